From an optimization exercise on the open Yosys and OpenROAD flow, aimed at small area; shortcuts taken in it are not production practice.
At most, simulation tests tie the RTL to the original design; equivalence was not proved.
Order is by start time. A run may have started before the one above it ended, and the first run may already hold edits.
Not every run is shown, and edits may drop behaviour that the tests do not exercise.
Only the layout flow was run in runs 2 to 4, 7 and 9; the RTL was not checked for function there.
Power figures rest on the tool's default switching activity, not on a simulated workload.

==> flow/design.v <==
module button (input clk, input rst, input pin, output q);
    localparam [13:0] SEED      = 14'b10111010000111;
    localparam [13:0] LAST      = 14'b11111001101111;
    localparam [13:0] LAST_MASK = 14'b01110101111111;
    reg        s0, s1;
    reg        r_q;
    reg [13:0] timer;
    wire rising = s0 & ~s1;
    wire last   = ((timer & LAST_MASK) == (LAST & LAST_MASK));
    always @(posedge clk) begin
        if (rst) begin
            s0    <= 1'b0;
            s1    <= 1'b0;
            r_q   <= 1'b0;
            timer <= 14'd0;
        end else begin
            s0  <= pin;
            s1  <= s0;
            r_q <= last & s0;
            if (rising)
                timer <= SEED;
            else if (last)
                timer <= 14'd0;
            else
                timer <= {timer[12:0], timer[13] ^ timer[0]};
        end
    end
    assign q = r_q;
endmodule
module clock_div (input clk, input rst, output clk_out, output tick);
    reg [2:0] j;
    always @(posedge clk) begin
        if (rst) j <= 3'b000;
        else     j <= {j[1:0], ~j[2]};
    end
    assign clk_out = j[2];
    assign tick    = j[1] & ~j[2];
endmodule
module pwm (
    input        i_clk,
    input        i_rst,
    input        i_en,
    input  [4:0] i_r,
    input  [4:0] i_g,
    input  [4:0] i_b,
    output       o_r,
    output       o_g,
    output       o_b
);
    reg [4:0] ph_q;
    reg [3:0] ph_r;
    reg       r_r, r_g, r_b;
    wire r_at_9  = ph_r[3] & ph_r[0];               
    wire at_255  = ph_q[4] & ph_q[3] & ph_q[0]      
                 & ph_r[2] & ph_r[0];               
    always @(posedge i_clk) begin
        if (i_rst) begin
            ph_q <= 5'd0;
            ph_r <= 4'd0;
            r_r  <= 1'b0;
            r_g  <= 1'b0;
            r_b  <= 1'b0;
        end else if (i_en) begin
            r_r <= ph_q < i_r;
            r_g <= ph_q < i_g;
            r_b <= ph_q < i_b;
            if (at_255) begin
                ph_q <= 5'd0;
                ph_r <= 4'd0;
            end else if (r_at_9) begin
                ph_q <= ph_q + 5'd1;
                ph_r <= 4'd0;
            end else
                ph_r <= ph_r + 4'd1;
        end
    end
    assign o_r = r_r;
    assign o_g = r_g;
    assign o_b = r_b;
endmodule
module binary_to_bcd (
    input  [4:0] i_lvl,
    output [3:0] o_tens,
    output [1:0] o_hundreds
);
    assign o_hundreds = (i_lvl >= 5'd20) ? 2'd2 : (i_lvl >= 5'd10) ? 2'd1 : 2'd0;
    assign o_tens     = (i_lvl >= 5'd20) ? i_lvl - 5'd20 :
                        (i_lvl >= 5'd10) ? i_lvl - 5'd10 : i_lvl;
endmodule
module four_digit_display (
    input        i_clk,
    input        i_rst,
    input  [4:0] i_lvl,
    output [7:0] o_cathode,
    output [3:0] o_anode
);
    localparam [10:0] RST_STATE  = 11'b10001010110;
    localparam [10:0] WRAP_STATE = 11'b01000110100;
    localparam [10:0] LAST       = 11'b11110011111;
    localparam [10:0] LAST_MASK  = 11'b11110101111;
    reg [10:0] timer;
    reg [3:0]  r_anode;
    reg [3:0]  r_digit;
    reg [6:0]  r_cathode;
    wire step = ((timer & LAST_MASK) == (LAST & LAST_MASK));
    wire [3:0] tens;
    wire [1:0] hundreds;
    binary_to_bcd u_bcd (.i_lvl(i_lvl), .o_tens(tens), .o_hundreds(hundreds));
    wire idle = ~r_anode[0] & ~r_anode[1];
    always @(posedge i_clk) begin
        if (i_rst) begin
            timer   <= RST_STATE;
            r_anode <= 4'b0000;
            r_digit <= 4'd0;
        end else begin
            if (step) begin
                timer   <= WRAP_STATE;
                r_anode <= {r_anode[2:0] | {3{idle}}, r_anode[3]};
                if (~r_anode[0] & r_anode[1])
                    r_digit <= tens;
                else if (r_anode[0] & ~r_anode[1])
                    r_digit <= {2'b00, hundreds};
                else
                    r_digit <= 4'd0;
            end else
                timer <= {timer[9:0], timer[10] ^ timer[8]};
        end
    end
    always @(*) begin
        case (r_digit)
            4'd0    : r_cathode = 7'b0111111;
            4'd1    : r_cathode = 7'b0000110;
            4'd2    : r_cathode = 7'b1011011;
            4'd3    : r_cathode = 7'b1001111;
            4'd4    : r_cathode = 7'b1100110;
            4'd5    : r_cathode = 7'b1101101;
            4'd6    : r_cathode = 7'b1111101;
            4'd7    : r_cathode = 7'b0000111;
            4'd8    : r_cathode = 7'b1111111;
            4'd9    : r_cathode = 7'b1100111;
            default : r_cathode = 7'bxxxxxxx;
        endcase
    end
    assign o_cathode = {1'b1, ~r_cathode};
    assign o_anode   = r_anode;
endmodule
module main
(
    input   CLK100MHZ,
    input   RESET,
    input   [2:0] SW,
    input BTNU, BTND, BTNC,
    output  CLK_LED,
    output  LED16_R,
    output  LED16_G,
    output  LED16_B,
    output [7:0] AN,
    output [7:0] SEG
);
    wire pwm_tick;
    reg [4:0] red, green, blue;
    wire is_up, is_down, is_ctr;
    clock_div u1 (CLK100MHZ, RESET, CLK_LED, pwm_tick);
    four_digit_display u_fdd
    (
        .i_clk(CLK100MHZ),
        .i_rst(RESET),
        .i_lvl(red),
        .o_cathode(SEG),
        .o_anode(AN[3:0])
    );
    pwm u_pwm (CLK100MHZ, RESET, pwm_tick, red, green, blue, LED16_R, LED16_G, LED16_B);
    button u_up  (CLK100MHZ, RESET, BTNU, is_up  );
    button u_ctr (CLK100MHZ, RESET, BTNC, is_ctr );
    button u_down(CLK100MHZ, RESET, BTND, is_down);
    function automatic [4:0] next_level(input [4:0] lvl, input sel);
        if (is_down && sel && lvl != 5'd0)
            next_level = lvl - 5'd1;
        else if (is_up && sel && lvl != 5'd25)
            next_level = lvl + 5'd1;
        else if (is_ctr)
            next_level = 5'd0;
        else
            next_level = lvl;
    endfunction
    always @(posedge CLK100MHZ) begin
        if (RESET) begin
            red   <= 5'd20;
            green <= 5'd10;
            blue  <= 5'd10;
        end else begin
            red   <= next_level(red,   SW[0]);
            green <= next_level(green, SW[1]);
            blue  <= next_level(blue,  SW[2]);
        end
    end
    assign AN[7:4] = 4'b1111;
endmodule
==> flow/run.sh <==
#!/bin/bash
# synth_recipe.tcl (not shown) runs the flow's synth.tcl, then flattens the netlist and writes it again
# the make line also repeats each setting of config.mk as NAME=value (left out here)
make -C /OpenROAD-flow-scripts/flow DESIGN_CONFIG=/design/flow/config.mk WORK_HOME=/design/flow/orfs CLKGATE_MAP_FILE= SYNTH_SCRIPT=/design/flow/synth_recipe.tcl finish
==> flow/config.mk <==
export PLATFORM = sky130hd
export DESIGN_NAME = main
export DESIGN_NICKNAME = main
export VERILOG_FILES = /design/flow/design.v
export SDC_FILE = /design/flow/constraint.sdc
export NUM_CORES = 4
export LEC_CHECK = 0
export CAP_MARGIN = 20
export CORE_MARGIN = 2
export CORE_UTILIZATION = 40
export SLEW_MARGIN = 20
==> flow/constraint.sdc <==
create_clock -name core_clock -period 10.0 [get_ports {CLK100MHZ}]
set_input_delay 2.0000 -clock core_clock [delete_from_list [all_inputs] [get_ports {CLK100MHZ}]]
set_output_delay 2.0000 -clock core_clock [all_outputs]
set_load 0.01 [all_outputs]
==> flow_metrics.tcl, run 1 <==
set metrics [dict create \
    outcome "complete, no violations" \
    grt.total_usage 0.152 \
    crit_chain "buf_2 -> buf_4 -> inv_1 -> and3_1 -> a31oi_1 -> inv_1 -> or4_1" \
    synthMuxAreaShare 0.00656 \
    irDropWorstVdd_mv 0.0996 \
    antenna_found_initial 0 \
    synth_xor_area_frac 0.0275 \
    die_w_um 113 \
    cts_resized 0 \
    hold_buffers 0 \
    dp_cells 663 \
    n_antenna_cell 0 \
    max_freq_mhz 249 \
    critical-path-max-stage-delay_ps 440 \
    die_h_um 113 \
    grt_pass1_vias 3361 \
    rows 39 \
    crit_arrival_ps 4250 \
    viasPerCell 5.21 \
    reg2regPathDepth 9 \
    cts_max_path_buffers 2 \
    cts_root_buf "clkbuf_16" \
    min_path_cells 1 \
    synth-simple-area-share 0.212 \
    critPathSlowestCell "inv_1" \
    io-pin-count 28 \
    synth.avg_cell_area_um2 9.21 \
    leakagePower_nw 2.44 \
    report.final.setup_viol 0 \
    htree_levels 3 \
    drtPass1Iterations 15 \
    syn_to_final_growth_pct 12.9 \
    grt_max_degree 48 \
    drc 0 \
    multiInputGateArea_um2 2410 \
    ys_ff_latch 107 \
    hold_path_class "flop to flop" \
    synth_compound_area_frac 0.163 \
    fin_skew_ps 11.3 \
    ys.flop_type "dfxtp_1" \
    synthAdderAreaFrac 0.0918 \
    startpoint "RESET" \
    critPathTopFamily "buffers and inverters" \
    wl_per_cell_um 13.4 \
    finalCritPeriodShare 0.402 \
    coreArea_um2 11500 \
    synth_top_family_by_area "simple AND/OR/NAND/NOR gates" \
    worst_slew_pin_slew_ps 729 \
    netlist-cell-type-count 52 \
    cp_max_fo 47 \
    timing.rr.start "red[2]" \
    gp_congestion 0.807 \
    cp-start-kind "input port" \
    end_kind "flop" \
    nNetsFinal 574 \
    slew-limit-headroom 0.514 \
    clk_latency_ps 340 \
    min_period_ps 4020 \
    fin_setup_tns_ps 0 \
    io_buffers 22 \
    fin_cells 679 \
    hold_violations 0 \
    critPathMostFrequentCell "inv_1" \
    slew_viol_final 0 \
    dp_slack_ps 5580 \
    drtAntennaViolNets 0 \
    placed_cell_area_um2 5080 \
    yosysWarnings 5 \
    synth-edff-count 0 \
    cp_num_cells 7 \
    maxCapViolCount 0 \
    netlist_area_um2 4770 \
    cts_setup_buffers 0 \
    nFillCells 1090 \
    clkTransAtPathRegs_ps 80 \
    layout_setup_ws_ps 5980 \
    globalRoute.totalOverflow 0 \
    fin_util 0.468 \
    final_cell_mix "107 x dfxtp_1, 38 x nand2_1, 35 x ha_1" \
    ys_seq_area_frac 0.449 \
    crit_required_ps 10230 \
    dp_hpwl_mm 6.22 \
    netlist_instances 518 \
    crit_buf_inv 4 \
    grt_pass1_wl_mm 15.9 \
    drt_iter0_markers 173 \
    die_area_um2 12800 \
    synthArstFlopShare 0 \
    layout_commonest_cell "dfxtp_1" \
    power_density_nw_per_um2 156 \
    cts.sinks 107 \
    cts-buffers-inserted 9 \
    path_class "input port to flop" \
    drive_above_1_share 0.0485 \
    seqCellArea_um2 2140 \
    cts_tree "yes" \
    final_cell_area_um2 5390 \
    vias 3537 \
    hold_path.startpoint "u_ctr.timer[9]" \
    routed_wl_mm 9.11 \
    start_util 0.414 \
    rsz0062_at_grt "no" \
]
final timing paths:
kind                             end  slack [ps]
setup / recovery  u_fdd.r_cathode[2]        5980
hold / removal       u_ctr.timer[10]         430
setup reg to reg  u_fdd.r_cathode[1]        6730
hold reg to reg      u_ctr.timer[10]         430
state kept, by name, summed over array words and instances (netlist names), 3 cells and up:
signal	count
red	5
u_ctr.timer	14
u_fdd.r_anode	4
blue	5
u_up.timer	14
u_fdd.r_digit	4
u1.j	3
u_fdd.r_cathode	7
u_fdd.timer	11
u_pwm.ph_r	4
u_pwm.ph_q	5
u_down.timer	14
green	5
per-layer routing:
layer	share of wire	track usage
met3	0.032	0.0300
met4	0.013	0.0512
met1	0.50	0.204
met5	0	0
met2	0.45	0.244
power by group:
part | internal, mW | total [mW] | switching (mW)
logic | 0.0159 | 0.0324 | 0.0165
registers | 0.441 | 0.449 | 0.00801
clock network | 0.184 | 0.356 | 0.172
cells in the mapped netlist, types with 3 or more instances:
| master | number | area, um2 |
|---|---|---|
| a41oi_1 | 4 | 35.0 |
| buf_4 | 5 | 37.5 |
| o31ai_1 | 3 | 22.5 |
| a211oi_1 | 11 | 82.6 |
| and2_1 | 26 | 163 |
| nor3_1 | 18 | 90.1 |
| xor2_1 | 7 | 61.3 |
| inv_1 | 30 | 113 |
| a211o_1 | 3 | 26.3 |
| nand4_1 | 7 | 43.8 |
| nor2_1 | 29 | 109 |
| a21oi_1 | 14 | 70.1 |
| or2_2 | 3 | 18.8 |
| buf_1 | 3 | 11.3 |
| or4_1 | 3 | 22.5 |
| o311ai_0 | 3 | 26.3 |
| nor2b_1 | 20 | 125 |
| a31oi_1 | 6 | 37.5 |
| and3_1 | 9 | 56.3 |
| nand3_1 | 8 | 40.0 |
| a21o_1 | 33 | 248 |
| nor4_1 | 3 | 18.8 |
| dfxtp_1 | 107 | 2140 |
| and2_0 | 4 | 25.0 |
| o21ai_0 | 16 | 80.1 |
| clkbuf_1 | 16 | 60.1 |
| ha_1 | 35 | 438 |
| nand2_1 | 38 | 143 |
| nand2b_1 | 11 | 68.8 |
| nand4b_1 | 5 | 43.8 |
| xnor2_1 | 8 | 70.1 |
per-stage QoR:
stage | total power, mW | hold slack [ps]
finish | 0.838 | 430
CTS | 0.851 | 434
global route | 0.870 | 441
detailed placement | 0.493 | 416
global placement | 0.491 | 411
floorplan | 0.482 | 403
logic make-up after synthesis:
family / after synthesis
multiplexers: 3
buffers and inverters: 57
other: 1
flip-flops: 107
adder cells (fa/ha/maj): 35
AND/OR/NAND/NOR: 190
AO/OA/AOI/OAI: 110
XOR/XNOR: 15
layout make-up:
cell class,count,area share
sequential,107,0.398
clock inverter,6,0.0121
tap,143,0.0332
timing repair buffer,24,0.0428
clock buffer,10,0.0444
inverter,31,0.0216
multi-input combinational,358,0.448
==> run 2, diff against run 1 <==
--- a/flow/design.v
+++ b/flow/design.v
@@ -52,9 +52,29 @@
     reg       r_r, r_g, r_b;
-    wire r_at_9  = ph_r[3] & ph_r[0];               
-    wire at_255  = ph_q[4] & ph_q[3] & ph_q[0]      
-                 & ph_r[2] & ph_r[0];               
+    function automatic lt5(input [4:0] a, input [4:0] b);
+        reg     l;
+        integer k;
+        begin
+            l = 1'b0;
+            for (k = 0; k < 5; k = k + 1)
+                l = (~a[k] & b[k]) | (~a[k] & l) | (b[k] & l);
+            lt5 = l;
+        end
+    endfunction
+    wire r_at_9 = ph_r[3] & ph_r[0];                        
+    wire at_255 = ph_q[4] & ph_q[3] & ph_q[0] & ph_r[2] & ph_r[0];   
+    wire step_q = i_en & r_at_9;
+    wire wrap   = i_rst | (i_en & at_255);
+    reg [4:0] q_ones;
+    reg [3:0] r_ones;
+    integer k;
+    always @(*) begin
+        q_ones[0] = step_q;
+        for (k = 1; k < 5; k = k + 1) q_ones[k] = q_ones[k-1] & ph_q[k-1];
+        r_ones[0] = i_en;
+        for (k = 1; k < 4; k = k + 1) r_ones[k] = r_ones[k-1] & ph_r[k-1];
+    end
     always @(posedge i_clk) begin
+        ph_q <= (ph_q ^ q_ones) & ~{5{wrap}};
+        ph_r <= (ph_r ^ r_ones) & ~{4{wrap | step_q}};
         if (i_rst) begin
-            ph_q <= 5'd0;
-            ph_r <= 4'd0;
             r_r  <= 1'b0;
@@ -63,13 +83,5 @@
         end else if (i_en) begin
-            r_r <= ph_q < i_r;
-            r_g <= ph_q < i_g;
-            r_b <= ph_q < i_b;
-            if (at_255) begin
-                ph_q <= 5'd0;
-                ph_r <= 4'd0;
-            end else if (r_at_9) begin
-                ph_q <= ph_q + 5'd1;
-                ph_r <= 4'd0;
-            end else
-                ph_r <= ph_r + 4'd1;
+            r_r <= lt5(ph_q, i_r);
+            r_g <= lt5(ph_q, i_g);
+            r_b <= lt5(ph_q, i_b);
         end
@@ -85,5 +97,6 @@
 );
-    assign o_hundreds = (i_lvl >= 5'd20) ? 2'd2 : (i_lvl >= 5'd10) ? 2'd1 : 2'd0;
-    assign o_tens     = (i_lvl >= 5'd20) ? i_lvl - 5'd20 :
-                        (i_lvl >= 5'd10) ? i_lvl - 5'd10 : i_lvl;
+    localparam [127:0] TENS = {4'd11, 4'd10, 4'd9, 4'd8, 4'd7, 4'd6, 4'd5, 4'd4, 4'd3, 4'd2, 4'd1, 4'd0, 4'd9, 4'd8, 4'd7, 4'd6, 4'd5, 4'd4, 4'd3, 4'd2, 4'd1, 4'd0, 4'd9, 4'd8, 4'd7, 4'd6, 4'd5, 4'd4, 4'd3, 4'd2, 4'd1, 4'd0};
+    localparam [63:0]  HUND = {2'd2, 2'd2, 2'd2, 2'd2, 2'd2, 2'd2, 2'd2, 2'd2, 2'd2, 2'd2, 2'd2, 2'd2, 2'd1, 2'd1, 2'd1, 2'd1, 2'd1, 2'd1, 2'd1, 2'd1, 2'd1, 2'd1, 2'd0, 2'd0, 2'd0, 2'd0, 2'd0, 2'd0, 2'd0, 2'd0, 2'd0, 2'd0};
+    assign o_tens     = TENS[i_lvl * 4 +: 4];
+    assign o_hundreds = HUND[i_lvl * 2 +: 2];
 endmodule
@@ -128,16 +141,11 @@
     end
+    wire A = r_digit[3], B = r_digit[2], C = r_digit[1], D = r_digit[0];
     always @(*) begin
-        case (r_digit)
-            4'd0    : r_cathode = 7'b0111111;
-            4'd1    : r_cathode = 7'b0000110;
-            4'd2    : r_cathode = 7'b1011011;
-            4'd3    : r_cathode = 7'b1001111;
-            4'd4    : r_cathode = 7'b1100110;
-            4'd5    : r_cathode = 7'b1101101;
-            4'd6    : r_cathode = 7'b1111101;
-            4'd7    : r_cathode = 7'b0000111;
-            4'd8    : r_cathode = 7'b1111111;
-            4'd9    : r_cathode = 7'b1100111;
-            default : r_cathode = 7'bxxxxxxx;
-        endcase
+        r_cathode[0] = A | C | (B & D) | (~B & ~D);
+        r_cathode[1] = ~B | (~C & ~D) | (C & D);
+        r_cathode[2] = B | ~C | D;
+        r_cathode[3] = (~B & ~D) | (~B & C) | (C & ~D) | (B & ~C & D);
+        r_cathode[4] = (~B & ~D) | (C & ~D);
+        r_cathode[5] = A | (~C & ~D) | (B & ~C) | (B & ~D);
+        r_cathode[6] = A | (B & ~C) | (~B & C) | (C & ~D);
     end
@@ -176,10 +184,17 @@
     function automatic [4:0] next_level(input [4:0] lvl, input sel);
-        if (is_down && sel && lvl != 5'd0)
-            next_level = lvl - 5'd1;
-        else if (is_up && sel && lvl != 5'd25)
-            next_level = lvl + 5'd1;
-        else if (is_ctr)
-            next_level = 5'd0;
-        else
-            next_level = lvl;
+        reg       dn, up, clr;
+        reg [4:0] ones, zeros;
+        integer   k;
+        begin
+            dn  = is_down & sel & (lvl != 5'd0);
+            up  = is_up & sel & ~(lvl[4] & lvl[3] & lvl[0]) & ~dn;
+            clr = is_ctr & ~dn & ~up;
+            ones[0]  = 1'b1;
+            zeros[0] = 1'b1;
+            for (k = 1; k < 5; k = k + 1) begin
+                ones[k]  = ones[k-1] & lvl[k-1];
+                zeros[k] = zeros[k-1] & ~lvl[k-1];
+            end
+            next_level = (lvl ^ ((ones & {5{up}}) | (zeros & {5{dn}}))) & ~{5{clr}};
+        end
     endfunction
--- a/flow/config.mk
+++ b/flow/config.mk
@@ -10,2 +10,4 @@
 export CORE_UTILIZATION = 40
+export CTS_BUF_LIST = sky130_fd_sc_hd__clkbuf_8
+export CTS_CLUSTER_SIZE = 50
 export SLEW_MARGIN = 20
==> run 2 against run 1 <==
Effect of this change:
- die area is 12% lower
- fmax rose by 8.5%
- area after synthesis down 12%
- count of clock-buffer cells in the layout unchanged
- non-clock buffer count stayed put
- total power down 15%
- sequential power shrank 6.0%
- sequential share of layout area increased by 3.0 points
- wire length fell by 15%
- critical path depth decreased by 3
- critical endpoint is now SEG[3]
==> flow_metrics.tcl, run 2 <==
set metrics [dict create \
    fin_setup_tns_ps 0 \
    path_class "flop to primary output" \
    report.final.setup_viol 0 \
    clkTransAtPathRegs_ps 110 \
    slew_viol_final 0 \
    min_period_ps 3710 \
    wl_per_cell_um 12.9 \
    globalRoute.totalOverflow 0 \
    synth_xor_area_frac 0.0378 \
    synthAdderAreaFrac 0.0354 \
    crit_chain "nand2b_1 -> nand3_1 -> o21ai_0 -> clkdlybuf4s50_1" \
    clk_latency_ps 360 \
    synthMuxAreaShare 0.0147 \
    io_buffers 22 \
    drtPass1Iterations 4 \
    htree_levels 3 \
    synth-edff-count 0 \
    finalCritPeriodShare 0.371 \
    die_area_um2 11300 \
    cp_num_cells 4 \
    grt_pass1_wl_mm 13.4 \
    drive_above_1_share 0.0693 \
    yosys-top-cells-count "100 x dfxtp_1, 39 x and2_1, 28 x nand2_1" \
    cts_root_buf "clkbuf_8" \
    critPathSlowestCell "clkdlybuf4s50_1" \
    cp-start-kind "flop" \
    drt_iter0_markers 102 \
    yosysWarnings 5 \
    synthArstFlopShare 0 \
    top_regs "u_ctr.timer: 14 flops, u_down.timer: 14 flops, u_up.timer: 14 flops" \
    cts_tree "yes" \
    min_path_cells 1 \
    maxCapViolCount 0 \
    final_cell_mix "100 x dfxtp_1, 39 x and2_1, 28 x nand2_1" \
    synth.largest_area_cell "dfxtp_1" \
    crit_required_ps 8000 \
    rsz0062_at_grt "no" \
    outcome "complete, no violations" \
    synth-simple-area-share 0.230 \
    hold_path_class "flop to flop" \
    max_freq_mhz 270 \
    ys_seq_area_frac 0.479 \
    end_kind "primary output" \
    cts_setup_buffers 0 \
    routed_wl_mm 7.70 \
    gp_congestion 0.819 \
    drc 0 \
    crit_arrival_ps 1710 \
    critical-path-max-stage-delay_ps 550 \
    hold_buffers 0 \
    viasPerCell 5.04 \
    netlist_area_um2 4180 \
    dp_hpwl_mm 5.44 \
    cts_max_path_buffers 2 \
    grt.total_usage 0.147 \
    critPathTopFamily "buffers and inverters" \
    antenna_found_initial 0 \
    netlist_instances 442 \
    fin_skew_ps 12.3 \
    cts-buffers-inserted 9 \
    synthTopCellsByArea "dfxtp_1 48%, and2_1 5.8%, a21o_1 4.9%" \
    vias 3014 \
    reg2regPathDepth 8 \
    fin_util 0.457 \
    drtAntennaViolNets 0 \
    rows 37 \
    layout_commonest_cell "dfxtp_1" \
    power_density_nw_per_um2 152 \
    cts_resized 0 \
    coreArea_um2 10200 \
    die_h_um 106 \
    ys.flop_type "dfxtp_1" \
    worst_slew_pin_slew_ps 671 \
    grt_max_degree 43 \
    synth_top_family_by_area "simple AND/OR/NAND/NOR gates" \
    syn_to_final_growth_pct 12.0 \
    hold_violations 0 \
    irDropWorstVdd_mv 0.0624 \
    grt_pass1_vias 2859 \
    synth_compound_area_frac 0.162 \
    cts.sinks 100 \
    leakagePower_nw 1.96 \
    synth.most_common_cell "dfxtp_1" \
    ys_ff_latch 100 \
    io-pin-count 28 \
    die_w_um 106 \
    cp_max_fo 7 \
    n_antenna_cell 0 \
    synth.avg_cell_area_um2 9.45 \
    nNetsFinal 476 \
    netlist-cell-type-count 54 \
    crit_buf_inv 1 \
    start_util 0.408 \
    slew-limit-headroom 0.552 \
    synth_top_area_frac 0.479 \
]
[run 2: final cells by class]
cell class | instances | area [um2]
fillers | 969 | 5550
multi-input cells | 309 | 2020
flip-flops and latches | 100 | 2000
repair buffers | 24 | 235
well taps | 136 | 170
clock buffers | 10 | 138
clock inverters | 6 | 65.1
inverters | 13 | 48.8
[run 2: logic make-up after synthesis]
family,after synthesis
buffers and inverters,37
xor gates and xnor gates,18
adders and majority gates,12
AOI/OAI and AO/OA,94
and+or+nand+nor,174
muxes,6
DFF,100
other,1
[run 2: final timing paths]
path / from / slack (ps) / end
worst max-delay path: u_fdd.r_digit[1] / 6290 / SEG[3]
worst min-delay path: u_ctr.timer[9] / 430 / u_ctr.timer[10]
worst max register to register: u1.j[1] / 7940 / u_pwm.ph_q[4]
worst min register to register: u_ctr.timer[9] / 430 / u_ctr.timer[10]
[run 2: power by group]
part	switching [mW]	internal [mW]	total (mW)
Sequential	0.00820	0.414	0.422
Clock	0.150	0.106	0.256
Combinational	0.0156	0.0160	0.0316
[run 2: per-layer routing]
| metal | routed length, um | track usage |
|---|---|---|
| met1 | 3790 | 0.188 |
| met2 | 3600 | 0.242 |
| met3 | 257 | 0.0411 |
| met4 | 57 | 0.0423 |
| met5 | 0 | 0 |
[run 2: stage by stage]
stage	std cells	setup slack [ps]	instance area (um2)	hold slack [ps]	power, mW
floorplan	446	6970	4190	403	0.452
global placement	582	6240	4470	414	0.462
detailed placement	582	6160	4470	413	0.463
CTS	598	6260	4680	432	0.723
global route	598	6140	4680	454	0.745
finish	598	6290	4680	429	0.709
==> run 3, diff against run 2 <==
==> flow/flow/run.sh (new file) <==
#!/bin/bash
# Layout flow: the standard synthesis, then its combinational logic
# re-mapped for area by ABC (registers and tie cells kept: same instances,
# names and cells), proven equivalent to the standard netlist by yosys, then
# the standard layout from the floorplan on.  If the re-mapping or the
# proof fails, the standard netlist is laid out unchanged.
set -uo pipefail
R=orfs/results/$FLOW_PLATFORM/main/base
bash standard.sh synth > 1_standard_synth.log 2>&1 || exit 1
cp $R/1_2_yosys.v synth_standard.v
if REABC_SCRIPT=flow/area.abc yosys -c flow/reabc.tcl > 2_reabc.log 2>&1 &&
   yosys -c flow/eq.tcl > 3_equiv.log 2>&1; then
    cp synth_reabc.v $R/1_2_yosys.v
    rm -f $R/1_synth.odb
    echo "re-mapped netlist used" > netlist_choice.log
else
    echo "standard netlist used" > netlist_choice.log
fi
bash standard.sh > 4_standard_layout.log 2>&1
==> flow/flow/area.abc (new file) <==
strash
&get -n
&deepsyn -T 5
&put
dch -f
map -a
==> flow/flow/eq.tcl (new file) <==
yosys -import
set lib $::env(FLOW_HOME)/platforms/sky130hd/lib/sky130_fd_sc_hd__tt_025C_1v80.lib
read_liberty -ignore_miss_func $lib
read_verilog synth_standard.v
yosys rename main gold
read_verilog synth_reabc.v
yosys rename main gate
flatten gold gate
opt_clean gold gate
equiv_make gold gate equiv
hierarchy -top equiv
equiv_simple -seq 2 equiv
equiv_induct equiv
tee -o eq_status.txt equiv_status equiv
equiv_status -assert equiv
==> flow/flow/reabc.tcl (new file) <==
# Re-map the combinational logic of the standard synthesis for area.
# Registers and tie cells are kept as they are (same instances, names, cells).
yosys -import
set lib $::env(FLOW_HOME)/platforms/sky130hd/lib/sky130_fd_sc_hd__tt_025C_1v80.lib
set dont_use {sky130_fd_sc_hd__probe_p_8 sky130_fd_sc_hd__probec_p_8 sky130_fd_sc_hd__lpflow_bleeder_1 sky130_fd_sc_hd__lpflow_clkbufkapwr_1 sky130_fd_sc_hd__lpflow_clkbufkapwr_16 sky130_fd_sc_hd__lpflow_clkbufkapwr_2 sky130_fd_sc_hd__lpflow_clkbufkapwr_4 sky130_fd_sc_hd__lpflow_clkbufkapwr_8 sky130_fd_sc_hd__lpflow_clkinvkapwr_1 sky130_fd_sc_hd__lpflow_clkinvkapwr_16 sky130_fd_sc_hd__lpflow_clkinvkapwr_2 sky130_fd_sc_hd__lpflow_clkinvkapwr_4 sky130_fd_sc_hd__lpflow_clkinvkapwr_8 sky130_fd_sc_hd__lpflow_decapkapwr_12 sky130_fd_sc_hd__lpflow_decapkapwr_3 sky130_fd_sc_hd__lpflow_decapkapwr_4 sky130_fd_sc_hd__lpflow_decapkapwr_6 sky130_fd_sc_hd__lpflow_decapkapwr_8 sky130_fd_sc_hd__lpflow_inputiso0n_1 sky130_fd_sc_hd__lpflow_inputiso0p_1 sky130_fd_sc_hd__lpflow_inputiso1n_1 sky130_fd_sc_hd__lpflow_inputiso1p_1 sky130_fd_sc_hd__lpflow_inputisolatch_1 sky130_fd_sc_hd__lpflow_isobufsrc_1 sky130_fd_sc_hd__lpflow_isobufsrc_16 sky130_fd_sc_hd__lpflow_isobufsrc_2 sky130_fd_sc_hd__lpflow_isobufsrc_4 sky130_fd_sc_hd__lpflow_isobufsrc_8 sky130_fd_sc_hd__lpflow_isobufsrckapwr_16 sky130_fd_sc_hd__lpflow_lsbuf_lh_hl_isowell_tap_1 sky130_fd_sc_hd__lpflow_lsbuf_lh_hl_isowell_tap_2 sky130_fd_sc_hd__lpflow_lsbuf_lh_hl_isowell_tap_4 sky130_fd_sc_hd__lpflow_lsbuf_lh_isowell_4 sky130_fd_sc_hd__lpflow_lsbuf_lh_isowell_tap_1 sky130_fd_sc_hd__lpflow_lsbuf_lh_isowell_tap_2 sky130_fd_sc_hd__lpflow_lsbuf_lh_isowell_tap_4 }
read_liberty -ignore_miss_func $lib
read_verilog synth_standard.v
hierarchy -top main
setattr -mod -set keep_hierarchy 1 sky130_fd_sc_hd__dfxtp_1 sky130_fd_sc_hd__conb_1
flatten main
yosys rename -hide main/w:_*_.*
opt_clean main
tee -o stat_before.txt stat -liberty $lib main
set du_args {}
foreach c $dont_use { lappend du_args -dont_use $c }
abc -liberty $lib -script $::env(REABC_SCRIPT) {*}$du_args main
opt_clean -purge main
tee -o stat_after.txt stat -liberty $lib main
select main
write_verilog -noattr -nohex -nodec -selected synth_reabc.v
==> flow/standard.sh (new file) <==
#!/bin/bash
# synth_recipe.tcl (not shown) runs the flow's synth.tcl, then flattens the netlist and writes it again
# the make line also repeats each setting of config.mk as NAME=value (left out here)
make -C /OpenROAD-flow-scripts/flow DESIGN_CONFIG=/design/flow/config.mk WORK_HOME=/design/flow/orfs CLKGATE_MAP_FILE= SYNTH_SCRIPT=/design/flow/synth_recipe.tcl "${@:-finish}"
removed: flow/run.sh
==> run 3 against run 2 <==
Effect of this change:
- still clean
- clock skew down 1.4 ps
- count of clock-buffer cells in the layout down 1
- die area is 8.0% lower
- sequential cell count unchanged
- setup slack worse by 670 ps
- non-clock buffer count shrank 2
- fmax fell by 15%
- first-iteration DRC count rose by 71%
- via count grew 7.6%
- largest cell class is now registers
==> flow_metrics.tcl, run 3 <==
set metrics [dict create \
    finalCritPeriodShare 0.438 \
    fin_skew_ps 11.0 \
    cts_resized 0 \
    crit_required_ps 10240 \
    rsz0062_at_grt "no" \
    cts_tree "yes" \
    n_antenna_cell 0 \
    slew-limit-headroom 0.504 \
    cp_max_fo 24 \
    cts-buffers-inserted 9 \
    drc 0 \
    dp_cells 668 \
    critPathTopFamily "buffers and inverters" \
    irDropWorstVdd_mv 0.0749 \
    grt_max_degree 25 \
    grtUsageMet2 0.257 \
    vias 3243 \
    critPathSlowestCell "clkdlybuf4s50_1" \
    clk_latency_ps 360 \
    synth.avg_cell_area_um2 7.47 \
    report.final.setup_viol 0 \
    cts_setup_buffers 0 \
    grt_use_met1 0.189 \
    htree_levels 3 \
    routed_wl_mm 7.28 \
    yosysWarnings 5 \
    start_util 0.413 \
    wl_per_cell_um 10.6 \
    fin_cells 684 \
    drive_above_1_share 0.0288 \
    hold_buffers 0 \
    crit_buf_inv 3 \
    globalRoute.totalOverflow 0 \
    fin_setup_tns_ps 0 \
    outcome "complete, no violations" \
    grt_pass1_wl_mm 12.7 \
    worst_slew_pin_slew_ps 740 \
    hold_path_class "flop to flop" \
    io-pin-count 28 \
    hold_violations 0 \
    leakagePower_nw 1.61 \
    final_cell_mix "105 x clkinv_1, 100 x dfxtp_1, 97 x nor2_1" \
    end_kind "flop" \
    max_freq_mhz 228 \
    drtPass1Iterations 4 \
    die_w_um 102 \
    clkTransAtPathRegs_ps 100 \
    io_buffers 22 \
    drtAntennaViolNets 0 \
    cp-start-kind "input port" \
    netlist_instances 513 \
    coreArea_um2 9280 \
    cts_root_buf "clkbuf_8" \
    dp_hpwl_mm 5.38 \
    die_h_um 102 \
    gp_congestion 0.868 \
    die_area_um2 10400 \
    critical-path-max-stage-delay_ps 950 \
    cts_max_path_buffers 2 \
    viasPerCell 4.74 \
    antenna_found_initial 0 \
    crit_chain "clkdlybuf4s50_1 -> clkinv_1 -> nand2_1 -> clkinv_1 -> nand2_1 -> o221ai_1" \
    netlist_area_um2 3830 \
    rows 35 \
    syn_to_final_growth_pct 15.3 \
    grt_busiest_layer "met2" \
    cts.sinks 100 \
    power_density_nw_per_um2 158 \
    drt_iter0_markers 174 \
    grt_pass1_vias 2987 \
    slew_viol_final 0 \
    crit_arrival_ps 4620 \
    top_regs "u_ctr.timer: 14 flops, u_down.timer: 14 flops, u_up.timer: 14 flops" \
    grt.total_usage 0.153 \
    min_period_ps 4380 \
    maxCapViolCount 0 \
    use_met3 0.0451 \
    nNetsFinal 558 \
    path_class "input port to flop" \
    layout_commonest_cell "clkinv_1" \
]
-- run 3: power breakdown --
part / switching (mW) / leakage (nW) / internal (mW)
Clock: 0.146 / 0.0955 / 0.0948
Combinational: 0.0232 / 0.693 / 0.0133
Sequential: 0.00749 / 0.818 / 0.414
-- run 3: area by class of cell --
class | instances | area [um2]
Clock buffer | 9 | 124
Clock inverter | 7 | 65.1
Fill cell | 952 | 4870
Inverter | 105 | 394
Multi-Input combinational cell | 312 | 1450
Sequential cell | 100 | 2000
Tap cell | 129 | 161
Timing Repair Buffer | 22 | 220
-- run 3: metal layers --
metal	up-vias	wire [um]	part of all wire
met2	56	3320	0.46
met3	11	289	0.040
met4	0	133	0.018
li1	1730	-	-
met5	-	0	0
met1	1446	3540	0.49
-- run 3: through the flow --
stage               utilization  setup WS, ps  power, mW  hold WS (ps)  instance area, um2
floorplan                     -          6500      0.453           383                3840
global placement          0.455          5290      0.467           385                4230
detailed placement        0.455          5150      0.468           395                4230
CTS                       0.476          5590      0.708           412                4420
global route              0.476          5320      0.732           424                4420
finish                    0.476          5620      0.699           408                4420
-- run 3: worst paths after layout --
check | start | end | slack [ps] | cells past startpoint
setup / recovery | RESET | u_fdd.r_digit[0] | 5620 | 6
hold / removal | u_fdd.timer[6] | u_fdd.timer[7] | 410 | 2
setup reg to reg | red[4] | red[3] | 7930 | 13
hold reg to reg | u_fdd.timer[6] | u_fdd.timer[7] | 410 | 2
-- run 3: worst min-delay path: cells and delay by family, from the launching register on --
kind / cells / cell delay [ps]
flip-flops: 1 / 310
buffers and inverters: 1 / 40
AND/OR/NAND/NOR: 1 / 30
==> run 4, diff against run 3 <==
==> flow/run.sh (new file) <==
#!/bin/bash
# synth_recipe.tcl (not shown) runs the flow's synth.tcl, then flattens the netlist and writes it again
# the make line also repeats each setting of config.mk as NAME=value (left out here)
make -C /OpenROAD-flow-scripts/flow DESIGN_CONFIG=/design/flow/config.mk WORK_HOME=/design/flow/orfs CLKGATE_MAP_FILE= SYNTH_SCRIPT=/design/flow/synth_recipe.tcl finish
--- a/flow/config.mk
+++ b/flow/config.mk
@@ -10,4 +10,5 @@
 export CORE_UTILIZATION = 40
-export CTS_BUF_LIST = sky130_fd_sc_hd__clkbuf_8
-export CTS_CLUSTER_SIZE = 50
+export CTS_BUF_LIST = sky130_fd_sc_hd__clkbuf_16
+export CTS_CLUSTER_DIAMETER = 500
+export CTS_CLUSTER_SIZE = 100
 export SLEW_MARGIN = 20
removed: flow/flow/run.sh
removed: flow/flow/area.abc
removed: flow/flow/eq.tcl
removed: flow/flow/reabc.tcl
removed: flow/standard.sh
==> run 4 against run 3 <==
Effect of this change:
- clock skew fell by 4.8 ps
- global-route usage fell by 0.60 points
- sequential share of layout area fell by 3.4 points
- still clean on timing, DRC and antenna
- area after synthesis rose by 9.0%
- final cell count fell by 13%
- register-to-register slack barely moved
- core utilization fell by 0.95 points
- design area rose by 8.0%
- sequential power barely moved
- non-clock buffer count rose by 2
- total power rose by 13%
- die area rose by 8.7%
==> flow_metrics.tcl, run 4 <==
set metrics [dict create \
    io-pin-count 28 \
    hold_violations 0 \
    cp_max_fo 7 \
    total_power_mw 0.792 \
    slew-limit-headroom 0.541 \
    yosys-top-cells-count "100 x dfxtp_1, 39 x and2_1, 28 x nand2_1" \
    io_buffers 22 \
    viasPerCell 5.06 \
    synth.largest_area_cell "dfxtp_1" \
    synth-edff-count 0 \
    netlist_instances 442 \
    synth.avg_cell_area_um2 9.45 \
    final_cell_mix "100 x dfxtp_1, 39 x and2_1, 28 x nand2_1" \
    report.final.setup_viol 0 \
    vias 3027 \
    grt_max_degree 43 \
    fin_skew_ps 6.21 \
    cts_root_buf "clkbuf_16" \
    finalCritPeriodShare 0.368 \
    synthMuxAreaShare 0.0147 \
    synthAdderAreaFrac 0.0354 \
    coreArea_um2 10200 \
    antenna_found_initial 0 \
    clk_latency_ps 340 \
    routed_wl_mm 7.73 \
    start_util 0.408 \
    path_class "flop to primary output" \
    worst_slew_pin_slew_ps 687 \
    crit_chain "nand2b_1 -> nand3_1 -> o21ai_0 -> clkdlybuf4s50_1" \
    globalRoute.totalOverflow 0 \
    crit_arrival_ps 1680 \
    min_period_ps 3680 \
    cts-buffers-inserted 9 \
    rows 37 \
    drc 0 \
    maxCapViolCount 0 \
    die_area_um2 11300 \
    htree_levels 3 \
    n_antenna_cell 0 \
    dp_hpwl_mm 5.44 \
    wl_per_cell_um 12.9 \
    drtPass1Iterations 4 \
    final_cell_area_um2 4770 \
    hold_path_class "flop to flop" \
    hold_buffers 0 \
    synthArstFlopShare 0 \
    critical-path-max-stage-delay_ps 550 \
    synth.most_common_cell "dfxtp_1" \
    synth_xor_area_frac 0.0378 \
    syn_to_final_growth_pct 14.2 \
    grt.total_usage 0.147 \
    leakagePower_nw 2.00 \
    placed_cell_area_um2 4470 \
    top_regs "u_ctr.timer: 14 flops, u_down.timer: 14 flops, u_up.timer: 14 flops" \
    drt_iter0_markers 116 \
    clkTransAtPathRegs_ps 70 \
    slew_viol_final 0 \
    cts_setup_buffers 0 \
    drtAntennaViolNets 0 \
    nFillCells 956 \
    cts_resized 0 \
    synth_top_area_frac 0.479 \
    end_kind "primary output" \
    rsz0062_at_grt "no" \
    cts.sinks 100 \
    cts_tree "yes" \
    layout_commonest_cell "dfxtp_1" \
    critPathSlowestCell "clkdlybuf4s50_1" \
    yosysWarnings 5 \
    cp-start-kind "flop" \
    max_freq_mhz 271 \
    crit_required_ps 8000 \
    synth-simple-area-share 0.230 \
    fin_setup_tns_ps 0 \
    nNetsFinal 476 \
    synth_compound_area_frac 0.162 \
    synthTopCellsByArea "dfxtp_1 48%, and2_1 5.8%, a21o_1 4.9%" \
    gp_congestion 0.819 \
    ys_ff_latch 100 \
    grt_pass1_wl_mm 13.4 \
    cts_max_path_buffers 2 \
    ys.flop_type "dfxtp_1" \
    netlist_area_um2 4180 \
    grt_pass1_vias 2872 \
    die_h_um 106 \
    outcome "complete, no violations" \
    irDropWorstVdd_mv 0.0865 \
    netlist-cell-type-count 54 \
    synth_top_family_by_area "simple AND/OR/NAND/NOR gates" \
    drive_above_1_share 0.0671 \
    power_density_nw_per_um2 166 \
    die_w_um 106 \
    ys_seq_area_frac 0.479 \
]
[run 4: power breakdown]
part | total (mW) | leakage [nW] | internal (mW) | switching, mW
clock | 0.338 | 0.145 | 0.176 | 0.162
combinational | 0.0316 | 1.04 | 0.0160 | 0.0157
sequential | 0.422 | 0.818 | 0.414 | 0.00816
[run 4: worst max-delay path, delay by kind of cell (launching register included)]
kind / cells / cell delay (ps)
flops: 1 / 450
compound gates: 1 / 90
simple gates: 2 / 250
buf+inv: 1 / 550
[run 4: area by class of cell]
| class | count | area [um2] | area share |
|---|---|---|---|
| clock buffers | 9 | 225 | 0.0472 |
| clock inverters | 7 | 68.8 | 0.0144 |
| inverters | 13 | 48.8 | 0.0102 |
| multi-input cells | 309 | 2020 | 0.423 |
| flip-flops and latches | 100 | 2000 | 0.420 |
| well taps | 136 | 170 | 0.0357 |
| repair buffers | 24 | 235 | 0.0493 |
[run 4: final timing paths]
check                                       from               to  slack [ps]  depth (start not counted)
worst max-delay path            u_fdd.r_digit[1]           SEG[3]        6320                          4
worst min-delay path              u_ctr.timer[9]  u_ctr.timer[10]         430                          1
worst max register to register           u1.j[1]    u_pwm.ph_q[4]        7940                          8
worst min register to register    u_ctr.timer[9]  u_ctr.timer[10]         430                          1
[run 4: cells by family (layout without fill, tap and decap cells)]
family	count (synthesis)	in the layout
AO/OA/AOI/OAI	94	94
AND/OR/NAND/NOR	174	174
other	1	5
buffers and inverters	37	53
XOR/XNOR	18	18
flip-flops	100	100
multiplexers	6	6
adder cells (fa/ha/maj)	12	12
[run 4: metal layers]
| metal | global-route usage | vias up | share of wire |
|---|---|---|---|
| li1 | - | 1556 | - |
| met1 | 0.187 | 1420 | 0.49 |
| met2 | 0.242 | 40 | 0.46 |
| met3 | 0.0374 | 11 | 0.036 |
| met4 | 0.0508 | 0 | 0.014 |
| met5 | 0 | - | 0 |
[run 4: through the flow]
stage | hold WS [ps] | setup WS [ps] | cells | utilization
floorplan | 403 | 6970 | 446 | -
finish | 431 | 6320 | 598 | 0.466
CTS | 434 | 6300 | 598 | 0.466
global placement | 414 | 6240 | 582 | 0.437
detailed placement | 413 | 6160 | 582 | 0.437
global route | 452 | 6180 | 598 | 0.466
==> run 5, diff against run 4 <==
--- a/flow/design.v
+++ b/flow/design.v
@@ -9,2 +9,3 @@
     wire last   = ((timer & LAST_MASK) == (LAST & LAST_MASK));
+    always @(posedge clk) s1 <= s0;
     always @(posedge clk) begin
@@ -12,3 +13,2 @@
             s0    <= 1'b0;
-            s1    <= 1'b0;
             r_q   <= 1'b0;
@@ -17,3 +17,2 @@
             s0  <= pin;
-            s1  <= s0;
             r_q <= last & s0;
@@ -92,12 +91,2 @@
 endmodule
-module binary_to_bcd (
-    input  [4:0] i_lvl,
-    output [3:0] o_tens,
-    output [1:0] o_hundreds
-);
-    localparam [127:0] TENS = {4'd11, 4'd10, 4'd9, 4'd8, 4'd7, 4'd6, 4'd5, 4'd4, 4'd3, 4'd2, 4'd1, 4'd0, 4'd9, 4'd8, 4'd7, 4'd6, 4'd5, 4'd4, 4'd3, 4'd2, 4'd1, 4'd0, 4'd9, 4'd8, 4'd7, 4'd6, 4'd5, 4'd4, 4'd3, 4'd2, 4'd1, 4'd0};
-    localparam [63:0]  HUND = {2'd2, 2'd2, 2'd2, 2'd2, 2'd2, 2'd2, 2'd2, 2'd2, 2'd2, 2'd2, 2'd2, 2'd2, 2'd1, 2'd1, 2'd1, 2'd1, 2'd1, 2'd1, 2'd1, 2'd1, 2'd1, 2'd1, 2'd0, 2'd0, 2'd0, 2'd0, 2'd0, 2'd0, 2'd0, 2'd0, 2'd0, 2'd0};
-    assign o_tens     = TENS[i_lvl * 4 +: 4];
-    assign o_hundreds = HUND[i_lvl * 2 +: 2];
-endmodule
 module four_digit_display (
@@ -113,26 +102,25 @@
     localparam [10:0] LAST_MASK  = 11'b11110101111;
+    localparam [3:0] S_RESET = 4'd10, S_ONES = 4'd14, S_THOUSANDS = 4'd11;
+    localparam [63:0]  ANODES   = {4'b1011, 4'b1110, 4'b1011, 4'b1011, 4'b0111, 4'b0000, 4'b1101, 4'b1101, 4'b1101, 4'b1101, 4'b1101, 4'b1101, 4'b1101, 4'b1101, 4'b1101, 4'b1101};
+    localparam [111:0] CATHODES = {7'b0100100, 7'b1000000, 7'b1111001, 7'b1000000, 7'b1000000, 7'b1000000, 7'b0011000, 7'b0000000, 7'b1111000, 7'b0000010, 7'b0010010, 7'b0011001, 7'b0110000, 7'b0100100, 7'b1111001, 7'b1000000};
+    localparam [31:0]  NEXT     = {2'd1, 2'd2, 2'd1, 2'd1, 2'd3, 2'd3, 2'd0, 2'd0, 2'd0, 2'd0, 2'd0, 2'd0, 2'd0, 2'd0, 2'd0, 2'd0};
+    localparam [127:0] TENS     = {4'd9, 4'd9, 4'd9, 4'd9, 4'd9, 4'd9, 4'd5, 4'd4, 4'd3, 4'd2, 4'd1, 4'd0, 4'd9, 4'd8, 4'd7, 4'd6, 4'd5, 4'd4, 4'd3, 4'd2, 4'd1, 4'd0, 4'd9, 4'd8, 4'd7, 4'd6, 4'd5, 4'd4, 4'd3, 4'd2, 4'd1, 4'd0};
+    localparam [127:0] HUNDREDS = {4'd15, 4'd15, 4'd15, 4'd15, 4'd15, 4'd15, 4'd15, 4'd15, 4'd15, 4'd15, 4'd15, 4'd15, 4'd13, 4'd13, 4'd13, 4'd13, 4'd13, 4'd13, 4'd13, 4'd13, 4'd13, 4'd13, 4'd12, 4'd12, 4'd12, 4'd12, 4'd12, 4'd12, 4'd12, 4'd12, 4'd12, 4'd12};
     reg [10:0] timer;
-    reg [3:0]  r_anode;
-    reg [3:0]  r_digit;
-    reg [6:0]  r_cathode;
+    reg [3:0]  state;
     wire step = ((timer & LAST_MASK) == (LAST & LAST_MASK));
-    wire [3:0] tens;
-    wire [1:0] hundreds;
-    binary_to_bcd u_bcd (.i_lvl(i_lvl), .o_tens(tens), .o_hundreds(hundreds));
-    wire idle = ~r_anode[0] & ~r_anode[1];
+    wire [1:0] next = NEXT[state * 2 +: 2];
     always @(posedge i_clk) begin
         if (i_rst) begin
-            timer   <= RST_STATE;
-            r_anode <= 4'b0000;
-            r_digit <= 4'd0;
+            timer <= RST_STATE;
+            state <= S_RESET;
         end else begin
             if (step) begin
-                timer   <= WRAP_STATE;
-                r_anode <= {r_anode[2:0] | {3{idle}}, r_anode[3]};
-                if (~r_anode[0] & r_anode[1])
-                    r_digit <= tens;
-                else if (r_anode[0] & ~r_anode[1])
-                    r_digit <= {2'b00, hundreds};
-                else
-                    r_digit <= 4'd0;
+                timer <= WRAP_STATE;
+                case (next)
+                    2'd0: state <= HUNDREDS[i_lvl * 4 +: 4];
+                    2'd1: state <= S_THOUSANDS;
+                    2'd2: state <= TENS[i_lvl * 4 +: 4];
+                    2'd3: state <= S_ONES;
+                endcase
             end else
@@ -141,14 +129,4 @@
     end
-    wire A = r_digit[3], B = r_digit[2], C = r_digit[1], D = r_digit[0];
-    always @(*) begin
-        r_cathode[0] = A | C | (B & D) | (~B & ~D);
-        r_cathode[1] = ~B | (~C & ~D) | (C & D);
-        r_cathode[2] = B | ~C | D;
-        r_cathode[3] = (~B & ~D) | (~B & C) | (C & ~D) | (B & ~C & D);
-        r_cathode[4] = (~B & ~D) | (C & ~D);
-        r_cathode[5] = A | (~C & ~D) | (B & ~C) | (B & ~D);
-        r_cathode[6] = A | (B & ~C) | (~B & C) | (C & ~D);
-    end
-    assign o_cathode = {1'b1, ~r_cathode};
-    assign o_anode   = r_anode;
+    assign o_anode   = ANODES[state * 4 +: 4];
+    assign o_cathode = {1'b1, CATHODES[state * 7 +: 7]};
 endmodule
==> flow/flow/run.sh (new file) <==
#!/bin/bash
# Layout flow: the standard synthesis, then its combinational logic
# re-mapped for area by ABC (registers and tie cells kept: same instances,
# names and cells), proven equivalent to the standard netlist by yosys, then
# the standard layout from the floorplan on.  If the re-mapping or the
# proof fails, the standard netlist is laid out unchanged.
set -uo pipefail
R=orfs/results/$FLOW_PLATFORM/main/base
bash standard.sh synth > 1_standard_synth.log 2>&1 || exit 1
cp $R/1_2_yosys.v synth_standard.v
if REABC_SCRIPT=flow/area.abc yosys -c flow/reabc.tcl > 2_reabc.log 2>&1 &&
   yosys -c flow/eq.tcl > 3_equiv.log 2>&1; then
    cp synth_reabc.v $R/1_2_yosys.v
    rm -f $R/1_synth.odb
    echo "re-mapped netlist used" > netlist_choice.log
else
    echo "standard netlist used" > netlist_choice.log
fi
bash standard.sh > 4_standard_layout.log 2>&1
==> flow/flow/area.abc (new file) <==
strash
balance -l
resub -K 6 -l
rewrite -l
resub -K 6 -N 2 -l
refactor -l
resub -K 8 -l
balance -l
resub -K 8 -N 2 -l
rewrite -l
resub -K 10 -l
rewrite -z -l
resub -K 10 -N 2 -l
balance -l
resub -K 12 -l
refactor -z -l
resub -K 12 -N 2 -l
rewrite -z -l
balance -l
&get -n
&dch -f
&nf -a -R 1000
&put
mfs2 -W 4 -M 5000
strash
&get -n
&dch -f
&nf -a -R 1000
&put
==> flow/flow/eq.tcl (new file) <==
yosys -import
set lib $::env(FLOW_HOME)/platforms/sky130hd/lib/sky130_fd_sc_hd__tt_025C_1v80.lib
read_liberty -ignore_miss_func $lib
read_verilog synth_standard.v
yosys rename main gold
read_verilog synth_reabc.v
yosys rename main gate
flatten gold gate
opt_clean gold gate
equiv_make gold gate equiv
hierarchy -top equiv
equiv_simple -seq 2 equiv
equiv_induct equiv
tee -o eq_status.txt equiv_status equiv
equiv_status -assert equiv
==> flow/flow/reabc.tcl (new file) <==
# Re-map the combinational logic of the standard synthesis for area.
# Registers and tie cells are kept as they are (same instances, names, cells).
yosys -import
set lib $::env(FLOW_HOME)/platforms/sky130hd/lib/sky130_fd_sc_hd__tt_025C_1v80.lib
set dont_use {sky130_fd_sc_hd__probe_p_8 sky130_fd_sc_hd__probec_p_8 sky130_fd_sc_hd__lpflow_bleeder_1 sky130_fd_sc_hd__lpflow_clkbufkapwr_1 sky130_fd_sc_hd__lpflow_clkbufkapwr_16 sky130_fd_sc_hd__lpflow_clkbufkapwr_2 sky130_fd_sc_hd__lpflow_clkbufkapwr_4 sky130_fd_sc_hd__lpflow_clkbufkapwr_8 sky130_fd_sc_hd__lpflow_clkinvkapwr_1 sky130_fd_sc_hd__lpflow_clkinvkapwr_16 sky130_fd_sc_hd__lpflow_clkinvkapwr_2 sky130_fd_sc_hd__lpflow_clkinvkapwr_4 sky130_fd_sc_hd__lpflow_clkinvkapwr_8 sky130_fd_sc_hd__lpflow_decapkapwr_12 sky130_fd_sc_hd__lpflow_decapkapwr_3 sky130_fd_sc_hd__lpflow_decapkapwr_4 sky130_fd_sc_hd__lpflow_decapkapwr_6 sky130_fd_sc_hd__lpflow_decapkapwr_8 sky130_fd_sc_hd__lpflow_inputiso0n_1 sky130_fd_sc_hd__lpflow_inputiso0p_1 sky130_fd_sc_hd__lpflow_inputiso1n_1 sky130_fd_sc_hd__lpflow_inputiso1p_1 sky130_fd_sc_hd__lpflow_inputisolatch_1 sky130_fd_sc_hd__lpflow_isobufsrc_1 sky130_fd_sc_hd__lpflow_isobufsrc_16 sky130_fd_sc_hd__lpflow_isobufsrc_2 sky130_fd_sc_hd__lpflow_isobufsrc_4 sky130_fd_sc_hd__lpflow_isobufsrc_8 sky130_fd_sc_hd__lpflow_isobufsrckapwr_16 sky130_fd_sc_hd__lpflow_lsbuf_lh_hl_isowell_tap_1 sky130_fd_sc_hd__lpflow_lsbuf_lh_hl_isowell_tap_2 sky130_fd_sc_hd__lpflow_lsbuf_lh_hl_isowell_tap_4 sky130_fd_sc_hd__lpflow_lsbuf_lh_isowell_4 sky130_fd_sc_hd__lpflow_lsbuf_lh_isowell_tap_1 sky130_fd_sc_hd__lpflow_lsbuf_lh_isowell_tap_2 sky130_fd_sc_hd__lpflow_lsbuf_lh_isowell_tap_4 }
read_liberty -ignore_miss_func $lib
read_verilog synth_standard.v
hierarchy -top main
setattr -mod -set keep_hierarchy 1 sky130_fd_sc_hd__dfxtp_1 sky130_fd_sc_hd__conb_1
flatten main
yosys rename -hide main/w:_*_.*
opt_clean main
tee -o stat_before.txt stat -liberty $lib main
set du_args {}
foreach c $dont_use { lappend du_args -dont_use $c }
abc -liberty $lib -script $::env(REABC_SCRIPT) {*}$du_args main
opt_clean -purge main
tee -o stat_after.txt stat -liberty $lib main
select main
write_verilog -noattr -nohex -nodec -selected synth_reabc.v
==> flow/standard.sh (new file) <==
#!/bin/bash
# synth_recipe.tcl (not shown) runs the flow's synth.tcl, then flattens the netlist and writes it again
# the make line also repeats each setting of config.mk as NAME=value (left out here)
make -C /OpenROAD-flow-scripts/flow DESIGN_CONFIG=/design/flow/config.mk WORK_HOME=/design/flow/orfs CLKGATE_MAP_FILE= SYNTH_SCRIPT=/design/flow/synth_recipe.tcl "${@:-finish}"
--- a/flow/config.mk
+++ b/flow/config.mk
@@ -10,5 +10,4 @@
 export CORE_UTILIZATION = 40
-export CTS_BUF_LIST = sky130_fd_sc_hd__clkbuf_16
-export CTS_CLUSTER_DIAMETER = 500
-export CTS_CLUSTER_SIZE = 100
+export CTS_BUF_LIST = sky130_fd_sc_hd__clkbuf_8
+export CTS_CLUSTER_SIZE = 50
 export SLEW_MARGIN = 20
removed: flow/run.sh
==> run 5 against run 4 <==
Effect of this change:
- via count fell by 2.4%
- die area fell by 12%
- largest power group unchanged
- hold slack got worse by 82 ps
- clock power fell by 36%
- total power fell by 17%
- critical endpoint is now SEG[2]
- sequential cell count fell by 4
- first-iteration DRC count rose by 14%
- global-route usage rose by 0.99 points
- largest cell class is now registers
- clock skew rose by 6.8 ps
==> flow_metrics.tcl, run 5 <==
set metrics [dict create \
    power_density_nw_per_um2 157 \
    io-pin-count 28 \
    critPathSlowestCell "clkdlybuf4s50_1" \
    clk_latency_ps 360 \
    viasPerCell 5.30 \
    layout_setup_ws_ps 5840 \
    drt_iter0_markers 132 \
    grt_max_degree 34 \
    hold_path_class "flop to flop" \
    r2r-end "u_pwm.ph_r[3]" \
    path_class "flop to primary output" \
    placed_cell_area_um2 4020 \
    dp_slack_ps 5740 \
    cts_resized 0 \
    drtAntennaViolNets 0 \
    cts_max_path_buffers 2 \
    min_to "u_down.s1" \
    start_util 0.416 \
    drtPass1Iterations 4 \
    hold_path.startpoint "u_down.s0" \
    io_buffers 22 \
    grt.total_usage 0.157 \
    crit_arrival_ps 2160 \
    cp_max_fo 8 \
    maxCapViolCount 0 \
    syn_to_final_growth_pct 14.8 \
    final_cell_mix "96 x dfxtp_1, 50 x nor2_1, 30 x nand2_1" \
    clkTransAtPathRegs_ps 90 \
    leakagePower_nw 1.71 \
    outcome "complete, no violations" \
    min_period_ps 4160 \
    slew_viol_final 0 \
    coreArea_um2 8760 \
    rsz0062_at_grt "no" \
    irDropWorstVdd_mv 0.0726 \
    cts_root_buf "clkbuf_8" \
    reg2regPathDepth 6 \
    fin_util 0.477 \
    cts_setup_buffers 0 \
    vias 2953 \
    dp_hpwl_mm 5.02 \
    top_regs "u_ctr.timer: 14 flops, u_down.timer: 14 flops, u_up.timer: 14 flops" \
    drc 0 \
    min_path_cells 0 \
    rows 34 \
    finalCritPeriodShare 0.416 \
    crit_required_ps 8000 \
    synth.avg_cell_area_um2 8.96 \
    fin_skew_ps 13.1 \
    grt_pass1_vias 2748 \
    hold_violations 0 \
    critical-path-max-stage-delay_ps 540 \
    antenna_found_initial 0 \
    regToRegSetupSlack_ps 7840 \
    cts_tree "yes" \
    cp-start-kind "flop" \
    worst_slew_pin_slew_ps 938 \
    drive_above_1_share 0.0334 \
    hold_buffers 0 \
    cts-buffers-inserted 9 \
    layout_commonest_cell "dfxtp_1" \
    netlist_instances 407 \
    fin_setup_tns_ps 0 \
    yosysWarnings 5 \
    gp_congestion 0.887 \
    die_area_um2 9890 \
    die_w_um 99.5 \
    timing.rr.start "u1.j[2]" \
    crit_chain "clkinv_1 -> a22oi_1 -> o22ai_1 -> nor2b_1 -> clkdlybuf4s50_1" \
    netlist_area_um2 3640 \
    final_cell_area_um2 4180 \
    max_freq_mhz 240 \
    wl_per_cell_um 12.9 \
    cts.sinks 96 \
    end_kind "primary output" \
    die_h_um 99.5 \
    report.final.setup_viol 0 \
    htree_levels 3 \
    globalRoute.totalOverflow 0 \
    nNetsFinal 453 \
    routed_wl_mm 7.21 \
    grt_pass1_wl_mm 12.6 \
    n_antenna_cell 0 \
    slew-limit-headroom 0.373 \
]
run 5: worst max-delay path, delay by kind of cell, from the launching register on:
kind            cells  cell delay (ps)
compound gates      2              450
buf+inv             2              740
flops               1              490
simple gates        1              120
run 5: power by group:
part           leakage [nW]  internal, mW  switching [mW]
registers             0.786         0.398         0.00897
logic                 0.839        0.0159          0.0168
clock network        0.0827        0.0881           0.130
run 5: per-layer routing:
layer  up-vias  track usage  wire length [um]
li1       1514            -                 -
met1      1362        0.215              3610
met2        63        0.239              3130
met3        14       0.0358               340
met4         0       0.0664               133
met5         -            0                 0
run 5: layout make-up:
cell class | instances | area (um2)
Fill cell | 854 | 4580
Clock inverter | 6 | 37.5
Tap cell | 108 | 135
Sequential cell | 96 | 1920
Inverter | 11 | 41.3
Timing Repair Buffer | 23 | 228
Multi-Input combinational cell | 304 | 1700
Clock buffer | 9 | 124
run 5: how the worst max path moves through the flow:
stage                   startpoint       endpoint  slack, ps  cells past startpoint
global placement             RESET  u_pwm.ph_r[2]       5780                      6
CTS                 u_fdd.state[3]         SEG[2]       5810                      5
global route        u_fdd.state[3]         SEG[2]       5600                      5
finish              u_fdd.state[3]         SEG[2]       5840                      5
detailed placement           RESET  u_pwm.ph_r[2]       5740                      6
floorplan           u_fdd.state[2]         SEG[2]       6670                      4
run 5: metrics by stage:
step                      power, mW  hold slack (ps)  cells
final                         0.658              350    557
after CTS                     0.667              350    557
after global placement        0.448              341    542
after global routing          0.689              370    557
after floorplan               0.434              336    411
after detailed placement      0.449              348    542
==> run 6, diff against run 5 <==
--- a/flow/flow/run.sh
+++ b/flow/flow/run.sh
@@ -4,3 +4,5 @@
 # names and cells), proven equivalent to the standard netlist by yosys, then
-# the standard layout from the floorplan on.  If the re-mapping or the
+# the standard layout from the floorplan on, with two settings passed to
+# its steps: ports buffered with buf_1 rather than clkdlybuf4s50_1, and clock
+# tree synthesis without dummy loads.  If the re-mapping or the
 # proof fails, the standard netlist is laid out unchanged.
@@ -18,2 +20,5 @@
 fi
-bash standard.sh > 4_standard_layout.log 2>&1
+bash standard.sh \
+    BUFFER_PORTS_ARGS="-inputs -outputs -buffer_cell sky130_fd_sc_hd__buf_1" \
+    CTS_ARGS="-sink_clustering_enable -repair_clock_nets -sink_clustering_size 50 -buf_list sky130_fd_sc_hd__clkbuf_8 -dont_use_dummy_load" \
+    finish > 4_standard_layout.log 2>&1
==> run 6 against run 5 <==
Effect of this change:
- hold slack improved by 9.4 ps
- area after synthesis unchanged
- clock power decreased by 12%
- wire length is 1.4% lower
- sequential power is essentially flat
- count of clock-buffer cells in the layout is the same
- fmax is 11% higher
- core utilization decreased by 2.0 points
- critical endpoint unchanged
- combinational power decreased by 9.5%
- total power decreased by 4.4%
==> flow_metrics.tcl, run 6 <==
set metrics [dict create \
    vias 2880 \
    cts_root_buf "clkbuf_8" \
    path_class "flop to primary output" \
    final_cell_mix "96 x dfxtp_1, 50 x nor2_1, 30 x nand2_1" \
    nFillCells 868 \
    syn_to_final_growth_pct 9.99 \
    irDropWorstVdd_mv 0.0717 \
    die_area_um2 9890 \
    critical-path-max-stage-delay_ps 490 \
    fin_cells 551 \
    dp_hpwl_mm 5.04 \
    maxCapViolCount 0 \
    total_power_mw 0.629 \
    io_buffers 22 \
    netlist_instances 407 \
    htree_levels 3 \
    finalCritPeriodShare 0.376 \
    drc 0 \
    rsz0062_at_grt "no" \
    worst_slew_pin_slew_ps 964 \
    start_util 0.416 \
    hold_violations 0 \
    viasPerCell 5.23 \
    coreArea_um2 8760 \
    drtPass1Iterations 4 \
    cts_tree "yes" \
    netlist_area_um2 3640 \
    wl_per_cell_um 12.9 \
    globalRoute.totalOverflow 0 \
    yosysWarnings 5 \
    slew_viol_final 0 \
    fin_skew_ps 38.3 \
    hold_buffers 0 \
    hold_path_class "flop to flop" \
    min_period_ps 3760 \
    critPathSlowestCell "dfxtp_1" \
    grt_max_degree 34 \
    regToRegSetupSlack_ps 7810 \
    outcome "complete, no violations" \
    grt_pass1_wl_mm 12.2 \
    drive_above_1_share 0.0226 \
    dp_cells 542 \
    top_regs "u_ctr.timer: 14 flops, u_down.timer: 14 flops, u_up.timer: 14 flops" \
    io-pin-count 28 \
    routed_wl_mm 7.10 \
    end_kind "primary output" \
    power_density_nw_per_um2 157 \
    fin_setup_tns_ps 0 \
    cp_max_fo 8 \
    layout_commonest_cell "dfxtp_1" \
    max_freq_mhz 266 \
    drtAntennaViolNets 0 \
    rows 34 \
    antenna_found_initial 0 \
    synth.avg_cell_area_um2 8.96 \
    n_antenna_cell 0 \
    grt.total_usage 0.152 \
    cts.sinks 96 \
    clkTransAtPathRegs_ps 100 \
    clk_latency_ps 350 \
    cts-buffers-inserted 9 \
    grt_pass1_vias 2647 \
    report.final.setup_viol 0 \
    die_w_um 99.5 \
    die_h_um 99.5 \
    cts_resized 0 \
    leakagePower_nw 1.64 \
    gp_congestion 0.859 \
    crit_required_ps 8000 \
    cp-start-kind "flop" \
    cts_max_path_buffers 2 \
    crit_arrival_ps 1760 \
    crit_chain "clkinv_1 -> a22oi_1 -> o22ai_1 -> nor2b_1 -> buf_1" \
    nNetsFinal 453 \
    drt_iter0_markers 101 \
    cts_setup_buffers 0 \
    slew-limit-headroom 0.356 \
]
## run 6: critical path, delay by kind of cell, from the launching register on
kind / cells / cell delay [ps]
simple gates: 1 / 120
compound gates: 2 / 470
buf+inv: 2 / 330
flops: 1 / 490
## run 6: worst paths after layout
check                                    start       endpoint  cells past startpoint
worst max-delay path            u_fdd.state[3]         SEG[2]                      5
worst min-delay path                 u_down.s0      u_down.s1                      0
worst max register to register         u1.j[2]  u_pwm.ph_r[2]                      6
worst min register to register       u_down.s0      u_down.s1                      0
## run 6: power by group
group	total, mW	internal, mW	switching [mW]
combinational	0.0296	0.0129	0.0167
clock	0.192	0.0809	0.111
sequential	0.407	0.398	0.00920
## run 6: area by class of cell
type | instances | area [um2] | share of cell area
Inverter | 11 | 41.3 | 0.0103
Timing Repair Buffer | 23 | 90.1 | 0.0225
Multi-Input combinational cell | 304 | 1700 | 0.423
Tap cell | 108 | 135 | 0.0337
Clock buffer | 9 | 124 | 0.0309
Sequential cell | 96 | 1920 | 0.479
## run 6: per-stage QoR
| step | cell area (um2) | setup WS, ps | hold WS (ps) | utilization |
|---|---|---|---|---|
| floorplan | 3660 | 6670 | 336 | - |
| detailed placement | 3880 | 6200 | 348 | 0.443 |
| finish | 4010 | 6240 | 359 | 0.457 |
| global placement | 3880 | 6220 | 348 | 0.443 |
| global route | 4010 | 6060 | 363 | 0.457 |
| CTS | 4010 | 6200 | 359 | 0.457 |
## run 6: per-layer routing
layer,up-vias,GRT usage,routed length (um)
met5,-,0,0
met4,0,0.0558,83
met3,9,0.0288,300
met2,62,0.229,3050
met1,1304,0.216,3670
li1,1505,-,-
==> run 7, diff against run 6 <==
--- a/flow/design.v
+++ b/flow/design.v
@@ -98,6 +98,5 @@
 );
-    localparam [10:0] RST_STATE  = 11'b10001010110;
-    localparam [10:0] WRAP_STATE = 11'b01000110100;
-    localparam [10:0] LAST       = 11'b11110011111;
-    localparam [10:0] LAST_MASK  = 11'b11110101111;
+    localparam [9:0] START     = 10'b1110111110;
+    localparam [9:0] LAST      = 10'b0110111111;
+    localparam [9:0] LAST_MASK = 10'b0110111111;
     localparam [3:0] S_RESET = 4'd10, S_ONES = 4'd14, S_THOUSANDS = 4'd11;
@@ -106,7 +105,19 @@
     localparam [31:0]  NEXT     = {2'd1, 2'd2, 2'd1, 2'd1, 2'd3, 2'd3, 2'd0, 2'd0, 2'd0, 2'd0, 2'd0, 2'd0, 2'd0, 2'd0, 2'd0, 2'd0};
-    localparam [127:0] TENS     = {4'd9, 4'd9, 4'd9, 4'd9, 4'd9, 4'd9, 4'd5, 4'd4, 4'd3, 4'd2, 4'd1, 4'd0, 4'd9, 4'd8, 4'd7, 4'd6, 4'd5, 4'd4, 4'd3, 4'd2, 4'd1, 4'd0, 4'd9, 4'd8, 4'd7, 4'd6, 4'd5, 4'd4, 4'd3, 4'd2, 4'd1, 4'd0};
+    localparam [127:0] TENS     = {4'd11, 4'd10, 4'd9, 4'd8, 4'd7, 4'd6, 4'd5, 4'd4, 4'd3, 4'd2, 4'd1, 4'd0, 4'd9, 4'd8, 4'd7, 4'd6, 4'd5, 4'd4, 4'd3, 4'd2, 4'd1, 4'd0, 4'd9, 4'd8, 4'd7, 4'd6, 4'd5, 4'd4, 4'd3, 4'd2, 4'd1, 4'd0};
     localparam [127:0] HUNDREDS = {4'd15, 4'd15, 4'd15, 4'd15, 4'd15, 4'd15, 4'd15, 4'd15, 4'd15, 4'd15, 4'd15, 4'd15, 4'd13, 4'd13, 4'd13, 4'd13, 4'd13, 4'd13, 4'd13, 4'd13, 4'd13, 4'd13, 4'd12, 4'd12, 4'd12, 4'd12, 4'd12, 4'd12, 4'd12, 4'd12, 4'd12, 4'd12};
-    reg [10:0] timer;
-    reg [3:0]  state;
-    wire step = ((timer & LAST_MASK) == (LAST & LAST_MASK));
+    reg [9:0] timer;
+    reg       half;
+    reg [3:0] state;
+    wire last = ((timer & LAST_MASK) == (LAST & LAST_MASK));
+    wire step = last & ~half;
+    always @(posedge i_clk) begin
+        if (i_rst | last)
+            timer <= START;
+        else
+            timer <= {timer[8:0], ~(timer[9] ^ timer[6])};
+        if (i_rst)
+            half <= 1'b0;
+        else if (last)
+            half <= ~half;
+    end
     wire [1:0] next = NEXT[state * 2 +: 2];
@@ -114,3 +125,2 @@
         if (i_rst) begin
-            timer <= RST_STATE;
             state <= S_RESET;
@@ -118,3 +128,2 @@
             if (step) begin
-                timer <= WRAP_STATE;
                 case (next)
@@ -125,4 +134,3 @@
                 endcase
-            end else
-                timer <= {timer[9:0], timer[10] ^ timer[8]};
+            end
         end
--- a/flow/flow/run.sh
+++ b/flow/flow/run.sh
@@ -5,4 +5,5 @@
 # the standard layout from the floorplan on, with two settings passed to
-# its steps: ports buffered with buf_1 rather than clkdlybuf4s50_1, and clock
-# tree synthesis without dummy loads.  If the re-mapping or the
+# its steps: ports buffered with buf_1 rather than clkdlybuf4s50_1, clock
+# tree synthesis without dummy loads, and one tie cell shared by the constant
+# outputs.  If the re-mapping or the
 # proof fails, the standard netlist is laid out unchanged.
@@ -23,2 +24,3 @@
     CTS_ARGS="-sink_clustering_enable -repair_clock_nets -sink_clustering_size 50 -buf_list sky130_fd_sc_hd__clkbuf_8 -dont_use_dummy_load" \
+    SKIP_REPAIR_TIE_FANOUT=1 \
     finish > 4_standard_layout.log 2>&1
==> run 7 against run 6 <==
Effect of this change:
- total power up 0.83%
- combinational power is 15% higher
- still clean
- register-to-register slack got worse by 40 ps
==> flow_metrics.tcl, run 7 <==
set metrics [dict create \
    layout_setup_ws_ps 6320 \
    cts.sinks 96 \
    final_cell_mix "96 x dfxtp_1, 49 x nor2_1, 23 x a21o_1" \
    gp_congestion 0.850 \
    drtAntennaViolNets 0 \
    die_area_um2 10000 \
    leakagePower_nw 1.62 \
    start_util 0.407 \
    power_density_nw_per_um2 156 \
    drc 0 \
    cts_tree "yes" \
    drive_above_1_share 0.0253 \
    r2r-end "u_pwm.ph_q[4]" \
    min_path_cells 0 \
    layout_commonest_cell "dfxtp_1" \
    grt_pass1_vias 2542 \
    startpoint "u_fdd.state[0]" \
    irDropWorstVdd_mv 0.0586 \
    timing.rr.start "u1.j[1]" \
    hold_violations 0 \
    regToRegSetupSlack_ps 7770 \
    coreArea_um2 9110 \
    dp_cells 537 \
    finalCritPeriodShare 0.368 \
    hold_path.startpoint "u_up.s0" \
    hold_buffers 0 \
    cp-start-kind "flop" \
    nFillCells 914 \
    routed_wl_mm 6.81 \
    die_h_um 100 \
    clk_latency_ps 350 \
    vias 2866 \
    n_antenna_cell 0 \
    fin_setup_tns_ps 0 \
    path_class "flop to primary output" \
    min_period_ps 3680 \
    drtPass1Iterations 4 \
    cts_root_buf "clkbuf_8" \
    dp_slack_ps 6440 \
    end_kind "primary output" \
    max_freq_mhz 272 \
    maxCapViolCount 0 \
    synth.avg_cell_area_um2 9.19 \
    grt_max_degree 53 \
    die_w_um 100 \
    slew_viol_final 0 \
    fin_skew_ps 31.4 \
    slew-limit-headroom 0.529 \
    globalRoute.totalOverflow 0 \
    rows 35 \
    cts-buffers-inserted 9 \
    io-pin-count 28 \
    fin_util 0.446 \
    outcome "complete, no violations" \
    cts_max_path_buffers 2 \
    reg2regPathDepth 7 \
    htree_levels 3 \
    crit_arrival_ps 1680 \
    grt.total_usage 0.143 \
    io_buffers 22 \
    drt_iter0_markers 88 \
    min_to "u_up.s1" \
    syn_to_final_growth_pct 9.56 \
    worst_slew_pin_slew_ps 701 \
    nNetsFinal 445 \
    hold_path_class "flop to flop" \
    viasPerCell 5.25 \
    cts_resized 0 \
    yosysWarnings 5 \
    wl_per_cell_um 12.5 \
    top_regs "u_ctr.timer: 14 flops, u_down.timer: 14 flops, u_up.timer: 14 flops" \
    netlist_instances 403 \
    total_power_mw 0.634 \
    cts_setup_buffers 0 \
    cp_max_fo 9 \
    fin_cells 546 \
    antenna_found_initial 0 \
    report.final.setup_viol 0 \
    clkTransAtPathRegs_ps 70 \
    dp_hpwl_mm 4.80 \
    rsz0062_at_grt "no" \
    netlist_area_um2 3700 \
    crit_required_ps 8000 \
    grt_pass1_wl_mm 11.7 \
]
-- run 7: final cells by class --
type | instances | area, um2 | share of cell area
repair buffers | 23 | 91.3 | 0.0225
multi-input cells | 294 | 1730 | 0.427
flip-flops and latches | 96 | 1920 | 0.473
well taps | 111 | 139 | 0.0342
clock buffers | 9 | 124 | 0.0305
inverters | 13 | 48.8 | 0.0120
-- run 7: report_power, final --
group	internal, mW	total, mW	switching [mW]
Combinational	0.0151	0.0340	0.0188
Clock	0.0809	0.194	0.113
Sequential	0.398	0.406	0.00842
Total	0.494	0.634	0.140
-- run 7: per-layer routing --
| layer | wire [um] | global-route usage | vias up |
|---|---|---|---|
| li1 | - | - | 1485 |
| met1 | 3560 | 0.198 | 1322 |
| met2 | 2890 | 0.212 | 47 |
| met3 | 215 | 0.0279 | 12 |
| met4 | 148 | 0.0695 | 0 |
| met5 | 0 | 0 | - |
-- run 7: worst max-delay path by stage --
stage | cells after the start | endpoint | slack (ps)
after floorplan | 6 | SEG[3] | 6690
after global placement | 6 | green[1] | 6520
after detailed placement | 6 | green[1] | 6440
after CTS | 7 | SEG[3] | 6300
after global routing | 7 | SEG[3] | 6140
final | 7 | SEG[3] | 6320
-- run 7: stage by stage --
step	hold WS [ps]	instance area, um2
floorplan	337	3700
global placement	349	3940
detailed placement	355	3940
CTS	367	4060
global route	374	4060
finish	365	4060
-- run 7: critical path, stage by stage (launching register included) --
cell and delay (ps):
dfxtp_1 480, nor2_1 120, nor2_1 170, nor2_1 60
a21oi_1 160, nor3_1 80, a21oi_1 130, buf_1 160
==> run 8, diff against run 7 <==
--- a/flow/design.v
+++ b/flow/design.v
@@ -98,5 +98,6 @@
 );
-    localparam [9:0] START     = 10'b1110111110;
-    localparam [9:0] LAST      = 10'b0110111111;
-    localparam [9:0] LAST_MASK = 10'b0110111111;
+    localparam [10:0] RST_STATE  = 11'b10001010110;
+    localparam [10:0] WRAP_STATE = 11'b01000110100;
+    localparam [10:0] LAST       = 11'b11110011111;
+    localparam [10:0] LAST_MASK  = 11'b11110101111;
     localparam [3:0] S_RESET = 4'd10, S_ONES = 4'd14, S_THOUSANDS = 4'd11;
@@ -105,19 +106,7 @@
     localparam [31:0]  NEXT     = {2'd1, 2'd2, 2'd1, 2'd1, 2'd3, 2'd3, 2'd0, 2'd0, 2'd0, 2'd0, 2'd0, 2'd0, 2'd0, 2'd0, 2'd0, 2'd0};
-    localparam [127:0] TENS     = {4'd11, 4'd10, 4'd9, 4'd8, 4'd7, 4'd6, 4'd5, 4'd4, 4'd3, 4'd2, 4'd1, 4'd0, 4'd9, 4'd8, 4'd7, 4'd6, 4'd5, 4'd4, 4'd3, 4'd2, 4'd1, 4'd0, 4'd9, 4'd8, 4'd7, 4'd6, 4'd5, 4'd4, 4'd3, 4'd2, 4'd1, 4'd0};
+    localparam [127:0] TENS     = {4'd9, 4'd9, 4'd9, 4'd9, 4'd9, 4'd9, 4'd5, 4'd4, 4'd3, 4'd2, 4'd1, 4'd0, 4'd9, 4'd8, 4'd7, 4'd6, 4'd5, 4'd4, 4'd3, 4'd2, 4'd1, 4'd0, 4'd9, 4'd8, 4'd7, 4'd6, 4'd5, 4'd4, 4'd3, 4'd2, 4'd1, 4'd0};
     localparam [127:0] HUNDREDS = {4'd15, 4'd15, 4'd15, 4'd15, 4'd15, 4'd15, 4'd15, 4'd15, 4'd15, 4'd15, 4'd15, 4'd15, 4'd13, 4'd13, 4'd13, 4'd13, 4'd13, 4'd13, 4'd13, 4'd13, 4'd13, 4'd13, 4'd12, 4'd12, 4'd12, 4'd12, 4'd12, 4'd12, 4'd12, 4'd12, 4'd12, 4'd12};
-    reg [9:0] timer;
-    reg       half;
-    reg [3:0] state;
-    wire last = ((timer & LAST_MASK) == (LAST & LAST_MASK));
-    wire step = last & ~half;
-    always @(posedge i_clk) begin
-        if (i_rst | last)
-            timer <= START;
-        else
-            timer <= {timer[8:0], ~(timer[9] ^ timer[6])};
-        if (i_rst)
-            half <= 1'b0;
-        else if (last)
-            half <= ~half;
-    end
+    reg [10:0] timer;
+    reg [3:0]  state;
+    wire step = ((timer & LAST_MASK) == (LAST & LAST_MASK));
     wire [1:0] next = NEXT[state * 2 +: 2];
@@ -125,2 +114,3 @@
         if (i_rst) begin
+            timer <= RST_STATE;
             state <= S_RESET;
@@ -128,2 +118,3 @@
             if (step) begin
+                timer <= WRAP_STATE;
                 case (next)
@@ -134,3 +125,4 @@
                 endcase
-            end
+            end else
+                timer <= {timer[9:0], timer[10] ^ timer[8]};
         end
==> flow/flow/run.sh (replaced) <==
#!/bin/bash
# Layout flow.
# 1. the standard synthesis (standard.sh synth).
# 2. Its combinational logic re-mapped for area by ABC with each script in
#    flow/abc/ (registers and tie cells kept: same instances, names and
#    cells); the smallest netlist that yosys proves equivalent to the
#    standard one is used (if none is, the standard netlist is kept).
# 3. the standard layout from the floorplan on (standard.sh finish), with
#    these settings passed to its steps: ports buffered with buf_1 rather than
#    clkdlybuf4s50_1; one tie cell shared by the constant outputs; and clock
#    tree synthesis with clkbuf_8 and without dummy loads.
# Each tool's output goes to a log file of its own in this folder.
set -uo pipefail
R=orfs/results/$FLOW_PLATFORM/main/base
bash standard.sh synth > 1_standard_synth.log 2>&1 || exit 1
cp $R/1_2_yosys.v synth_standard.v

for f in flow/abc/*.abc; do
    b=$(basename $f .abc)
    mkdir -p reabc_$b
    cp synth_standard.v reabc_$b/
    (cd reabc_$b && REABC_SCRIPT=$PWD/../$f yosys -c ../flow/reabc.tcl > ../2_reabc_$b.log 2>&1) &
    while (( $(jobs -rp | wc -l) >= ${NUM_CORES:-4} )); do sleep 1; done
done
wait
: > netlist_choice.log
for b in $(for d in reabc_*; do
               a=$(awk '/Chip area/ {print $NF}' $d/stat_after.txt 2>/dev/null)
               [ -n "$a" ] && [ -f $d/synth_reabc.v ] && echo "$a ${d#reabc_}"
           done | sort -g | awk '{print $2}'); do
    a=$(awk '/Chip area/ {print $NF}' reabc_$b/stat_after.txt)
    if (cd reabc_$b && yosys -c ../flow/eq.tcl > ../3_equiv_$b.log 2>&1); then
        cp reabc_$b/synth_reabc.v $R/1_2_yosys.v
        rm -f $R/1_synth.odb
        echo "re-mapped netlist from flow/abc/$b.abc used ($a um2)" >> netlist_choice.log
        break
    fi
    echo "flow/abc/$b.abc: not proven equivalent, skipped" >> netlist_choice.log
done
[ -s netlist_choice.log ] && grep -q used netlist_choice.log || echo "standard netlist used" >> netlist_choice.log

bash standard.sh \
    BUFFER_PORTS_ARGS="-inputs -outputs -buffer_cell sky130_fd_sc_hd__buf_1" \
    SKIP_REPAIR_TIE_FANOUT=1 \
    CTS_ARGS="-sink_clustering_enable -repair_clock_nets -sink_clustering_size 50 -buf_list sky130_fd_sc_hd__clkbuf_8 -dont_use_dummy_load" \
    finish > 4_standard_layout.log 2>&1
==> flow/flow/abc/a1.abc (new file) <==
strash
balance -l
resub -K 6 -l
rewrite -l
resub -K 6 -N 2 -l
refactor -l
resub -K 8 -l
balance -l
resub -K 8 -N 2 -l
rewrite -l
resub -K 10 -l
rewrite -z -l
resub -K 10 -N 2 -l
balance -l
resub -K 12 -l
refactor -z -l
resub -K 12 -N 2 -l
rewrite -z -l
balance -l
&get -n
&dch -f
&nf -a -R 1000
&put
==> flow/flow/abc/a2.abc (new file) <==
strash
balance -l
resub -K 6 -l
rewrite -l
resub -K 6 -N 2 -l
refactor -l
resub -K 8 -l
balance -l
resub -K 8 -N 2 -l
rewrite -l
resub -K 10 -l
rewrite -z -l
resub -K 10 -N 2 -l
balance -l
resub -K 12 -l
refactor -z -l
resub -K 12 -N 2 -l
rewrite -z -l
balance -l
balance -l
resub -K 6 -l
rewrite -l
resub -K 6 -N 2 -l
refactor -l
resub -K 8 -l
balance -l
resub -K 8 -N 2 -l
rewrite -l
resub -K 10 -l
rewrite -z -l
resub -K 10 -N 2 -l
balance -l
resub -K 12 -l
refactor -z -l
resub -K 12 -N 2 -l
rewrite -z -l
balance -l
&get -n
&dch -f
&nf -a -R 1000
&put
mfs2
strash
&get -n
&dch -f
&nf -a -R 1000
&put
==> flow/flow/abc/a3.abc (new file) <==
strash
balance -l
resub -K 6 -l
rewrite -l
resub -K 6 -N 2 -l
refactor -l
resub -K 8 -l
balance -l
resub -K 8 -N 2 -l
rewrite -l
resub -K 10 -l
rewrite -z -l
resub -K 10 -N 2 -l
balance -l
resub -K 12 -l
refactor -z -l
resub -K 12 -N 2 -l
rewrite -z -l
balance -l
&get -n
&dch -f
&nf -a -R 1000
&put
mfs2 -W 4 -M 5000
strash
&get -n
&dch -f
&nf -a -R 1000
&put
==> flow/flow/abc/a4.abc (new file) <==
strash
balance -l
resub -K 6 -l
rewrite -l
resub -K 6 -N 2 -l
refactor -l
resub -K 8 -l
balance -l
resub -K 8 -N 2 -l
rewrite -l
resub -K 10 -l
rewrite -z -l
resub -K 10 -N 2 -l
balance -l
resub -K 12 -l
refactor -z -l
resub -K 12 -N 2 -l
rewrite -z -l
balance -l
&get -n
&dch -f
&nf -a -R 1000
&put
mfs2 -W 4 -M 5000
strash
&get -n
&dch -f
&nf -a -R 1000
&put
mfs2 -W 4 -M 5000
strash
&get -n
&dch -f
&nf -a -R 1000
&put
==> flow/flow/abc/a5.abc (new file) <==
strash
balance -l
resub -K 6 -l
rewrite -l
resub -K 6 -N 2 -l
refactor -l
resub -K 8 -l
balance -l
resub -K 8 -N 2 -l
rewrite -l
resub -K 10 -l
rewrite -z -l
resub -K 10 -N 2 -l
balance -l
resub -K 12 -l
refactor -z -l
resub -K 12 -N 2 -l
rewrite -z -l
balance -l
&get -n
&dch -f
&nf -a -R 3000 -C 32
&put
mfs2 -W 4 -M 5000
strash
&get -n
&dch -f
&nf -a -R 3000 -C 32
&put
==> flow/flow/abc/a6.abc (new file) <==
strash
balance -l
resub -K 6 -l
rewrite -l
resub -K 6 -N 2 -l
refactor -l
resub -K 8 -l
balance -l
resub -K 8 -N 2 -l
rewrite -l
resub -K 10 -l
rewrite -z -l
resub -K 10 -N 2 -l
balance -l
resub -K 12 -l
refactor -z -l
resub -K 12 -N 2 -l
rewrite -z -l
balance -l
&get -n
&synch2
&nf -a -R 1000
&put
mfs2 -W 4 -M 5000
strash
&get -n
&dch -f
&nf -a -R 1000
&put
==> flow/flow/abc/a7.abc (new file) <==
strash
balance -l
resub -K 6 -l
rewrite -l
resub -K 6 -N 2 -l
refactor -l
resub -K 8 -l
balance -l
resub -K 8 -N 2 -l
rewrite -l
resub -K 10 -l
rewrite -z -l
resub -K 10 -N 2 -l
balance -l
resub -K 12 -l
refactor -z -l
resub -K 12 -N 2 -l
rewrite -z -l
balance -l
&get -n
&dch -f
&nf -R 1000
&put
removed: flow/flow/area.abc
==> run 8 against run 7 <==
Effect of this change:
- still clean on timing, DRC and antenna
- area after synthesis fell by 1.6%
- core utilization up 1.0 points
- total power down 0.85%
- clock skew is essentially flat
- hold slack lost 3.9 ps
==> flow_metrics.tcl, run 8 <==
set metrics [dict create \
    die_area_um2 9890 \
    path_class "flop to primary output" \
    drive_above_1_share 0.0228 \
    grt.total_usage 0.153 \
    synth.avg_cell_area_um2 8.96 \
    cts-buffers-inserted 9 \
    yosysWarnings 5 \
    cts_resized 0 \
    rsz0062_at_grt "no" \
    leakagePower_nw 1.62 \
    power_density_nw_per_um2 157 \
    die_h_um 99.5 \
    gp_congestion 0.839 \
    rows 34 \
    crit_required_ps 8000 \
    grt_pass1_wl_mm 12.4 \
    n_antenna_cell 0 \
    start_util 0.416 \
    wl_per_cell_um 13.0 \
    min_period_ps 3820 \
    slew_viol_final 0 \
    cts_setup_buffers 0 \
    p_clk_frac 0.305 \
    finalCritPeriodShare 0.382 \
    fin_setup_tns_ps 0 \
    antenna_found_initial 0 \
    cts.sinks 96 \
    drtPass1Iterations 4 \
    drtAntennaViolNets 0 \
    netlist_area_um2 3640 \
    outcome "complete, no violations" \
    cts_tree "yes" \
    vias 2923 \
    syn_to_final_growth_pct 9.58 \
    hold_path_class "flop to flop" \
    grt_pass1_vias 2704 \
    coreArea_um2 8760 \
    die_w_um 99.5 \
    netlist_instances 407 \
    end_kind "primary output" \
    io_buffers 22 \
    cp-start-kind "flop" \
    fin_util 0.456 \
    p_switching_mw 0.137 \
    combinationalPowerShare 0.047 \
    drc 0 \
    routed_wl_mm 7.11 \
    irDropWorstVdd_mv 0.0674 \
    seqPwrFrac 0.648 \
    maxCapViolCount 0 \
    report.final.setup_viol 0 \
    globalRoute.totalOverflow 0 \
    cp_max_fo 8 \
    io-pin-count 28 \
    worst_slew_pin_slew_ps 932 \
    clkTransAtPathRegs_ps 100 \
    cts_root_buf "clkbuf_8" \
    layout_commonest_cell "dfxtp_1" \
    nNetsFinal 449 \
    final_cell_mix "96 x dfxtp_1, 50 x nor2_1, 30 x nand2_1" \
    top_regs "u_ctr.timer: 14 flops, u_down.timer: 14 flops, u_up.timer: 14 flops" \
    max_freq_mhz 262 \
    viasPerCell 5.34 \
    hold_buffers 0 \
    power.internal_mw 0.492 \
    switching_share 0.218 \
    fin_skew_ps 31.7 \
    drt_iter0_markers 87 \
    fin_cells 547 \
    crit_arrival_ps 1820 \
    timing.hold.ws_ps 362 \
    clk_latency_ps 350 \
    htree_levels 3 \
    slew-limit-headroom 0.377 \
    grt_max_degree 34 \
    cts_max_path_buffers 2 \
    hold_violations 0 \
    dp_hpwl_mm 5.05 \
    dp_cells 538 \
]
[run 8: layer usage]
layer | up-vias | global-route usage | routed length [um]
met1 | 1344 | 0.213 | 3590
met5 | - | 0 | 0
li1 | 1503 | - | -
met2 | 69 | 0.234 | 3110
met3 | 7 | 0.0316 | 329
met4 | 0 | 0.0601 | 75
[run 8: area by class of cell]
| class | instances | area, um2 |
|---|---|---|
| Multi-Input combinational cell | 300 | 1680 |
| Timing Repair Buffer | 23 | 90.1 |
| Clock buffer | 9 | 124 |
| Tap cell | 108 | 135 |
| Sequential cell | 96 | 1920 |
| Fill cell | 859 | 4770 |
| Inverter | 11 | 41.3 |
[run 8: power groups by stage]
stage	Clock [mW]	Combinational, mW	Sequential [mW]
6_report	0.192	0.0296	0.407
2_1_floorplan	0	0.0210	0.413
3_5_place_dp	0	0.0300	0.416
5_1_grt	0.214	0.0342	0.409
3_3_place_gp	0	0.0292	0.416
4_1_cts	0.199	0.0302	0.407
[run 8: per-stage QoR]
step                      worst slack [ps]  cell area, um2  power, mW
after global routing                  6020            3990      0.658
after detailed placement              6180            3870      0.446
after global placement                6230            3870      0.445
final                                 6180            3990      0.629
after floorplan                       6670            3640      0.434
after CTS                             6160            3990      0.636
[run 8: worst max-delay path, stage by stage (launching register included)]
cell	delay, ps
dfxtp_1	500
clkinv_1	190
a22oi_1	330
o22ai_1	170
nor2b_1	130
buf_1	150
[run 8: worst paths after layout]
path,start,to,slack [ps],depth (start not counted)
worst max-delay path,u_fdd.state[3],SEG[2],6180,5
worst min-delay path,u_down.s0,u_down.s1,360,0
worst max register to register,u1.j[2],u_pwm.ph_r[2],7820,6
worst min register to register,u_down.s0,u_down.s1,360,0
==> run 9, diff against run 8 <==
--- a/flow/design.v
+++ b/flow/design.v
@@ -4,5 +4,7 @@
     localparam [13:0] LAST_MASK = 14'b01110101111111;
+    localparam [13:0] INV       = 14'b10101010101010;
     reg        s0, s1;
     reg        r_q;
-    reg [13:0] timer;
+    reg [13:0] r;
+    wire [13:0] timer = r ^ INV;
     wire rising = s0 & ~s1;
@@ -14,3 +16,3 @@
             r_q   <= 1'b0;
-            timer <= 14'd0;
+            r     <= INV;
         end else begin
@@ -19,7 +21,7 @@
             if (rising)
-                timer <= SEED;
+                r <= SEED ^ INV;
             else if (last)
-                timer <= 14'd0;
+                r <= INV;
             else
-                timer <= {timer[12:0], timer[13] ^ timer[0]};
+                r <= {timer[12:0], timer[13] ^ timer[0]} ^ INV;
         end
==> run 9 against run 8 <==
Effect of this change:
- critical path type unchanged
- clock power hardly changed
- largest power group unchanged
- largest cell class unchanged
- synthesized cell count up 0.98%
- global-route usage rose by 0.14 points
- wire length shrank 1.6%
- still clean on timing, DRC and antenna
- combinational power is 13% lower
==> flow_metrics.tcl, run 9 <==
set metrics [dict create \
    drt_iter0_markers 141 \
    leakagePower_nw 1.45 \
    nFillCells 878 \
    cp_max_fo 9 \
    layout_setup_ws_ps 6170 \
    drive_above_1_share 0.0226 \
    grt.total_usage 0.155 \
    seqCellArea_um2 1920 \
    crit_arrival_ps 1830 \
    irDropWorstVdd_mv 0.0633 \
    syn_to_final_growth_pct 9.65 \
    io-pin-count 28 \
    worst_slew_pin_slew_ps 697 \
    n_antenna_cell 0 \
    htree_levels 3 \
    maxCapViolCount 0 \
    cts_root_buf "clkbuf_8" \
    start_util 0.413 \
    netlist_area_um2 3620 \
    cts_resized 0 \
    drtPass1Iterations 4 \
    multiInputGateArea_um2 1670 \
    end_kind "primary output" \
    slew-limit-headroom 0.531 \
    cts_max_path_buffers 2 \
    vias 2878 \
    cts_tree "yes" \
    finalCritPeriodShare 0.383 \
    slew_viol_final 0 \
    fin_setup_tns_ps 0 \
    top_regs "u_ctr.r: 14 flops, u_down.r: 14 flops, u_up.r: 14 flops" \
    wl_per_cell_um 12.7 \
    grt_pass1_vias 2727 \
    max_freq_mhz 261 \
    io_buffers 22 \
    gp_congestion 0.826 \
    clkTransAtPathRegs_ps 90 \
    report.final.setup_viol 0 \
    nNetsFinal 453 \
    grt_pass1_wl_mm 12.3 \
    crit_required_ps 8000 \
    dp_slack_ps 6010 \
    drtAntennaViolNets 0 \
    routed_wl_mm 6.99 \
    die_w_um 99.1 \
    viasPerCell 5.22 \
    antenna_found_initial 0 \
    grt_max_degree 34 \
    netlist_instances 411 \
    placed_cell_area_um2 3840 \
    outcome "complete, no violations" \
    die_area_um2 9820 \
    synth.avg_cell_area_um2 8.80 \
    fin_util 0.452 \
    rows 34 \
    drc 0 \
    yosysWarnings 5 \
    final_cell_area_um2 3970 \
    die_h_um 99.1 \
    timing.hold.ws_ps 376 \
    layout_commonest_cell "dfxtp_1" \
    clk_latency_ps 350 \
    dp_hpwl_mm 4.96 \
    min_path_cells 1 \
    reg2regPathDepth 7 \
    cts.sinks 96 \
    power_density_nw_per_um2 157 \
    path_class "flop to primary output" \
    cp-start-kind "flop" \
    final_cell_mix "96 x dfxtp_1, 56 x nor2_1, 46 x nand2_1" \
    hold_path_class "flop to flop" \
    globalRoute.totalOverflow 0 \
    cts_setup_buffers 0 \
    min_period_ps 3830 \
    fin_skew_ps 23.1 \
    cts-buffers-inserted 9 \
    rsz0062_at_grt "no" \
    hold_violations 0 \
    coreArea_um2 8760 \
    hold_buffers 0 \
]
==> run 9: layout make-up <==
| class | instances | share of cell area |
|---|---|---|
| Inverter | 7 | 0.00663 |
| Timing Repair Buffer | 23 | 0.0227 |
| Tap cell | 108 | 0.0341 |
| Multi-Input combinational cell | 308 | 0.421 |
| Clock buffer | 9 | 0.0312 |
| Sequential cell | 96 | 0.485 |
==> run 9: metrics by stage <==
step	power (mW)	instances
2_1_floorplan	0.430	411
3_3_place_gp	0.440	542
3_5_place_dp	0.441	542
4_1_cts	0.633	551
5_1_grt	0.654	551
6_report	0.624	551
==> run 9: critical path, cell delays in order, from the launching register on <==
cell and delay [ps]:
dfxtp_1 470, nand2b_1 190, nand3_1 170, a211oi_1 330
and2_0 170, buf_1 150
==> run 9: final timing paths <==
check,start,to,slack (ps)
setup reg to reg,u1.j[1],u_pwm.ph_r[1],7450
hold / removal,u_ctr.r[4],u_ctr.r[5],380
hold reg to reg,u_ctr.r[4],u_ctr.r[5],380
setup / recovery,u_fdd.state[0],SEG[2],6170
==> run 9: power by group <==
| part | internal (mW) | switching, mW |
|---|---|---|
| Combinational | 0.00975 | 0.0160 |
| Clock | 0.0808 | 0.112 |
| Sequential | 0.397 | 0.00830 |
==> run 9: layer usage <==
| layer | up-vias | wire, um | global-route usage |
|---|---|---|---|
| met1 | 1310 | 3540 | 0.209 |
| met2 | 47 | 3080 | 0.239 |
| met4 | 0 | 87 | 0.0674 |
| li1 | 1513 | - | - |
| met5 | - | 0 | 0 |
| met3 | 8 | 286 | 0.0326 |
==> run 10, diff against run 9 <==
--- a/flow/design.v
+++ b/flow/design.v
@@ -5,3 +5,4 @@
     localparam [13:0] INV       = 14'b10101010101010;
-    reg        s0, s1;
+    reg        s0_n, s1_n;
+    wire       s0 = ~s0_n;
     reg        r_q;
@@ -9,8 +10,8 @@
     wire [13:0] timer = r ^ INV;
-    wire rising = s0 & ~s1;
+    wire rising = s0 & s1_n;
     wire last   = ((timer & LAST_MASK) == (LAST & LAST_MASK));
-    always @(posedge clk) s1 <= s0;
+    always @(posedge clk) s1_n <= s0_n;
     always @(posedge clk) begin
         if (rst) begin
-            s0    <= 1'b0;
+            s0_n  <= 1'b1;
             r_q   <= 1'b0;
@@ -18,3 +19,3 @@
         end else begin
-            s0  <= pin;
+            s0_n <= ~pin;
             r_q <= last & s0;
==> run 10 against run 9 <==
Effect of this change:
- largest cell class unchanged
- core utilization is essentially flat
- synthesized cell count is the same
- highest routed layer unchanged
- sequential power is essentially flat
- register-to-register slack gained 130 ps
==> flow_metrics.tcl, run 10 <==
set metrics [dict create \
    timing.rr.start "u1.j[1]" \
    hold_violations 0 \
    end_kind "primary output" \
    clk_latency_ps 330 \
    worst_slew_pin_slew_ps 735 \
    dp_hpwl_mm 4.88 \
    drc 0 \
    fin_cells 551 \
    die_area_um2 9760 \
    path_class "flop to primary output" \
    drtPass1Iterations 4 \
    top_regs "u_ctr.r: 14 flops, u_down.r: 14 flops, u_up.r: 14 flops" \
    min_period_ps 3980 \
    irDropWorstVdd_mv 0.0922 \
    rows 34 \
    r2r-end "u_pwm.ph_r[2]" \
    crit_buf_inv 2 \
    netlist_area_um2 3590 \
    slew_viol_final 0 \
    drive_above_1_share 0.0226 \
    final_cell_mix "96 x dfxtp_1, 63 x nor2_1, 41 x nand2_1" \
    grt.total_usage 0.149 \
    cts.sinks 96 \
    drtAntennaViolNets 0 \
    cts_root_buf "clkbuf_8" \
    cts-buffers-inserted 9 \
    cts_max_path_buffers 2 \
    synth.avg_cell_area_um2 8.74 \
    syn_to_final_growth_pct 9.71 \
    rsz0062_at_grt "no" \
    io_buffers 22 \
    routed_wl_mm 6.91 \
    leakagePower_nw 1.42 \
    cp_num_cells 6 \
    nNetsFinal 453 \
    cts_resized 0 \
    yosysWarnings 5 \
    crit_end "SEG[2]" \
    max_freq_mhz 251 \
    coreArea_um2 8720 \
    nFillCells 870 \
    start_util 0.412 \
    drt_iter0_markers 141 \
    fin_setup_tns_ps 0 \
    gp_congestion 0.838 \
    slew-limit-headroom 0.506 \
    grt_max_degree 30 \
    finalCritPeriodShare 0.398 \
    min_path_cells 0 \
    clkTransAtPathRegs_ps 80 \
    cts_setup_buffers 0 \
    report.final.setup_viol 0 \
    cts_tree "yes" \
    startpoint "u_fdd.state[0]" \
    grt_pass1_wl_mm 12.1 \
    crit_required_ps 8000 \
    n_antenna_cell 0 \
    grt_pass1_vias 2717 \
    critical-path-max-stage-delay_ps 430 \
    viasPerCell 5.26 \
    hold_buffers 0 \
    power_density_nw_per_um2 159 \
    fin_skew_ps 18.1 \
    die_h_um 98.8 \
    outcome "complete, no violations" \
    vias 2899 \
    htree_levels 3 \
    cp-start-kind "flop" \
    dp_cells 542 \
    crit_arrival_ps 1980 \
    die_w_um 98.8 \
    wl_per_cell_um 12.5 \
    io-pin-count 28 \
    maxCapViolCount 0 \
    critPathSlowestCell "dfxtp_1" \
    critPathTopFamily "simple AND/OR/NAND/NOR gates" \
    reg2regPathDepth 6 \
    cp_max_fo 7 \
    crit_chain "clkinv_1 -> nand4_1 -> nand3_1 -> a211oi_1 -> nor2b_1 -> buf_1" \
    globalRoute.totalOverflow 0 \
    antenna_found_initial 0 \
    regToRegSetupSlack_ps 7580 \
    hold_path_class "flop to flop" \
    layout_commonest_cell "dfxtp_1" \
    netlist_instances 411 \
]
[run 10: layout make-up]
type	instances	area [um2]	area share
Sequential cell	96	1920	0.487
Multi-Input combinational cell	306	1640	0.415
Tap cell	108	135	0.0343
Clock buffer	9	124	0.0314
Timing Repair Buffer	23	90.1	0.0228
Inverter	9	33.8	0.00857
[run 10: routing by layer]
| layer | global-route usage | up-vias | part of all wire |
|---|---|---|---|
| li1 | - | 1514 | - |
| met1 | 0.198 | 1344 | 0.50 |
| met2 | 0.241 | 39 | 0.47 |
| met3 | 0.0397 | 2 | 0.027 |
| met4 | 0.0421 | 0 | 0.0048 |
| met5 | 0 | - | 0 |
[run 10: worst min path at each step]
stage,startpoint,to,slack (ps)
after global routing,u_up.s0_n,u_up.s1_n,380
after CTS,u_up.s0_n,u_up.s1_n,370
after detailed placement,u_up.s0_n,u_up.s1_n,360
after floorplan,u_down.s0_n,u_down.s1_n,340
final,u_up.s0_n,u_up.s1_n,370
after global placement,u_up.s0_n,u_up.s1_n,350
[run 10: where the power goes]
group	leakage, nW	internal [mW]	switching [mW]
clock network	0.0647	0.0809	0.109
registers	0.787	0.398	0.00939
logic	0.571	0.0106	0.0175
[run 10: metrics by stage]
stage / worst slack (ps) / utilization / hold WS (ps) / power [mW] / instance area (um2)
3_3_place_gp: 6140 / 0.438 / 352 / 0.444 / 3820
6_report: 6020 / 0.452 / 369 / 0.625 / 3940
5_1_grt: 5810 / 0.452 / 384 / 0.656 / 3940
3_5_place_dp: 6080 / 0.438 / 357 / 0.444 / 3820
4_1_cts: 5990 / 0.452 / 369 / 0.636 / 3940
2_1_floorplan: 6440 / - / 344 / 0.433 / 3590
==> run 11, diff against run 10 <==
--- a/flow/design.v
+++ b/flow/design.v
@@ -101,6 +101,6 @@
 );
-    localparam [10:0] RST_STATE  = 11'b10001010110;
-    localparam [10:0] WRAP_STATE = 11'b01000110100;
-    localparam [10:0] LAST       = 11'b11110011111;
-    localparam [10:0] LAST_MASK  = 11'b11110101111;
+    localparam [9:0] START     = 10'b1110111110;
+    localparam [9:0] LAST      = 10'b0110111111;
+    localparam [9:0] LAST_MASK = 10'b0110111111;
+    localparam [9:0] INV       = 10'b1010101010;
     localparam [3:0] S_RESET = 4'd10, S_ONES = 4'd14, S_THOUSANDS = 4'd11;
@@ -109,7 +109,20 @@
     localparam [31:0]  NEXT     = {2'd1, 2'd2, 2'd1, 2'd1, 2'd3, 2'd3, 2'd0, 2'd0, 2'd0, 2'd0, 2'd0, 2'd0, 2'd0, 2'd0, 2'd0, 2'd0};
-    localparam [127:0] TENS     = {4'd9, 4'd9, 4'd9, 4'd9, 4'd9, 4'd9, 4'd5, 4'd4, 4'd3, 4'd2, 4'd1, 4'd0, 4'd9, 4'd8, 4'd7, 4'd6, 4'd5, 4'd4, 4'd3, 4'd2, 4'd1, 4'd0, 4'd9, 4'd8, 4'd7, 4'd6, 4'd5, 4'd4, 4'd3, 4'd2, 4'd1, 4'd0};
+    localparam [127:0] TENS     = {4'd11, 4'd10, 4'd9, 4'd8, 4'd7, 4'd6, 4'd5, 4'd4, 4'd3, 4'd2, 4'd1, 4'd0, 4'd9, 4'd8, 4'd7, 4'd6, 4'd5, 4'd4, 4'd3, 4'd2, 4'd1, 4'd0, 4'd9, 4'd8, 4'd7, 4'd6, 4'd5, 4'd4, 4'd3, 4'd2, 4'd1, 4'd0};
     localparam [127:0] HUNDREDS = {4'd15, 4'd15, 4'd15, 4'd15, 4'd15, 4'd15, 4'd15, 4'd15, 4'd15, 4'd15, 4'd15, 4'd15, 4'd13, 4'd13, 4'd13, 4'd13, 4'd13, 4'd13, 4'd13, 4'd13, 4'd13, 4'd13, 4'd12, 4'd12, 4'd12, 4'd12, 4'd12, 4'd12, 4'd12, 4'd12, 4'd12, 4'd12};
-    reg [10:0] timer;
-    reg [3:0]  state;
-    wire step = ((timer & LAST_MASK) == (LAST & LAST_MASK));
+    reg [9:0] r;
+    wire [9:0] timer = r ^ INV;
+    reg       half;
+    reg [3:0] state;
+    wire last = ((timer & LAST_MASK) == (LAST & LAST_MASK));
+    wire step = last & ~half;
+    always @(posedge i_clk) begin
+        if (i_rst | last)
+            r <= START ^ INV;
+        else
+            r <= {timer[8:0], ~(timer[9] ^ timer[6])} ^ INV;
+        if (i_rst)
+            half <= 1'b0;
+        else if (last)
+            half <= ~half;
+    end
     wire [1:0] next = NEXT[state * 2 +: 2];
@@ -117,3 +130,2 @@
         if (i_rst) begin
-            timer <= RST_STATE;
             state <= S_RESET;
@@ -121,3 +133,2 @@
             if (step) begin
-                timer <= WRAP_STATE;
                 case (next)
@@ -128,4 +139,3 @@
                 endcase
-            end else
-                timer <= {timer[9:0], timer[10] ^ timer[8]};
+            end
         end
==> run 11 against run 10 <==
Effect of this change:
- die area is 1.1% lower
- wire length is 3.0% lower
- synthesized cell count is 0.73% lower
- critical path depth is 1 higher
- hold slack worse by 1.3 ps
- sequential cell count stayed put
- global-route usage is 0.15 points lower
- clock skew is 4.4 ps higher
- combinational power is 28% higher
- design area is 0.83% lower
- still clean on timing, DRC and antenna
==> flow_metrics.tcl, run 11 <==
set metrics [dict create \
    coreArea_um2 8680 \
    grt_pass1_vias 2647 \
    min_period_ps 3910 \
    final_cell_mix "96 x dfxtp_1, 66 x nor2_1, 48 x nand2_1" \
    cts-buffers-inserted 9 \
    slew_viol_final 0 \
    cts_root_buf "clkbuf_8" \
    drtAntennaViolNets 0 \
    critPathSlowestCell "dfxtp_1" \
    fin_skew_ps 22.5 \
    maxCapViolCount 0 \
    power.internal_mw 0.492 \
    power_density_nw_per_um2 163 \
    drc 0 \
    die_h_um 98.3 \
    yosysWarnings 5 \
    crit_buf_inv 1 \
    drt_iter0_markers 60 \
    crit_required_ps 8000 \
    switching_share 0.227 \
    fin_setup_tns_ps 0 \
    netlist_area_um2 3550 \
    n_antenna_cell 0 \
    path_class "flop to primary output" \
    die_w_um 98.3 \
    crit_arrival_ps 1910 \
    grt_max_degree 24 \
    wl_per_cell_um 12.2 \
    cts.sinks 96 \
    max_freq_mhz 256 \
    p_clk_frac 0.304 \
    start_util 0.409 \
    cts_tree "yes" \
    hold_buffers 0 \
    top_regs "u_ctr.r: 14 flops, u_down.r: 14 flops, u_up.r: 14 flops" \
    viasPerCell 5.13 \
    die_area_um2 9650 \
    nNetsFinal 451 \
    cts_setup_buffers 0 \
    netlist_instances 408 \
    drive_above_1_share 0.0249 \
    drtPass1Iterations 4 \
    syn_to_final_growth_pct 10.0 \
    total_power_mw 0.636 \
    io-pin-count 28 \
    io_buffers 22 \
    crit_chain "nor2_1 -> nor2_1 -> and3_1 -> nor3_1 -> o21a_1 -> nor3_1 -> buf_1" \
    p_switching_mw 0.144 \
    grt.total_usage 0.148 \
    min_path_cells 0 \
    rows 34 \
    report.final.setup_viol 0 \
    leakagePower_nw 1.46 \
    end_kind "primary output" \
    critPathTopFamily "simple AND/OR/NAND/NOR gates" \
    cp_max_fo 9 \
    combinationalPowerShare 0.057 \
    seqPwrFrac 0.640 \
    globalRoute.totalOverflow 0 \
    clkTransAtPathRegs_ps 70 \
    layout_commonest_cell "dfxtp_1" \
    hold_path_class "flop to flop" \
    routed_wl_mm 6.70 \
    rsz0062_at_grt "no" \
    irDropWorstVdd_mv 0.0753 \
    slew-limit-headroom 0.586 \
    grt_pass1_wl_mm 11.8 \
    cp-start-kind "flop" \
    finalCritPeriodShare 0.391 \
    synth.avg_cell_area_um2 8.71 \
    gp_congestion 0.775 \
    hold_violations 0 \
    cp_num_cells 7 \
    worst_slew_pin_slew_ps 614 \
    cts_max_path_buffers 2 \
    htree_levels 3 \
    clk_latency_ps 350 \
    reg2regPathDepth 7 \
    cts_resized 0 \
    vias 2816 \
    antenna_found_initial 0 \
    outcome "complete, no violations" \
    dp_hpwl_mm 4.80 \
    critical-path-max-stage-delay_ps 490 \
]
[run 11: path summary, 6_finish.rpt]
path | startpoint | end | slack, ps
min reg2reg | u_ctr.s0_n | u_ctr.s1_n | 370
max reg2reg | u1.j[1] | u_pwm.ph_q[4] | 7860
max | u_fdd.state[0] | SEG[2] | 6090
min | u_ctr.s0_n | u_ctr.s1_n | 370
[run 11: routing by layer]
layer,vias up,global-route usage,part of all wire
li1,1473,-,-
met1,1298,0.196,0.50
met2,39,0.238,0.45
met3,6,0.0444,0.046
met4,0,0.0348,0.0094
met5,-,0,0
[run 11: area by class of cell]
cell class | count | area, um2
clock buffer | 9 | 124
fill | 889 | 4770
inverter | 11 | 41.3
multi-input combinational | 301 | 1590
sequential | 96 | 1920
tap | 108 | 135
timing repair buffer | 24 | 97.6
[run 11: power by group through the flow]
stage	sequential, mW	clock (mW)	combinational [mW]
after global routing	0.409	0.216	0.0418
final	0.407	0.193	0.0361
after floorplan	0.414	0	0.0247
after CTS	0.407	0.203	0.0368
after global placement	0.416	0	0.0356
after detailed placement	0.416	0	0.0367
[run 11: through the flow]
| stage | instances | hold slack [ps] | setup slack (ps) | cell area (um2) | util |
|---|---|---|---|---|---|
| after floorplan | 408 | 344 | 6450 | 3550 | - |
| after global placement | 540 | 351 | 6160 | 3790 | 0.436 |
| after detailed placement | 540 | 361 | 6090 | 3790 | 0.436 |
| after CTS | 549 | 367 | 6080 | 3910 | 0.451 |
| after global routing | 549 | 384 | 5830 | 3910 | 0.451 |
| final | 549 | 367 | 6090 | 3910 | 0.451 |
==> run 12, diff against run 11 <==
==> flow/flow/abc/a10.abc (new file) <==
strash
balance -l
resub -K 6 -l
rewrite -l
resub -K 6 -N 2 -l
refactor -l
resub -K 8 -l
balance -l
resub -K 8 -N 2 -l
rewrite -l
resub -K 10 -l
rewrite -z -l
resub -K 10 -N 2 -l
balance -l
resub -K 12 -l
refactor -z -l
resub -K 12 -N 2 -l
rewrite -z -l
balance -l
&get -n
&dch -f
&nf -a -R 1000
&put
mfs2 -W 6 -M 10000
strash
balance -l
resub -K 6 -l
rewrite -l
resub -K 6 -N 2 -l
refactor -l
resub -K 8 -l
balance -l
resub -K 8 -N 2 -l
rewrite -l
resub -K 10 -l
rewrite -z -l
resub -K 10 -N 2 -l
balance -l
resub -K 12 -l
refactor -z -l
resub -K 12 -N 2 -l
rewrite -z -l
balance -l
&get -n
&dch -f
&nf -a -R 1000
&put
mfs2 -W 6 -M 10000
strash
&get -n
&dch -f
&nf -a -R 1000
&put
==> flow/flow/abc/a11.abc (new file) <==
strash
dc2
balance -l
resub -K 6 -l
rewrite -l
resub -K 6 -N 2 -l
refactor -l
resub -K 8 -l
balance -l
resub -K 8 -N 2 -l
rewrite -l
resub -K 10 -l
rewrite -z -l
resub -K 10 -N 2 -l
balance -l
resub -K 12 -l
refactor -z -l
resub -K 12 -N 2 -l
rewrite -z -l
balance -l
dc2
&get -n
&dch -f
&nf -a -R 1000
&put
mfs2 -W 4 -M 5000
strash
&get -n
&dch -f
&nf -a -R 1000
&put
==> flow/flow/abc/a12.abc (new file) <==
strash
balance -l
resub -K 6 -l
rewrite -l
resub -K 6 -N 2 -l
refactor -l
resub -K 8 -l
balance -l
resub -K 8 -N 2 -l
rewrite -l
resub -K 10 -l
rewrite -z -l
resub -K 10 -N 2 -l
balance -l
resub -K 12 -l
refactor -z -l
resub -K 12 -N 2 -l
rewrite -z -l
balance -l
&get -n
&dch -f
&nf -a -R 1000
&put
mfs2 -W 4 -M 5000
strash
dch -f
map -a
mfs2
strash
&get -n
&dch -f
&nf -a -R 1000
&put
==> flow/flow/abc/a8.abc (new file) <==
strash
balance -l
resub -K 6 -l
rewrite -l
resub -K 6 -N 2 -l
refactor -l
resub -K 8 -l
balance -l
resub -K 8 -N 2 -l
rewrite -l
resub -K 10 -l
rewrite -z -l
resub -K 10 -N 2 -l
balance -l
resub -K 12 -l
refactor -z -l
resub -K 12 -N 2 -l
rewrite -z -l
balance -l
&get -n
&dch -f
&nf -a -R 500
&put
mfs2 -W 4 -M 5000
strash
&get -n
&dch -f
&nf -a -R 500
&put
==> flow/flow/abc/a9.abc (new file) <==
strash
balance -l
resub -K 6 -l
rewrite -l
resub -K 6 -N 2 -l
refactor -l
resub -K 8 -l
balance -l
resub -K 8 -N 2 -l
rewrite -l
resub -K 10 -l
rewrite -z -l
resub -K 10 -N 2 -l
balance -l
resub -K 12 -l
refactor -z -l
resub -K 12 -N 2 -l
rewrite -z -l
balance -l
&get -n
&dch
&nf -a -R 1000
&put
mfs2 -W 4 -M 5000
strash
&get -n
&dch
&nf -a -R 1000
&put
--- a/flow/config.mk
+++ b/flow/config.mk
@@ -9,3 +9,3 @@
 export CORE_MARGIN = 2
-export CORE_UTILIZATION = 40
+export CORE_UTILIZATION = 65
 export CTS_BUF_LIST = sky130_fd_sc_hd__clkbuf_8
==> run 12 against run 11 <==
Effect of this change:
- final cell count fell by 7.1%
- fmax shrank 2.6%
- wire length fell by 1.8%
- sequential share of layout area grew 0.65 points
- hold slack worse by 5.3 ps
- critical path depth up 1
- setup slack worse by 100 ps
- total power about the same
- critical endpoint unchanged
- highest routed layer unchanged
==> flow_metrics.tcl, run 12 <==
set metrics [dict create \
    die_w_um 77.9 \
    htree_levels 3 \
    layout_setup_ws_ps 5980 \
    leakagePower_nw 1.49 \
    die_area_um2 6070 \
    end_kind "primary output" \
    drtAntennaViolNets 0 \
    io-pin-count 28 \
    worst_slew_pin_slew_ps 715 \
    rows 26 \
    cts-buffers-inserted 9 \
    start_util 0.682 \
    maxCapViolCount 0 \
    min_path_cells 0 \
    drt_iter0_markers 195 \
    final_cell_area_um2 3860 \
    cts_root_buf "clkbuf_8" \
    synth.avg_cell_area_um2 8.72 \
    io_buffers 22 \
    nNetsFinal 450 \
    irDropWorstVdd_mv 0.165 \
    cp_max_fo 8 \
    min_period_ps 4020 \
    hold_violations 0 \
    drive_above_1_share 0.0250 \
    n_antenna_cell 0 \
    coreArea_um2 5200 \
    antenna_found_initial 0 \
    dp_slack_ps 6300 \
    hold_buffers 0 \
    die_h_um 77.9 \
    dp_hpwl_mm 4.65 \
    grt_pass1_vias 2605 \
    globalRoute.totalOverflow 0 \
    drtPass1Iterations 4 \
    cts.sinks 96 \
    nFillCells 406 \
    cts_tree "yes" \
    reg2regPathDepth 6 \
    crit_arrival_ps 2020 \
    netlist_area_um2 3550 \
    grt_max_degree 20 \
    fin_skew_ps 27.2 \
    crit_required_ps 8000 \
    cts_resized 0 \
    slew_viol_final 0 \
    viasPerCell 5.67 \
    grt.total_usage 0.232 \
    rsz0062_at_grt "no" \
    slew-limit-headroom 0.520 \
    yosysWarnings 5 \
    path_class "flop to primary output" \
    fin_cells 510 \
    top_regs "u_ctr.r: 14 flops, u_down.r: 14 flops, u_up.r: 14 flops" \
    routed_wl_mm 6.58 \
    report.final.setup_viol 0 \
    cts_setup_buffers 0 \
    clkTransAtPathRegs_ps 70 \
    dp_cells 501 \
    gp_congestion 0.822 \
    grt_pass1_wl_mm 11.4 \
    max_freq_mhz 249 \
    clk_latency_ps 350 \
    final_cell_mix "96 x dfxtp_1, 58 x nor2_1, 54 x nand2_1" \
    outcome "complete, no violations" \
    cp-start-kind "flop" \
    drc 0 \
    cts_max_path_buffers 2 \
    layout_commonest_cell "dfxtp_1" \
    wl_per_cell_um 12.9 \
    power_density_nw_per_um2 165 \
    vias 2893 \
    hold_path_class "flop to flop" \
    netlist_instances 407 \
    syn_to_final_growth_pct 8.71 \
    fin_setup_tns_ps 0 \
    placed_cell_area_um2 3730 \
    finalCritPeriodShare 0.402 \
]
## run 12: worst paths after layout
check | from | endpoint | slack (ps)
max reg2reg | u1.j[2] | u_pwm.ph_r[2] | 7700
max | u_fdd.state[1] | SEG[2] | 5980
min | u_down.s0_n | u_down.s1_n | 360
min reg2reg | u_down.s0_n | u_down.s1_n | 360
## run 12: routing by layer
layer	part of all wire	global-route usage	wire length [um]	vias to the layer above
met1	0.49	0.306	3220	1322
met5	0	0	0	-
li1	-	-	-	1491
met2	0.45	0.372	2990	72
met3	0.047	0.0605	311	8
met4	0.010	0.0807	66	0
## run 12: final cells by class
class | instances | area, um2 | area share
sequential | 96 | 1920 | 0.498
multi-input combinational | 302 | 1590 | 0.413
clock buffer | 9 | 124 | 0.0321
timing repair buffer | 24 | 97.6 | 0.0253
tap | 70 | 87.6 | 0.0227
inverter | 9 | 33.8 | 0.00875
## run 12: worst max-delay path, cell delays in order (launching register included)
cell and delay [ps]:
dfxtp_1 480, nor2_1 80, nor2_1 130, and3_1 210
o21bai_1 170, nor3_1 90, a21o_1 180, nor3_1 170
buf_1 170
## run 12: per-stage QoR
stage           util  power (mW)  hold WS [ps]
2_1_floorplan      -       0.444           344
3_3_place_gp   0.718       0.457           352
3_5_place_dp   0.718       0.459           353
4_1_cts        0.741       0.643           363
5_1_grt        0.741       0.666           375
6_report       0.741       0.637           362
## run 12: where the power goes
group / internal (mW) / total [mW] / switching (mW)
registers: 0.398 / 0.409 / 0.0111
logic: 0.0153 / 0.0413 / 0.0260
clock network: 0.0807 / 0.186 / 0.105
total: 0.494 / 0.637 / 0.143
==> run 13, diff against run 12 <==
removed: flow/flow/abc/a10.abc
removed: flow/flow/abc/a11.abc
removed: flow/flow/abc/a12.abc
removed: flow/flow/abc/a8.abc
removed: flow/flow/abc/a9.abc
==> run 13 against run 12 <==
Effect of this change:
- first-iteration DRC count down 29%
- clock power about the same
- count of clock-buffer cells in the layout unchanged
==> flow_metrics.tcl, run 13 <==
set metrics [dict create \
    nFillCells 406 \
    drive_above_1_share 0.0227 \
    slew_viol_final 0 \
    coreArea_um2 5200 \
    io_buffers 22 \
    grt_pass1_wl_mm 11.7 \
    multiInputGateArea_um2 1590 \
    start_util 0.683 \
    viasPerCell 5.61 \
    irDropWorstVdd_mv 0.181 \
    clkTransAtPathRegs_ps 90 \
    grt_max_degree 33 \
    vias 2859 \
    crit_arrival_ps 1950 \
    grt_pass1_vias 2673 \
    top_regs "u_ctr.r: 14 flops, u_down.r: 14 flops, u_up.r: 14 flops" \
    final_cell_mix "96 x dfxtp_1, 66 x nor2_1, 48 x nand2_1" \
    placed_cell_area_um2 3730 \
    layout_setup_ws_ps 6050 \
    min_period_ps 3950 \
    wl_per_cell_um 13.0 \
    gp_congestion 0.923 \
    cp_max_fo 9 \
    slew-limit-headroom 0.470 \
    leakagePower_nw 1.45 \
    power_density_nw_per_um2 164 \
    drtPass1Iterations 5 \
    clk_latency_ps 350 \
    fin_setup_tns_ps 0 \
    die_h_um 77.9 \
    die_area_um2 6070 \
    globalRoute.totalOverflow 0 \
    rsz0062_at_grt "no" \
    crit_required_ps 8000 \
    hold_buffers 0 \
    outcome "complete, no violations" \
    hold_violations 0 \
    fin_skew_ps 23.1 \
    routed_wl_mm 6.64 \
    grt.total_usage 0.238 \
    io-pin-count 28 \
    report.final.setup_viol 0 \
    netlist_area_um2 3550 \
    drc 0 \
    cts_setup_buffers 0 \
    worst_slew_pin_slew_ps 790 \
    n_antenna_cell 0 \
    hold_path.startpoint "u_up.s0_n" \
    htree_levels 3 \
    end_kind "primary output" \
    rows 26 \
    synth.avg_cell_area_um2 8.71 \
    hold_path_class "flop to flop" \
    drtAntennaViolNets 0 \
    startpoint "u_fdd.state[0]" \
    final_cell_area_um2 3850 \
    cts_tree "yes" \
    cts_root_buf "clkbuf_8" \
    dp_hpwl_mm 4.63 \
    nNetsFinal 450 \
    finalCritPeriodShare 0.395 \
    netlist_instances 408 \
    yosysWarnings 5 \
    drt_iter0_markers 138 \
    max_freq_mhz 253 \
    antenna_found_initial 0 \
    path_class "flop to primary output" \
    cts_max_path_buffers 2 \
    seqCellArea_um2 1920 \
    maxCapViolCount 0 \
    cts.sinks 96 \
    cts-buffers-inserted 9 \
    syn_to_final_growth_pct 8.49 \
    cts_resized 0 \
    timing.rr.start "u1.j[1]" \
    cp-start-kind "flop" \
    dp_slack_ps 5960 \
    layout_commonest_cell "dfxtp_1" \
    die_w_um 77.9 \
]
==> run 13: changes by cell type in the layout (fill, tap and decap cells not counted), moves of 3 or more <==
cell / previous run / this run
a21oi_1: 41 / 44
nand4_1: 2 / 6
nand2_1: 54 / 48
nand3_1: 13 / 8
nor2_1: 58 / 66
==> run 13: layout make-up <==
cell class              count  share of cell area
flip-flops and latches     96               0.499
multi-input cells         301               0.413
clock buffers               9              0.0321
repair buffers             23              0.0234
well taps                  70              0.0227
inverters                  11              0.0107
==> run 13: metrics by stage <==
step | power [mW] | util | hold WS (ps) | instances
after floorplan | 0.438 | - | 344 | 408
after global placement | 0.450 | 0.717 | 350 | 501
after detailed placement | 0.452 | 0.717 | 357 | 501
after CTS | 0.636 | 0.741 | 355 | 510
after global routing | 0.659 | 0.741 | 367 | 510
final | 0.631 | 0.741 | 348 | 510
==> run 13: final timing paths <==
kind	end	slack [ps]	cells after the start
hold / removal	u_up.s1_n	350	0
setup reg to reg	u_pwm.ph_q[4]	7830	7
setup / recovery	SEG[2]	6050	7
hold reg to reg	u_up.s1_n	350	0
==> run 13: critical path, cell delays in order (launching register included) <==
cell and delay [ps]:
dfxtp_1 490, nor2_1 70, nor2_1 150, and3_1 270, nor3_1 90, o21a_1 180, nor3_1 180, buf_1 180
==> run 13: report_power, final <==
group          internal (mW)  switching, mW  leakage, nW  total (mW)
registers              0.398        0.00931        0.786       0.407
clock network         0.0807          0.107       0.0647       0.188
logic                 0.0131         0.0228        0.601      0.0360
==> run 13: per-layer routing <==
layer  part of all wire  GRT usage  vias up
li1                   -          -     1474
met1               0.47      0.304     1308
met2               0.47      0.400       72
met3              0.046     0.0709        5
met4             0.0078     0.0544        0
met5                  0          0        -
==> run 14, diff against run 13 <==
--- a/flow/design.v
+++ b/flow/design.v
@@ -1,5 +1,5 @@
 module button (input clk, input rst, input pin, output q);
-    localparam [13:0] SEED      = 14'b10111010000111;
-    localparam [13:0] LAST      = 14'b11111001101111;
-    localparam [13:0] LAST_MASK = 14'b01110101111111;
+    localparam [13:0] SEED      = 14'b00000000000001;
+    localparam [13:0] LAST      = 14'b01111111010000;
+    localparam [13:0] LAST_MASK = 14'b11011111111011;
     localparam [13:0] INV       = 14'b10101010101010;
@@ -31,10 +31,18 @@
 endmodule
+`timescale 1ns / 1ps
 module clock_div (input clk, input rst, output clk_out, output tick);
-    reg [2:0] j;
+    reg j0, j1_n, j2;
     always @(posedge clk) begin
-        if (rst) j <= 3'b000;
-        else     j <= {j[1:0], ~j[2]};
-    end
-    assign clk_out = j[2];
-    assign tick    = j[1] & ~j[2];
+        if (rst) begin
+            j0   <= 1'b0;
+            j1_n <= 1'b1;
+            j2   <= 1'b0;
+        end else begin
+            j0   <= ~j2;
+            j1_n <= ~j0;
+            j2   <= ~j1_n;
+        end
+    end
+    assign clk_out = j2;
+    assign tick    = ~j1_n & ~j2;
 endmodule
==> run 14 against run 13 <==
Effect of this change:
- design area down 0.49%
- sequential cell count unchanged
- via count down 0.35%
- non-clock buffer count unchanged
- clock power about the same
- setup slack better by 140 ps
- register-to-register slack worse by 60 ps
- area after synthesis down 0.53%
- critical endpoint is now AN[1]
- largest power group unchanged
==> flow_metrics.tcl, run 14 <==
set metrics [dict create \
    slew_viol_final 0 \
    vias 2849 \
    worst_slew_pin_slew_ps 594 \
    cts-buffers-inserted 9 \
    drive_above_1_share 0.0226 \
    maxCapViolCount 0 \
    outcome "complete, no violations" \
    seqPwrFrac 0.642 \
    total_power_mw 0.617 \
    cts_resized 0 \
    irDropWorstVdd_mv 0.144 \
    cp-start-kind "flop" \
    placed_cell_area_um2 3710 \
    p_clk_frac 0.308 \
    p_switching_mw 0.136 \
    cts_max_path_buffers 2 \
    final_cell_mix "96 x dfxtp_1, 71 x nand2_1, 68 x nor2_1" \
    rows 26 \
    hold_path.startpoint "u_down.r[2]" \
    drtPass1Iterations 5 \
    final_cell_area_um2 3840 \
    die_w_um 77.7 \
    grt_pass1_vias 2553 \
    n_antenna_cell 0 \
    io-pin-count 28 \
    drtAntennaViolNets 0 \
    power_density_nw_per_um2 161 \
    synth.avg_cell_area_um2 8.60 \
    yosysWarnings 5 \
    cts_setup_buffers 0 \
    die_area_um2 6040 \
    routed_wl_mm 6.44 \
    fin_skew_ps 21.0 \
    switching_share 0.220 \
    dp_hpwl_mm 4.54 \
    cts_root_buf "clkbuf_8" \
    rsz0062_at_grt "no" \
    cp_max_fo 5 \
    finalCritPeriodShare 0.382 \
    drt_iter0_markers 172 \
    wl_per_cell_um 12.6 \
    netlist_instances 411 \
    layout_commonest_cell "dfxtp_1" \
    grt_pass1_wl_mm 11.0 \
    nNetsFinal 453 \
    crit_required_ps 8000 \
    top_regs "u_ctr.r: 14 flops, u_down.r: 14 flops, u_up.r: 14 flops" \
    viasPerCell 5.55 \
    htree_levels 3 \
    grt.total_usage 0.227 \
    start_util 0.683 \
    combinationalPowerShare 0.050 \
    netlist_area_um2 3530 \
    coreArea_um2 5170 \
    startpoint "u_fdd.state[1]" \
    antenna_found_initial 0 \
    min_period_ps 3820 \
    die_h_um 77.7 \
    power.internal_mw 0.481 \
    fin_util 0.742 \
    timing.rr.start "u_pwm.ph_q[1]" \
    max_freq_mhz 262 \
    slew-limit-headroom 0.599 \
    end_kind "primary output" \
    clkTransAtPathRegs_ps 80 \
    cts_tree "yes" \
    leakagePower_nw 1.42 \
    report.final.setup_viol 0 \
    globalRoute.totalOverflow 0 \
    drc 0 \
    syn_to_final_growth_pct 8.53 \
    hold_path_class "flop to flop" \
    hold_buffers 0 \
    grt_max_degree 31 \
    io_buffers 22 \
    path_class "flop to primary output" \
    clk_latency_ps 360 \
    cts.sinks 96 \
    timing.hold.ws_ps 349 \
    hold_violations 0 \
    fin_setup_tns_ps 0 \
    gp_congestion 0.787 \
    nFillCells 399 \
    crit_arrival_ps 1820 \
]
==> run 14: through the flow <==
stage,instances,worst slack (ps)
floorplan,411,6720
global placement,504,6650
detailed placement,504,6560
CTS,513,6170
global route,513,5970
finish,513,6180
==> run 14: area by class of cell <==
class                   instances  area (um2)  area share
clock buffers                   9         124      0.0323
inverters                      14        52.6      0.0137
multi-input cells             301        1560       0.407
flip-flops and latches         96        1920       0.501
well taps                      70        87.6      0.0228
repair buffers                 23        90.1      0.0235
==> run 14: final timing paths <==
path | end | slack (ps) | cells after the start
max | AN[1] | 6180 | 6
min | u_down.r[3] | 350 | 1
max reg2reg | u_pwm.r_g | 7770 | 8
min reg2reg | u_down.r[3] | 350 | 1
==> run 14: critical path, stage by stage, from the launching register on <==
cell	delay, ps
dfxtp_1	390
clkinv_1	130
nor2_1	270
xnor2_1	190
o21ai_0	140
o21ai_0	190
buf_1	170
==> run 14: layer usage <==
layer	vias to the layer above	track usage	wire length, um	part of all wire
met5	-	0	0	0
met4	0	0.113	120	0.019
met3	12	0.0465	298	0.046
met2	67	0.355	2860	0.44
met1	1287	0.301	3160	0.49
li1	1483	-	-	-
==> run 14: power groups by stage <==
stage	registers (mW)	clock network, mW	logic (mW)
after global placement	0.405	0	0.0304
after global routing	0.397	0.208	0.0352
after floorplan	0.404	0	0.0202
after detailed placement	0.405	0	0.0310
final	0.396	0.190	0.0310
after CTS	0.396	0.195	0.0312

-- port drivers added, routing unchanged --
The flow's constraints put no driver on any port. The routed layouts listed below were extracted and timed again, unchanged, in two steps.
Step 1 (the two cells are an assumption about what drives the block):
set clk [get_ports {CLK100MHZ}]
set_driving_cell -lib_cell sky130_fd_sc_hd__clkbuf_16 $clk
set_driving_cell -lib_cell sky130_fd_sc_hd__buf_2 [delete_from_list [all_inputs] $clk]
Step 2 adds t to the input delays and takes it off the output delays; t is the mean of the earliest and latest rising clock arrival at the registers after step 1. Input paths then give back, and output paths get back, about the clock's delay inside the block.
Three values: no drivers, after step 1, after step 2; two values: the first two.
run	t (ns)	setup slack, ns	worst slew at a driven data input, ns
run 1	0.377	5.977 / 5.994 / 5.617	0.03
run 2	0.391	6.291 / 6.255 / 6.205	0.03
run 3	0.384	5.616 / 5.625 / 5.241	0.03
run 4	0.377	6.317 / 6.277 / 6.185	0.03
run 5	0.384	5.836 / 5.807 / 5.797	0.03
run 6	0.362	6.237 / 6.207 / 6.225	0.03
run 7	0.372	6.322 / 6.291 / 6.428	0.03
run 8	0.365	6.178 / 6.149 / 6.234	0.04
run 9	0.372	6.171 / 6.140 / 6.062	0.05
run 10	0.355	6.022 / 5.992 / 6.099	0.03
run 11	0.369	6.089 / 6.060 / 6.108	0.03
run 12	0.363	5.985 / 5.957 / 6.288	0.03
run 13	0.365	6.045 / 6.019 / 5.925	0.03
run 14	0.371	6.180 / 6.153 / 6.525	0.04
After both steps every run listed still meets setup and hold. The setup slack of run 3, which loses most, moves by +0.009 ns with the drivers and by -0.375 ns with both steps.
